What follows belongs to an exercise in optimizing a design on an open flow for small area; a production flow would make more cautious choices. RTL that was checked went through simulation tests only; none was proved equivalent to the original. Order is by start time. A run may have started before the one above it ended, and the first run may already hold edits. Some runs may be left out. An edit can pass the tests and still lose a function that they never use. Only the layout flow was run in runs 1 to 5 and 8; the RTL was not checked for function there. In runs 6 to 10 the design's own scripts or RTL, not TritonCTS, make the clock network. No driver is modelled on the clock port, so clock power and skew are understated where the tree is cut down; a real chip needs a root buffer or a tree. Power and IR drop assume default switching activity.

## config.mk

```make
export PLATFORM = sky130hd
export DESIGN_NAME = master
export DESIGN_NICKNAME = master
export VERILOG_FILES = /design/flow/design.v
export SDC_FILE = /design/flow/constraint.sdc
export NUM_CORES = 4
export LEC_CHECK = 0
export CAP_MARGIN = 20
export CORE_MARGIN = 2
export CORE_UTILIZATION = 40
export SLEW_MARGIN = 20
```

## run.sh

```bash
#!/bin/bash
# synth_recipe.tcl (not shown) runs the flow's synth.tcl, then flattens the netlist and writes it again
# the make line also repeats each setting of config.mk as NAME=value (left out here)
make -C /OpenROAD-flow-scripts/flow DESIGN_CONFIG=/design/flow/config.mk WORK_HOME=/design/flow/orfs CLKGATE_MAP_FILE= SYNTH_SCRIPT=/design/flow/synth_recipe.tcl finish
```

## constraint.sdc

```tcl
create_clock -name core_clock -period 10.0 [get_ports {clk}]
set_input_delay 2.0000 -clock core_clock [delete_from_list [all_inputs] [get_ports {clk}]]
set_output_delay 2.0000 -clock core_clock [all_outputs]
set_load 0.01 [all_outputs]
```

## design.v

```verilog
module master(
    input clk,
    input ADJ,
    input SEL,
    input rst,
    input PAUSE,
    output [6:0] out,
    output [3:0] an
    );
    reg [10:0] sc;
    reg [2:0]  seg;
    reg        c1;
    wire seg2 = seg[1] & ~seg[2];
    wire seg5 = seg[2] & ~seg[1];
    wire term = sc[10] & sc[9] & sc[7] & sc[1];       
    wire c2   = seg[2];                               
    wire cb   = c1 ^ (seg[1] & seg[0]) ^ (seg5 & term);
    always @(posedge clk)
        if (rst) begin
            sc  <= 11'd0;
            seg <= 3'b000;
            c1  <= 1'b0;
        end else begin
            if (term) begin
                sc  <= {10'd0, seg2};
                seg <= {seg[1:0], ~seg[2]};
            end else
                sc  <= sc + 11'd1;
            if (term & seg5)
                c1 <= ~c1;
        end
    reg [4:0] fc;
    wire fire  = fc[4] & fc[2] & ~fc[0];
    wire first = fc[4] & fc[2] & fc[0];
    always @(posedge clk)
        if (rst)
            fc <= 5'd21;
        else if (fc[4] & fc[2])
            fc <= 5'd0;
        else
            fc <= fc + 5'd1;
    reg [3:0] ph;
    reg [2:0] sd;
    reg       paused;
    always @(posedge clk)
        if (rst) begin
            ph     <= 4'd0;
            sd     <= 3'd0;
            paused <= 1'b0;
        end else begin
            ph <= ph + 4'd1;
            if (ph == 4'd0 && !first)
                sd <= {PAUSE, sd[2:1]};
            if (ph == 4'd2 && !sd[0] && sd[1])
                paused <= ~paused;
        end
    reg clkOut;
    reg clkPrev;
    always @(posedge clk)
        clkOut <= ADJ ? c2 : c1;
    always @(posedge clk)
        clkPrev <= rst ? 1'b0 : clkOut;
    wire step = (clkOut ^ clkPrev) & ~paused;
    reg [3:0] secO, minO;
    reg [2:0] secT, minT;
    wire secO9 = secO[3] & secO[0];
    wire minO9 = minO[3] & minO[0];
    wire secT5 = secT[2] & secT[0];
    wire minT5 = minT[2] & minT[0];
    wire incS  = ~ADJ | ~SEL;
    wire incM  = ADJ ? SEL : (secO9 & secT5);
    always @(posedge clk)
        if (rst) begin
            secO <= 4'd0; secT <= 3'd0; minO <= 4'd0; minT <= 3'd0;
        end else if (step) begin
            if (incS) begin
                secO <= secO9 ? 4'd0 : secO + 4'd1;
                if (secO9)
                    secT <= secT5 ? 3'd0 : secT + 3'd1;
            end
            if (incM) begin
                minO <= minO9 ? 4'd0 : minO + 4'd1;
                if (minO9)
                    minT <= minT5 ? 3'd0 : minT + 3'd1;
            end
        end
    reg [1:0] d;
    reg       blank;
    reg [3:0] code;
    reg [3:0] nxt;
    always @(*)
        case (d)
            2'd3: nxt = secO;
            2'd0: nxt = {1'b0, secT};
            2'd1: nxt = minO;
            default: nxt = {1'b0, minT};
        endcase
    always @(posedge clk)
        if (rst) begin
            d     <= 2'd3;
            blank <= 1'b1;
            code  <= 4'hf;
        end else if (fire) begin
            d     <= d + 2'd1;
            blank <= ADJ & cb;
            code  <= nxt;
        end
    assign an[0] = blank | (d != 2'd0);
    assign an[1] = blank | (d != 2'd1);
    assign an[2] = blank | (d != 2'd2);
    assign an[3] = blank | (d != 2'd3);
    reg [6:0] seg7;
    always @(*)
        case (code)
            4'd0: seg7 = 7'b1000000;
            4'd1: seg7 = 7'b1111001;
            4'd2: seg7 = 7'b0100100;
            4'd3: seg7 = 7'b0110000;
            4'd4: seg7 = 7'b0011001;
            4'd5: seg7 = 7'b0010010;
            4'd6: seg7 = 7'b0000010;
            4'd7: seg7 = 7'b1111000;
            4'd8: seg7 = 7'b0000000;
            4'd9: seg7 = 7'b0011000;
            default: seg7 = 7'b1111111;
        endcase
    assign out = seg7;
endmodule
```

==> results.txt, run 1 <==
Avg WL per Cell=11.63 um; worst-path maximum fanout=5; ANT cells=0; via count=1912; Num CTS Buffers=9; Least-Margin Pin Slew=0.4819 ns; CP Class=flip-flop to primary output; IO buf count=15; number of routed nets with antenna violations=0; Syn Area/Cell=9.334 um2; Final Non-Filler Cells=385; Hold-fix buffers, CTS=0; clock buffer depth=2; delay-heaviest family, CP=buffers and inverters; Post CTS Setup Buffer Count=0; setup tns final=0 ns; synth warn=1; gr busiest metal=met2; Clock Skew=0.007122 ns; sequential cell area fraction in the yosys report=0.4365; setup violators final=0; post-cts sizing count=0; DRT Pass-1 Iters=4; RePlAce Congestion=0.8087; insertion delay to the later sink of the worst-skew pair=0.33 ns; Synth cell types=45; layout cell share with drive strength beyond 1=0.09740; CTS tree=yes; dpl hpwl=3094 um; post-route minimum period=3.659 ns; Global Route met1 Usage=0.1771; top post-synthesis cells by area=dfxtp_1 44%, ha_1 8.0%, nor2_1 5.5%; num rows=29; Worst Hold Path EP=ph[0]$_SDFF_PP0_; Critical Path Start Type=flip-flop; worst vdd ir=0.00008724 V; Final Power=515.2 uW; first-pass GRT wire length=7866 um; register bit total from synthesis=58; clock sink count=58; Max H-tree Level=3; largest net degree at the start of global routing=45; Hold Crit Start=ph[0]$_SDFF_PP0_; Buffers & Inverters on Critical Path=2; post-route design area=0.003074 mm2; crit path DAT=1.66 ns; Iter 0 DRT Violations=93; crit share post-route=0.3659; top cell type's share of synthesized area=0.4365; Filler cells=623; Mapped Cells=285; initial antenna violation count=0; Hold Path Class=flip-flop to flip-flop; clock-pin slew of the registers on the worst-case setup and hold paths=0.07 ns; vias in the first global route=1767; placed cell area=0.002870 mm2; cell area after synthesis=0.002660 mm2; met2 Usage GRT=0.2003; Setup crit end kind=primary output; Starting Density=0.4165; hold slack=0.4734 ns; Root Driver=clkbuf_8; Post-Syn Nets=307; outcome=finished clean; worst reg2reg path depth=10; core footprint=0.006386 mm2; area delta synth->final=15.57%; Peak Freq=0.2733 GHz; Power per Cell Area=167.6 mW/mm2; Worst path max stage delay=0.53 ns; Post-synth EDFFs=0; I/O pins=16; P_leak=0.001224 uW; M3 GR Usage=0.06064; reg-to-reg endpoint=out[3]$_DFF_P_; Post-Route WL=4477 um; slowest CP cell=clkdlybuf4s50_1; # DRC=0; fin nets=325; Slew headroom=0.6777; count leader, synth=dfxtp_1; Max-Cap Viols=0; Final Hold Viols=0; Via density=4.966; RSZ-0062 raised after global routing=false; R2R Path Start=d[0]$_SDFFE_PP1N_; gr ovfl total=0; CP Cell Sequence=inv_1 -> ha_1 -> nand2b_1 -> clkdlybuf4s50_1; Post-synth top flop=dfxtp_1; hold depth=1; dominant cell type by area after synthesis=dfxtp_1; Synth async-reset ratio=0; Data required, critical path=8.00 ns; GRT Util Overall=0.1359; chip width=85.55 um; Die ar.=0.007319 mm2; Cells after DPL=369; final max-slew violation count=0; synth cell count leaders=58 x dfxtp_1, 39 x nor2_1, 21 x nand2_1, 17 x a21oi_1, 17 x ha_1; reg2reg setup slack=7.80 ns; Die Ht=85.55 um
kinds of logic after synthesis:
group           share of synthesized area
compound gates                     0.1336
xor+xnor                          0.07243
fa+ha+maj                         0.07996
buf+inv                           0.03763
flops                              0.4365
mux                               0.04186
simple gates                       0.1980
worst register-to-register path, delay by kind of cell, from the launching register on:
family	cells	cell delay, ns
simple gates	2	0.31
buf+inv	2	0.24
flops	1	0.32
compound gates	3	0.51
mux	1	0.12
fa+ha+maj	2	0.56
flip-flops by register name (all words and copies together) (netlist names):
name     cells
sc          11
out          7
fc           5
code         4
minO         4
ph           4
secO         4
minT         3
sd           3
secT         3
seg          3
d            2
blank        1
c1           1
clkOut       1
clkPrev      1
paused       1
cell type report:
cell class | instances | area (um2) | share of cell area
multi-input combinational | 205 | 1399 | 0.4550
sequential | 58 | 1161 | 0.3777
timing repair buffer | 16 | 157.7 | 0.05128
clock buffer | 11 | 151.4 | 0.04925
tap | 77 | 96.34 | 0.03134
inverter | 13 | 56.30 | 0.01832
clock inverter | 5 | 52.55 | 0.01709
cells in the final DEF, fill, tap and decap left out, types with 2 or more instances in the layout:
master,count
a21oi_1,17
o31ai_1,3
nand3_1,15
nand4_1,2
a221oi_2,2
and4_1,2
xor2_1,12
xnor2_1,10
nand2_1,21
nand2b_1,10
a22oi_1,5
nor2_1,39
o21ai_0,4
nor2b_1,3
inv_1,10
a211oi_4,2
clkdlybuf4s50_1,15
a211oi_1,2
mux2i_1,10
clkinv_2,3
nor3_1,7
and3_1,5
dfxtp_1,58
ha_1,17
clkbuf_8,11
where the power goes:
group | total, uW | switching (uW) | leakage (uW) | internal (uW)
registers | 247 | 6.89 | 0.000472 | 241
logic | 50.0 | 27.2 | 0.000647 | 22.8
clock network | 218 | 90.5 | 0.000105 | 127
metal layers:
metal	vias up	routed length, um
li1	1011	-
met1	879	2339
met2	17	1930
met3	5	168
met4	0	39
met5	-	0
how the worst max path moves through the flow:
stage,from,to,depth (start not counted),slack (ns)
after global routing,d[0]$_SDFFE_PP1N_,an[0],4,6.24
after detailed placement,rst,out[3]$_DFF_P_,7,6.19
after global placement,rst,out[3]$_DFF_P_,7,6.21
final,d[1]$_SDFFE_PP1N_,an[1],4,6.34
after floorplan,rst,out[5]$_DFF_P_,4,6.83
after CTS,d[1]$_SDFFE_PP1N_,an[1],4,6.30
stage by stage:
stage / setup slack [ns] / utilization
after CTS: 6.304 / 0.4814
after floorplan: 6.829 / -
final: 6.341 / 0.4814
after detailed placement: 6.187 / 0.4495
after global placement: 6.208 / 0.4495
after global routing: 6.239 / 0.4814
==> run 2: changes to the inputs <==
--- a/design.v
+++ b/design.v
@@ -13,5 +13,6 @@
     wire seg2 = seg[1] & ~seg[2];
     wire seg5 = seg[2] & ~seg[1];
-    wire term = sc[10] & sc[9] & sc[7] & sc[1];       
+    wire term = ~sc[0] & ~sc[1] & sc[2] & ~sc[3] & sc[4] & ~sc[5] & ~sc[6]
+              & ~sc[7] & ~sc[8] & ~sc[10];
     wire c2   = seg[2];                               
     wire cb   = c1 ^ (seg[1] & seg[0]) ^ (seg5 & term);
@@ -26,33 +27,37 @@
                 seg <= {seg[1:0], ~seg[2]};
             end else
-                sc  <= sc + 11'd1;
+                sc  <= {sc[9:0], ~(sc[7] ^ sc[10])};
             if (term & seg5)
                 c1 <= ~c1;
         end
     reg [4:0] fc;
-    wire fire  = fc[4] & fc[2] & ~fc[0];
-    wire first = fc[4] & fc[2] & fc[0];
+    wire fire  = fc[0] & ~fc[2] & ~fc[3] & fc[4];
+    wire first = ~fc[0] & ~fc[1] & ~fc[2] & ~fc[3];
     always @(posedge clk)
         if (rst)
-            fc <= 5'd21;
-        else if (fc[4] & fc[2])
             fc <= 5'd0;
+        else if (fire)
+            fc <= 5'd1;
         else
-            fc <= fc + 5'd1;
+            fc <= {fc[3:0], ~(fc[1] ^ fc[4])};
     reg [3:0] ph;
-    reg [2:0] sd;
+    reg [2:1] sd;
+    reg       sd0;
     reg       paused;
     always @(posedge clk)
         if (rst) begin
             ph     <= 4'd0;
-            sd     <= 3'd0;
+            sd     <= 2'd0;
             paused <= 1'b0;
         end else begin
             ph <= ph + 4'd1;
             if (ph == 4'd0 && !first)
-                sd <= {PAUSE, sd[2:1]};
-            if (ph == 4'd2 && !sd[0] && sd[1])
+                sd <= {PAUSE, sd[2]};
+            if (ph == 4'd2 && !sd0 && sd[1])
                 paused <= ~paused;
         end
+    always @(posedge clk)
+        if (!rst && ph == 4'd0 && !first)
+            sd0 <= sd[1];
     reg clkOut;
     reg clkPrev;
@@ -110,19 +115,11 @@
     assign an[2] = blank | (d != 2'd2);
     assign an[3] = blank | (d != 2'd3);
-    reg [6:0] seg7;
-    always @(*)
-        case (code)
-            4'd0: seg7 = 7'b1000000;
-            4'd1: seg7 = 7'b1111001;
-            4'd2: seg7 = 7'b0100100;
-            4'd3: seg7 = 7'b0110000;
-            4'd4: seg7 = 7'b0011001;
-            4'd5: seg7 = 7'b0010010;
-            4'd6: seg7 = 7'b0000010;
-            4'd7: seg7 = 7'b1111000;
-            4'd8: seg7 = 7'b0000000;
-            4'd9: seg7 = 7'b0011000;
-            default: seg7 = 7'b1111111;
-        endcase
-    assign out = seg7;
+    wire [3:0] k = code;
+    assign out[0] = (~k[3] & ~k[2] & ~k[1] &  k[0]) | (k[2] & ~k[1] & ~k[0]) | (k[3] & k[2]);
+    assign out[1] = (k[2] & ~k[1] &  k[0]) | (k[2] & k[1] & ~k[0]) | (k[3] & k[2]);
+    assign out[2] = (~k[2] & k[1] & ~k[0]) | (k[3] & k[2]);
+    assign out[3] = (~k[2] & ~k[1] & k[0]) | (k[2] & ~k[1] & ~k[0]) | (k[2] & k[1] & k[0]) | (k[3] & k[2]);
+    assign out[4] = k[0] | (k[2] & ~k[1]);
+    assign out[5] = (~k[3] & ~k[2] & k[0]) | (~k[2] & k[1]) | (k[1] & k[0]) | (k[3] & k[2]);
+    assign out[6] = (~k[3] & ~k[2] & ~k[1]) | (k[2] & k[1] & k[0]) | (k[3] & k[2]);
 endmodule
--- a/config.mk
+++ b/config.mk
@@ -9,3 +9,6 @@
 export CORE_MARGIN = 2
 export CORE_UTILIZATION = 40
+export CTS_BUF_LIST = sky130_fd_sc_hd__clkbuf_4 sky130_fd_sc_hd__clkbuf_8
+export CTS_CLUSTER_DIAMETER = 500
+export CTS_CLUSTER_SIZE = 100
 export SLEW_MARGIN = 20
==> results.txt, run 2 <==
outcome=finished clean; insertion delay to the later sink of the worst-skew pair=0.31 ns; Least-Margin Pin Slew=0.9148 ns; Buffers & Inverters on Critical Path=1; Post-Syn Nets=272; P_leak=0.0009962 uW; hold depth=1; RePlAce Congestion=0.8562; Max-Cap Viols=0; Final Power=374.2 uW; via count=1752; post-route minimum period=3.728 ns; final core utilization=0.4772; Root Driver=clkbuf_8; Mapped Cells=255; Via density=5.138; Multi-input gate area=0.001260 mm2; Sequential Power Share=0.562; delay-heaviest family, CP=buffers and inverters; layout cell share with drive strength beyond 1=0.06691; Internal=290.8 uW; NetSw=83.39 uW; final max-slew violation count=0; R2R Path Start=ph[0]$_SDFF_PP0_; post-cts sizing count=0; I/O pins=16; Slew headroom=0.3901; CP Class=flip-flop to primary output; placed cell area=0.002560 mm2; Starting Density=0.4206; Worst Hold Path EP=sc[10]$_SDFF_PP0_; top post-synthesis cells by area=dfxtp_1 42%, ha_1 6.4%, nor2b_1 4.2%; core footprint=0.005608 mm2; RSZ-0062 raised after global routing=false; setup tns final=0 ns; slowest CP cell=clkdlybuf4s50_1; Post CTS Setup Buffer Count=0; number of routed nets with antenna violations=0; Clock Skew=0.006416 ns; register bit total from synthesis=51; Post-synth top flop=dfxtp_1; dpl hpwl=2956 um; ANT cells=0; Power per Cell Area=139.8 mW/mm2; GRT Util Overall=0.1399; clock sink count=51; Worst path max stage delay=0.55 ns; Hold Path Class=flip-flop to flip-flop; Avg WL per Cell=12.28 um; Die ar.=0.006526 mm2; Hold Crit Start=sc[9]$_SDFF_PP0_; Post-Route WL=4188 um; vias in the first global route=1529; Clk pwr share=0.392; Setup crit end kind=primary output; largest net degree at the start of global routing=54; most frequent cells in the layout=50 x dfxtp_1, 23 x nor2_1, 16 x nor2b_1, 16 x nand2_1, 15 x a21oi_1; IO buf count=15; Post-synth EDFFs=1; switch share=0.2229; Num CTS Buffers=5; CTS tree=yes; crit share post-route=0.3728; Hold-fix buffers, CTS=0; hold slack=0.4445 ns; Largest Register=sc; FF/Latch Area=0.001031 mm2; clock-pin slew of the registers on the worst-case setup and hold paths=0.10 ns; first-pass GRT wire length=7072 um; cell area after synthesis=0.002359 mm2; synth cell count leaders=50 x dfxtp_1, 23 x nor2_1, 16 x nand2_1, 16 x nor2b_1, 15 x a21oi_1; count leader, synth=dfxtp_1; Final Hold Viols=0; gr ovfl total=0; worst vdd ir=0.00009344 V; clock buffer depth=2; post-route design area=0.002676 mm2; crit path DAT=1.73 ns; Die Ht=80.79 um; CP Cell Sequence=nor2_1 -> nand2b_1 -> a21boi_0 -> clkdlybuf4s50_1; reg-to-reg endpoint=sd0$_DFFE_PP_; DRT Pass-1 Iters=4; worst-path maximum fanout=8; Syn Area/Cell=9.249 um2; Critical Path Start Type=flip-flop; chip width=80.79 um; Data required, critical path=8.00 ns; initial antenna violation count=0; sequential cell area fraction in the yosys report=0.4371; # DRC=0; Synth cell types=47; reg2reg setup slack=8.38 ns; commonest non-fill, non-tap cell in the layout=dfxtp_1; Synth async-reset ratio=0; Iter 0 DRT Violations=104; Max H-tree Level=2; Crit path depth=4; num rows=27; Filler cells=550; setup violators final=0; dominant cell type by area after synthesis=dfxtp_1; combinational power share=0.045; Peak Freq=0.2682 GHz; synth warn=1; Largest register FFs=11; area delta synth->final=13.47%; worst reg2reg path depth=4; fin nets=285; top cell type's share of synthesized area=0.4244
==> run 2: how the worst max path moves through the flow <==
stage | start | endpoint
after floorplan | code[0]$_SDFFE_PP1P_ | out[1]
after global placement | ADJ | minT[2]$_SDFFE_PP0P_
after detailed placement | ADJ | minT[2]$_SDFFE_PP0P_
after CTS | code[0]$_SDFFE_PP1P_ | out[1]
after global routing | code[0]$_SDFFE_PP1P_ | out[1]
final | code[0]$_SDFFE_PP1P_ | out[1]
==> run 2: cell families (layout without fill, tap and decap cells) <==
kind of cell,Yosys count,in the layout,synth area share
buffers and inverters,18,32,0.02865
AOI/OAI and AO/OA,51,51,0.1496
adders and majority gates,12,12,0.06366
muxes,7,7,0.03024
xor gates and xnor gates,11,11,0.04404
DFF,51,51,0.4371
and+or+nand+nor,105,105,0.2467
==> run 2: worst reg2reg max path, stage by stage (launching register included) <==
cell and delay [ns]:
dfxtp_1 0.34, inv_1 0.08, ha_1 0.14, nor4b_1 0.54, nor2b_1 0.23
==> run 2: area by class of cell <==
type                            count  area share
Inverter                            9     0.01262
Multi-Input combinational cell    186      0.4708
Sequential cell                    51      0.3852
Tap cell                           72     0.03366
Timing Repair Buffer               15     0.05423
Clock inverter                      3     0.01777
Clock buffer                        5     0.02571
==> run 2: metrics by stage <==
step	worst slack [ns]	std cells
floorplan	6.986	255
global placement	6.418	333
detailed placement	6.356	333
CTS	6.249	341
global route	6.139	341
finish	6.272	341
==> run 2: per-layer routing <==
metal / GRT usage / routed length [um]
met5: 0 / 0
met3: 0.03444 / 165
met1: 0.1992 / 2180
met2: 0.2058 / 1778
met4: 0.05085 / 64
==> run 2: power by group through the flow <==
stage                     logic, uW  clock network, uW  registers [uW]
after floorplan                12.4                  0             214
after global placement         16.9                  0             215
after detailed placement       17.2                  0             215
after CTS                      17.3                151             211
after global routing           19.2                161             211
final                          16.9                147             210
==> run 3: changes to the inputs <==
--- a/config.mk
+++ b/config.mk
@@ -9,6 +9,3 @@
 export CORE_MARGIN = 2
 export CORE_UTILIZATION = 40
-export CTS_BUF_LIST = sky130_fd_sc_hd__clkbuf_4 sky130_fd_sc_hd__clkbuf_8
-export CTS_CLUSTER_DIAMETER = 500
-export CTS_CLUSTER_SIZE = 100
 export SLEW_MARGIN = 20
==> results.txt, run 3 <==
clock sink count=51; crit path DAT=1.73 ns; most frequent cells in the layout=50 x dfxtp_1, 23 x nor2_1, 16 x nor2b_1, 16 x nand2_1, 15 x a21oi_1; Multi-input gate area=0.001260 mm2; top post-synthesis cells by area=dfxtp_1 42%, ha_1 6.4%, nor2b_1 4.2%; NetSw=83.82 uW; count leader, synth=dfxtp_1; RePlAce Congestion=0.8562; num rows=27; Slew headroom=0.3898; hold depth=1; Least-Margin Pin Slew=0.9153 ns; setup violators final=0; Largest Register=sc; Max-Cap Viols=0; Final Hold Viols=0; ANT cells=0; Post-synth EDFFs=1; worst-path maximum fanout=8; fin nets=285; RSZ-0062 raised after global routing=false; Die Ht=80.79 um; # DRC=0; via count=1754; Iter 0 DRT Violations=104; Post-Syn Nets=272; Post CTS Setup Buffer Count=0; Clock Skew=0.005441 ns; Data required, critical path=8.00 ns; first-pass GRT wire length=7072 um; area delta synth->final=13.26%; dpl hpwl=2956 um; Post-Route WL=4187 um; clock buffer depth=2; Clk pwr share=0.377; vias in the first global route=1529; Peak Freq=0.2682 GHz; worst reg2reg path depth=4; synth warn=1; DRT Pass-1 Iters=4; Starting Density=0.4206; Via density=5.144; I/O pins=16; Internal=280.8 uW; crit share post-route=0.3729; Hold-fix buffers, CTS=0; Filler cells=551; synth cell count leaders=50 x dfxtp_1, 23 x nor2_1, 16 x nand2_1, 16 x nor2b_1, 15 x a21oi_1; Root Driver=clkbuf_8; post-cts sizing count=0; insertion delay to the later sink of the worst-skew pair=0.31 ns; final max-slew violation count=0; Avg WL per Cell=12.28 um; Die ar.=0.006526 mm2; worst vdd ir=0.00008367 V; Max H-tree Level=2; register bit total from synthesis=51; clock-pin slew of the registers on the worst-case setup and hold paths=0.10 ns; largest net degree at the start of global routing=54; gr ovfl total=0; Synth async-reset ratio=0; switch share=0.2299; Post-synth top flop=dfxtp_1; Largest register FFs=11; CTS tree=yes; post-route minimum period=3.729 ns; Critical Path Start Type=flip-flop; FF/Latch Area=0.001031 mm2; CP Class=flip-flop to primary output; IO buf count=15; chip width=80.79 um; Synth cell types=47; P_leak=0.0009944 uW; initial antenna violation count=0; top cell type's share of synthesized area=0.4244; layout cell share with drive strength beyond 1=0.06691; Sequential Power Share=0.577; hold slack=0.4446 ns; cell area after synthesis=0.002359 mm2; GRT Util Overall=0.1399; dominant cell type by area after synthesis=dfxtp_1; Setup crit end kind=primary output; setup tns final=0 ns; Power per Cell Area=136.5 mW/mm2; Hold Path Class=flip-flop to flip-flop; Num CTS Buffers=5; number of routed nets with antenna violations=0; sequential cell area fraction in the yosys report=0.4371; core footprint=0.005608 mm2; Final Power=364.6 uW; outcome=finished clean; commonest non-fill, non-tap cell in the layout=dfxtp_1; Mapped Cells=255; combinational power share=0.046; Syn Area/Cell=9.249 um2
==> run 3: cell types whose count changed in the layout (fill, tap and decap cells not counted) <==
cell       previous run  this run
bufinv_16             1         0
clkbuf_16             0         1
==> run 3: layout make-up <==
cell class	count	share of cell area
Sequential cell	51	0.3859
Clock buffer	6	0.03513
Timing Repair Buffer	15	0.05433
Inverter	9	0.01265
Tap cell	72	0.03372
Clock inverter	2	0.006557
Multi-Input combinational cell	186	0.4717
==> run 3: worst max-delay path, stage by stage (launching register included) <==
cell,delay [ns]
dfxtp_1,0.46
nor2_1,0.10
nand2b_1,0.15
a21boi_0,0.16
clkdlybuf4s50_1,0.55
==> run 3: per-layer routing <==
layer	wire length (um)	up-vias	GRT usage	part of all wire
li1	-	918	-	-
met1	2194	806	0.1992	0.52
met2	1768	25	0.2058	0.42
met3	159	5	0.03444	0.038
met4	64	0	0.05085	0.015
met5	0	-	0	0
==> run 3: stage by stage <==
stage | area, um2 | setup WS, ns | instances | utilization
global placement | 2560 | 6.418 | 333 | 0.4565
finish | 2671 | 6.271 | 341 | 0.4764
CTS | 2671 | 6.249 | 341 | 0.4764
global route | 2671 | 6.139 | 341 | 0.4764
floorplan | 2359 | 6.986 | 255 | -
detailed placement | 2560 | 6.356 | 333 | 0.4565
==> run 3: kinds of logic after synthesis <==
kind of cell	Yosys count	share of synthesized area
mux	7	0.03024
compound gates	51	0.1496
xor+xnor	11	0.04404
flops	51	0.4371
fa+ha+maj	12	0.06366
buf+inv	18	0.02865
simple gates	105	0.2467
==> run 3: final timing paths <==
path	from	end	slack (ns)
worst max register to register	ph[0]$_SDFF_PP0_	sd0$_DFFE_PP_	8.38
worst min-delay path	sc[9]$_SDFF_PP0_	sc[10]$_SDFF_PP0_	0.44
worst min register to register	sc[9]$_SDFF_PP0_	sc[10]$_SDFF_PP0_	0.44
worst max-delay path	code[0]$_SDFFE_PP1P_	out[1]	6.27
==> run 3: power by group through the flow <==
stage	Combinational, uW	Clock (uW)	Sequential [uW]
after floorplan	12.4	0	214
after global placement	16.9	0	215
after detailed placement	17.2	0	215
after CTS	17.3	142	211
after global routing	19.2	151	211
final	16.9	137	210
==> run 4: changes to the inputs <==
==> flow/run.sh (new file) <==
#!/bin/bash
# Standard ORFS flow (standard.sh) with a lighter clock tree and small port buffers.
set -euo pipefail
CTS="-sink_clustering_enable -repair_clock_nets -dont_use_dummy_load -sink_clustering_size 100 -sink_clustering_max_diameter 1000 -root_buf sky130_fd_sc_hd__clkbuf_8 -buf_list sky130_fd_sc_hd__clkbuf_8"
bash standard.sh synth > synth.log 2>&1
bash standard.sh "CTS_ARGS=$CTS" "BUFFER_PORTS_ARGS=-buffer_cell sky130_fd_sc_hd__buf_1" finish > layout.log 2>&1
==> standard.sh (new file) <==
#!/bin/bash
# synth_recipe.tcl (not shown) runs the flow's synth.tcl, then flattens the netlist and writes it again
# the make line also repeats each setting of config.mk as NAME=value (left out here)
make -C /OpenROAD-flow-scripts/flow DESIGN_CONFIG=/design/flow/config.mk WORK_HOME=/design/flow/orfs CLKGATE_MAP_FILE= SYNTH_SCRIPT=/design/flow/synth_recipe.tcl "${@:-finish}"
removed: run.sh
==> results.txt, run 4 <==
outcome=finished clean; DRT Pass-1 Iters=4; Hold Crit Start=sc[9]$_SDFF_PP0_; Clk pwr share=0.318; Starting Density=0.4206; Setup crit end kind=primary output; Iter 0 DRT Violations=108; Synth async-reset ratio=0; Post-Syn Nets=272; Hold-fix buffers, CTS=0; Post-synth top flop=dfxtp_1; largest family of logic cells by synthesized area=simple AND/OR/NAND/NOR gates; Synth Area in Compound Gates=0.1496; # DRC=0; Highest Signal Layer=met4; setup tns final=0 ns; I/O pins=16; met3 WL=168 um; post-cts sizing count=0; crit path DAT=1.30 ns; Largest register FFs=11; Power per Cell Area=130.6 mW/mm2; Root Driver=clkbuf_8; mux cell area share after synthesis=0.03024; post-route minimum period=3.301 ns; RSZ-0062 raised after global routing=false; Hold Path Class=flip-flop to flip-flop; area delta synth->final=7.745%; Critical Path Start Type=flip-flop; Max-Cap Viols=0; Die Ht=80.79 um; clock buffer depth=2; gr ovfl total=0; Die ar.=0.006526 mm2; fin nets=285; Data required, critical path=8.00 ns; Metal-1 WL=2305 um; synth warn=1; Syn Area/Cell=9.249 um2; met2 routed wirelength=1635 um; insertion delay to the later sink of the worst-skew pair=0.30 ns; top post-synthesis cells by area=dfxtp_1 42%, ha_1 6.4%, nor2b_1 4.2%; top cell type's share of synthesized area=0.4244; most frequent cells in the layout=50 x dfxtp_1, 23 x nor2_1, 16 x nor2b_1, 16 x nand2_1, 15 x a21oi_1; R2R Path Start=secO[0]$_SDFFE_PP0P_; combinational power share=0.047; setup violators final=0; Max H-tree Level=2; via count=1725; sequential cell area fraction in the yosys report=0.4371; synthesized-area fraction occupied by adder cells=0.06366; cell area after synthesis=0.002359 mm2; GRT Util Overall=0.1416; Avg WL per Cell=12.33 um; core footprint=0.005608 mm2; num rows=27; Final Hold Viols=0; Mapped Cells=255; commonest non-fill, non-tap cell in the layout=dfxtp_1; vias in the first global route=1538; RePlAce Congestion=0.7973; largest net degree at the start of global routing=54; Post CTS Setup Buffer Count=0; Via density=5.104; Synth cell types=47; initial antenna violation count=0; Sequential Power Share=0.634; crit share post-route=0.3301; P_leak=0.0009297 uW; number of routed nets with antenna violations=0; Largest Register=sc; dpl hpwl=2942 um; Peak Freq=0.3030 GHz; synth cell count leaders=50 x dfxtp_1, 23 x nor2_1, 16 x nand2_1, 16 x nor2b_1, 15 x a21oi_1; CP Launch Point=code[0]$_SDFFE_PP1P_; first-pass GRT wire length=7148 um; clock-pin slew of the registers on the worst-case setup and hold paths=0.10 ns; Num CTS Buffers=5; Post-Route WL=4169 um; Slew headroom=0.3205; CTS tree=yes; Internal=258.9 uW; ANT cells=0; CP Class=flip-flop to primary output; Post-Synth Simple-Gate Area=0.2467; final max-slew violation count=0; NetSw=72.88 uW; register bit total from synthesis=51; worst-path maximum fanout=8; layout cell share with drive strength beyond 1=0.05639; count leader, synth=dfxtp_1; worst vdd ir=0.00006244 V; IO buf count=15; Clock Skew=0.02516 ns; chip width=80.79 um; final core utilization=0.4531; Post-synth EDFFs=1; clock sink count=51; post-synthesis xor/xnor area fraction=0.04403; Least-Margin Pin Slew=1.019 ns; switch share=0.2196; dominant cell type by area after synthesis=dfxtp_1
-- run 4: cell types whose count changed in the layout (fill, tap and decap cells not counted) --
cell | previous run | this run
clkbuf_2 | 0 | 1
inv_6 | 1 | 0
clkinv_4 | 1 | 0
clkbuf_16 | 1 | 0
clkdlybuf4s50_1 | 14 | 0
buf_1 | 0 | 14
buf_2 | 1 | 0
-- run 4: per-stage QoR --
stage	setup WS (ns)	cells	cell area [um2]	total power, uW	hold slack, ns
floorplan	6.986	255	2359	226.8	0.4057
global placement	6.692	333	2472	231.0	0.4105
detailed placement	6.655	333	2472	231.1	0.4258
CTS	6.688	338	2541	336.8	0.4561
global route	6.588	338	2541	346.9	0.4846
finish	6.699	338	2541	331.8	0.4530
-- run 4: power by group through the flow --
stage	Combinational [uW]	Sequential [uW]	Clock [uW]
floorplan	12.4	214	0
global placement	15.7	215	0
detailed placement	15.8	215	0
CTS	15.9	211	110
global route	18.3	211	118
finish	15.6	211	106
-- run 4: cell families (layout without fill, tap and decap cells) --
group	Yosys count	count (layout)
adders and majority gates	12	12
DFF	51	51
muxes	7	7
and+or+nand+nor	105	105
buffers and inverters	18	29
AOI/OAI and AO/OA	51	51
xor gates and xnor gates	11	11
-- run 4: path summary, 6_finish.rpt --
kind	end	slack, ns	cells after the start
min reg2reg	sc[10]$_SDFF_PP0_	0.45	1
max	out[1]	6.70	4
min	sc[10]$_SDFF_PP0_	0.45	1
max reg2reg	minT[2]$_SDFFE_PP0P_	8.36	4
-- run 4: metal layers --
metal,vias to the layer above,track usage
met4,0,0.05085
met1,783,0.2098
met2,23,0.1967
li1,913,-
met5,-,0
met3,6,0.03778
-- run 4: cell type report --
class,count,area [um2]
inverters,9,33.78
multi-input cells,186,1260
clock buffers,5,68.82
well taps,72,90.09
flip-flops and latches,51,1031
fillers,568,3067
repair buffers,15,57.56
-- run 4: critical path: stages (launching register included) --
cell and delay [ns]:
dfxtp_1 0.45, nor2_1 0.10, nand2b_1 0.14, a21boi_0 0.16, buf_1 0.17
==> run 5: changes to the inputs <==
==> flow/run.sh (replaced) <==
#!/bin/bash
# ORFS flow (standard.sh) with an area-oriented ABC mapping script, adders left
# to ABC, a lighter clock tree and small port buffers. Each step logs to its own file.
set -euo pipefail
rm -rf myscripts
cp -r "$FLOW_HOME/scripts" myscripts
cp flow/abc.script myscripts/abc_speed.script
bash standard.sh "SCRIPTS_DIR=$PWD/myscripts" "ADDER_MAP_FILE=" synth > synth.log 2>&1
CTS="-sink_clustering_enable -repair_clock_nets -dont_use_dummy_load -sink_clustering_size 100 -sink_clustering_max_diameter 1000 -root_buf sky130_fd_sc_hd__clkbuf_8 -buf_list sky130_fd_sc_hd__clkbuf_8"
bash standard.sh "CTS_ARGS=$CTS" "BUFFER_PORTS_ARGS=-buffer_cell sky130_fd_sc_hd__buf_1" finish > layout.log 2>&1
==> flow/abc.script (new file) <==
strash; &get -n; &fraig -x; &put; scorr; dc2; strash; &get -n; &dch -f; &nf -R 1000; &put
==> results.txt, run 5 <==
Hold Crit Start=sc[5]$_SDFF_PP0_; RSZ-0062 raised after global routing=false; Largest Register=sc; cell area after synthesis=0.001958 mm2; outcome=finished clean; Post CTS Setup Buffer Count=0; Clock Skew=0.004862 ns; Power per Cell Area=150.3 mW/mm2; DRT Pass-1 Iters=4; post-route minimum period=3.421 ns; Num CTS Buffers=5; sequential cell area fraction in the yosys report=0.5265; dpl hpwl=2397 um; Least-Margin Pin Slew=0.6606 ns; gr ovfl total=0; Post-synth top flop=dfxtp_1; crit share post-route=0.3421; Largest register FFs=11; num rows=25; setup tns final=0 ns; Slew headroom=0.5534; setup violators final=0; Hold-fix buffers, CTS=0; top cell type's share of synthesized area=0.5112; Setup crit end kind=primary output; clock-pin slew of the registers on the worst-case setup and hold paths=0.08 ns; Worst Hold Path EP=sc[6]$_SDFF_PP0_; largest net degree at the start of global routing=36; insertion delay to the later sink of the worst-skew pair=0.29 ns; core footprint=0.004723 mm2; GRT Util Overall=0.1390; Synth async-reset ratio=0; reg2reg setup slack=8.02 ns; via count=1499; first-pass GRT wire length=5927 um; Multi-input gate area=923.4 um2; Synth cell types=31; Data required, critical path=8.00 ns; top post-synthesis cells by area=dfxtp_1 51%, nor2_1 7.3%, a21oi_1 5.1%; R2R Path Start=sc[6]$_SDFF_PP0_; Final Hold Viols=0; worst-path maximum fanout=11; final core utilization=0.4604; initial antenna violation count=0; Starting Density=0.4146; worst reg2reg path depth=8; Hold Path Class=flip-flop to flip-flop; Peak Freq=0.2923 GHz; worst vdd ir=0.00008121 V; commonest non-fill, non-tap cell in the layout=dfxtp_1; most frequent cells in the layout=50 x dfxtp_1, 38 x nor2_1, 20 x a21oi_1; Iter 0 DRT Violations=49; vias in the first global route=1319; FF/Latch Area=0.001031 mm2; Max-Cap Viols=0; Via density=4.867; hold depth=1; register bit total from synthesis=51; Post-Route WL=3414 um; IO buf count=15; CP Class=flip-flop to primary output; Syn Area/Cell=8.901 um2; # DRC=0; crit path DAT=1.42 ns; RePlAce Congestion=0.7471; Filler cells=492; Critical Path Start Type=flip-flop; Root Driver=clkbuf_8; Cells after DPL=303; Post-synth EDFFs=1; synth warn=1; Final Non-Filler Cells=308; fin nets=248; ANT cells=0; Mapped Cells=220; reg-to-reg endpoint=blank$_SDFFE_PP1P_; Max H-tree Level=2; final max-slew violation count=0; Die ar.=0.005471 mm2; synth cell count leaders=50 x dfxtp_1, 38 x nor2_1, 20 x a21oi_1, 15 x nand2_1, 15 x nor2b_1; I/O pins=16; Post-Syn Nets=225; post-cts sizing count=0; clock sink count=51; area delta synth->final=11.05%; clock buffer depth=2; layout cell share with drive strength beyond 1=0.02490; number of routed nets with antenna violations=0; P_leak=0.0007747 uW; dominant cell type by area after synthesis=dfxtp_1; Die Ht=73.97 um; hold slack=0.4595 ns; chip width=73.97 um; CTS tree=yes; count leader, synth=dfxtp_1; Avg WL per Cell=11.08 um
==> run 5: changes by cell type in the layout (fill, tap and decap cells not counted), moves of 4 or more <==
| cell | delta |
|---|---|
| ha_1 | -12 |
| o31ai_1 | -5 |
| nand2b_1 | -4 |
| nor2_1 | +15 |
| a21oi_1 | +5 |
| xnor2_1 | -5 |
| and3_1 | +7 |
| and2_1 | -7 |
| nor3_1 | +5 |
| and2_0 | +10 |
| o21ai_0 | -6 |
| inv_1 | -9 |
==> run 5: kinds of logic after synthesis <==
family,synth area share
muxes,0.02109
and+or+nand+nor,0.3022
AOI/OAI and AO/OA,0.1303
xor gates and xnor gates,0.01789
DFF,0.5265
buffers and inverters,0.001915
==> run 5: cell type report <==
cell class / instances / area share
clock buffer: 5 / 0.03165
inverter: 1 / 0.001726
tap: 67 / 0.03855
sequential: 51 / 0.4741
multi-input combinational: 168 / 0.4246
timing repair buffer: 16 / 0.02934
==> run 5: per-stage QoR <==
step	power (uW)	area, um2	setup WS (ns)
3_3_place_gp	227.4	2106	6.633
3_5_place_dp	227.4	2106	6.593
4_1_cts	331.6	2175	6.558
6_report	326.8	2175	6.579
5_1_grt	341.3	2175	6.413
2_1_floorplan	222.1	1958	6.938
==> run 5: critical path: stages (launching register included) <==
cell      delay (ns)
dfxtp_1         0.49
nor2b_1         0.41
nand2b_1        0.09
buf_1           0.13
==> run 5: how the worst max path moves through the flow <==
stage | from | endpoint | slack [ns] | cells after the start
floorplan | ADJ | minT[2]$_SDFFE_PP0P_ | 6.94 | 7
global placement | ADJ | minT[1]$_SDFFE_PP0P_ | 6.63 | 9
detailed placement | ADJ | minT[1]$_SDFFE_PP0P_ | 6.59 | 9
CTS | d[0]$_SDFFE_PP1P_ | an[1] | 6.56 | 3
global route | code[2]$_SDFFE_PP1P_ | out[1] | 6.41 | 5
finish | d[0]$_SDFFE_PP1P_ | an[1] | 6.58 | 3
==> run 5: per-layer routing <==
layer | global-route usage | vias up | wire length [um]
li1 | - | 811 | -
met2 | 0.2163 | 19 | 1418
met4 | 0.06061 | 0 | 63
met3 | 0.03659 | 6 | 112
met1 | 0.1824 | 663 | 1819
met5 | 0 | - | 0
==> run 5: power by group <==
group / switching, uW / total [uW] / internal, uW
Combinational: 7.12 / 12.4 / 5.29
Sequential: 2.90 / 210 / 207
Clock: 59.1 / 104 / 45.2
Total: 69.1 / 327 / 258
==> run 6: changes to the inputs <==
--- a/design.v
+++ b/design.v
@@ -51,5 +51,5 @@
             paused <= 1'b0;
         end else begin
-            ph <= ph + 4'd1;
+            ph <= {ph[2:0], ph[3] ^ ph[2] ^ (ph[2:0] == 3'd0)};    
             if (ph == 4'd0 && !first)
                 sd <= {PAUSE, sd[2]};
==> flow/run.sh (replaced) <==
#!/bin/bash
# ORFS flow (standard.sh) with:
#  - an area-oriented ABC mapping script, adders left to ABC (synthesis otherwise standard)
#  - small port buffers
#  - the clock tree replaced after CTS by three balanced clock buffers fed from the
#    clock port, each driving a third of the registers (flow/clocktree.tcl)
# Each step writes its full output to a log file of its own.
set -euo pipefail
rm -rf myscripts
cp -r "$FLOW_HOME/scripts" myscripts
cp flow/abc.script myscripts/abc_speed.script
bash standard.sh "SCRIPTS_DIR=$PWD/myscripts" "ADDER_MAP_FILE=" synth > synth.log 2>&1
export ONEBUF_CELL=sky130_fd_sc_hd__clkbuf_8
export ONEBUF_N=3
CTS="-sink_clustering_enable -repair_clock_nets -dont_use_dummy_load"
bash standard.sh "CTS_ARGS=$CTS" "POST_CTS_TCL=$PWD/flow/clocktree.tcl" \
  "BUFFER_PORTS_ARGS=-buffer_cell sky130_fd_sc_hd__buf_1" finish > layout.log 2>&1
==> flow/clocktree.tcl (new file) <==
# Replace the clock tree built by CTS with ONEBUF_N clock buffers, each driving
# one cluster of registers (split by position), all fed from the clock port.
set block [ord::get_db_block]
set buf_master [[ord::get_db] findMaster $::env(ONEBUF_CELL)]
set nbuf $::env(ONEBUF_N)
set clk_net [$block findNet clk]
foreach inst [$block getInsts] {
  set n [$inst getName]
  if {[string match clkbuf_* $n] || [string match clkload* $n]} { odb::dbInst_destroy $inst }
}
set sinks {}
foreach inst [$block getInsts] {
  if {![[$inst getMaster] isSequential]} continue
  foreach it [$inst getITerms] {
    if {[[$it getMTerm] getName] == "CLK"} {
      set bb [$inst getBBox]
      lappend sinks [list $it [$bb xMin] [$bb yMin]]
    }
  }
}
foreach net [$block getNets] {
  if {[string match clknet_* [$net getName]]} { odb::dbNet_destroy $net }
}
$clk_net setSigType CLOCK
# split by the wider dimension into nbuf groups of equal size
set xs [lmap s $sinks {lindex $s 1}]; set ys [lmap s $sinks {lindex $s 2}]
set dx [expr {[tcl::mathfunc::max {*}$xs] - [tcl::mathfunc::min {*}$xs]}]
set dy [expr {[tcl::mathfunc::max {*}$ys] - [tcl::mathfunc::min {*}$ys]}]
set key [expr {$dx >= $dy ? 1 : 2}]
set sinks [lsort -integer -index $key $sinks]
set n [llength $sinks]
for {set g 0} {$g < $nbuf} {incr g} {
  set lo [expr {$g * $n / $nbuf}]; set hi [expr {($g + 1) * $n / $nbuf - 1}]
  set bnet [odb::dbNet_create $block clknet_${g}_clk]
  $bnet setSigType CLOCK
  set sx 0; set sy 0; set c 0
  foreach s [lrange $sinks $lo $hi] {
    set it [lindex $s 0]
    $it disconnect
    $it connect $bnet
    set sx [expr {$sx + [lindex $s 1]}]; set sy [expr {$sy + [lindex $s 2]}]; incr c
  }
  set b [odb::dbInst_create $block $buf_master clkbuf_${g}_clk]
  [$b findITerm A] connect $clk_net
  [$b findITerm X] connect $bnet
  $b setLocation [expr {$sx / $c}] [expr {$sy / $c}]
  $b setPlacementStatus PLACED
  puts "clock buffer clkbuf_${g}_clk ([$buf_master getName]) drives $c registers"
}
detailed_placement
estimate_parasitics -placement
==> results.txt, run 6 <==
outcome=finished clean; cell area after synthesis=0.001922 mm2; final core utilization=0.4464; R2R Path Start=sc[5]$_SDFF_PP0_; worst reg2reg path depth=8; combinational power share=0.048; synth cell count leaders=50 x dfxtp_1, 38 x nor2_1, 18 x nor2b_1, 15 x a21oi_1, 12 x nand2_1; post-route design area=0.002095 mm2; Max-Cap Viols=0; final setup margin=6.638 ns; Synth async-reset ratio=0; Final Hold Viols=0; Filler cells=469; Largest register FFs=11; worst-path maximum fanout=5; crit path DAT=1.36 ns; FF/Latch Area=0.001031 mm2; final max-slew violation count=0; I/O pins=16; commonest non-fill, non-tap cell in the layout=dfxtp_1; largest net degree at the start of global routing=35; Setup crit end kind=primary output; setup violators final=0; synth warn=1; Critical Path Start Type=flip-flop; # DRC=0; P_leak=0.0007572 uW; post-route minimum period=3.362 ns; CP Class=flip-flop to primary output; Final Power=301.7 uW; Mapped Cells=213; reg-to-reg endpoint=blank$_SDFFE_PP1P_; crit share post-route=0.3362; Post-synth EDFFs=1; vias in the first global route=1327; Clk pwr share=0.255; dpl hpwl=2423 um; CP Launch Point=code[1]$_SDFFE_PP1P_; via count=1435; insertion delay to the later sink of the worst-skew pair=0.16 ns; top cell type's share of synthesized area=0.5208; NetSw=60.02 uW; worst vdd ir=0.0001151 V; gr ovfl total=0; DRT Pass-1 Iters=4; worst slack at placement=6.562 ns; chip width=73.32 um; Via density=5.017; reg2reg setup slack=7.99 ns; first-pass GRT wire length=5540 um; Hold Path Class=flip-flop to flip-flop; count leader, synth=dfxtp_1; clock-pin slew of the registers on the worst-case setup and hold paths=0.10 ns; Data required, critical path=8.00 ns; placed cell area=0.002053 mm2; Post-Route WL=3281 um; Peak Freq=0.2974 GHz; Starting Density=0.4096; Sequential Power Share=0.697; RePlAce Congestion=0.7342; top post-synthesis cells by area=dfxtp_1 52%, nor2_1 7.4%, nor2b_1 5.9%; Post-synth top flop=dfxtp_1; GRT Util Overall=0.1292; initial antenna violation count=0; Internal=241.7 uW; dominant cell type by area after synthesis=dfxtp_1; most frequent cells in the layout=50 x dfxtp_1, 38 x nor2_1, 18 x nor2b_1, 15 x a21oi_1, 15 x buf_1; setup tns final=0 ns; Power per Cell Area=144.0 mW/mm2; area delta synth->final=8.984%; Iter 0 DRT Violations=56; register bit total from synthesis=51; Syn Area/Cell=9.023 um2; Post-Syn Nets=218; IO buf count=15; Die Ht=73.32 um; fin nets=239; Largest Register=sc; ANT cells=0; Slew headroom=0.6448; Synth cell types=32; Multi-input gate area=875.8 um2; RSZ-0062 raised after global routing=false; switch share=0.1990; sequential cell area fraction in the yosys report=0.5365; clock sink count=51; core footprint=0.004692 mm2; Hold Crit Start=sc[9]$_SDFF_PP0_; crit path to=out[0]; Least-Margin Pin Slew=0.5287 ns; number of routed nets with antenna violations=0; Avg WL per Cell=11.47 um; num rows=25; Die ar.=0.005375 mm2; Clock Skew=0.008027 ns; layout cell share with drive strength beyond 1=0.01724
-- run 6: cells by family (layout without fill, tap and decap cells) --
| kind of cell | Yosys count | in the layout | synth area share |
|---|---|---|---|
| multiplexers | 3 | 3 | 0.01628 |
| XOR/XNOR | 5 | 5 | 0.02279 |
| buffers and inverters | 4 | 23 | 0.007810 |
| AND/OR/NAND/NOR | 108 | 108 | 0.2832 |
| flip-flops | 51 | 51 | 0.5365 |
| AO/OA/AOI/OAI | 42 | 42 | 0.1335 |
-- run 6: cell type report --
| class | instances | area share |
|---|---|---|
| buffer | 3 | 0.01971 |
| inverter | 4 | 0.007168 |
| multi-input combinational | 158 | 0.4182 |
| sequential | 51 | 0.4922 |
| tap | 54 | 0.03226 |
| timing repair buffer | 16 | 0.03047 |
-- run 6: power groups by stage --
stage	Clock, uW	Sequential, uW	Combinational [uW]
finish	76.8	210	14.6
global route	85.0	211	16.6
detailed placement	0	215	14.7
global placement	0	215	14.4
floorplan	0	214	9.73
-- run 6: through the flow --
step | hold slack [ns] | instances
finish | 0.4472 | 286
global placement | 0.4324 | 283
global route | 0.4769 | 286
detailed placement | 0.4379 | 283
floorplan | 0.4072 | 213
-- run 6: how the worst min path moves through the flow --
stage / end / slack [ns] / cells past startpoint
floorplan: sc[10]$_SDFF_PP0_ / 0.41 / 1
global placement: sc[10]$_SDFF_PP0_ / 0.43 / 1
detailed placement: fc[1]$_SDFF_PP0_ / 0.44 / 2
global route: fc[1]$_SDFF_PP0_ / 0.48 / 2
finish: sc[10]$_SDFF_PP0_ / 0.45 / 1
-- run 6: worst max-delay path, stage by stage (launching register included) --
cell	delay [ns]
dfxtp_1	0.35
or3_1	0.39
and2_0	0.16
o21ai_0	0.14
buf_1	0.16
-- run 6: routing by layer --
| metal | vias up | GRT usage | routed length [um] |
|---|---|---|---|
| met4 | 0 | 0.03030 | 27 |
| met5 | - | 0 | 0 |
| met1 | 636 | 0.1707 | 1692 |
| li1 | 775 | - | - |
| met2 | 21 | 0.2132 | 1423 |
| met3 | 3 | 0.03292 | 138 |
==> run 7: changes to the inputs <==
--- a/flow/run.sh
+++ b/flow/run.sh
@@ -14,4 +14,4 @@
 export ONEBUF_N=3
 CTS="-sink_clustering_enable -repair_clock_nets -dont_use_dummy_load"
-bash standard.sh "CTS_ARGS=$CTS" "POST_CTS_TCL=$PWD/flow/clocktree.tcl" \
+bash standard.sh "CORE_UTILIZATION=65" "CTS_ARGS=$CTS" "POST_CTS_TCL=$PWD/flow/clocktree.tcl" \
   "BUFFER_PORTS_ARGS=-buffer_cell sky130_fd_sc_hd__buf_1" finish > layout.log 2>&1
==> flow/abc.script (replaced) <==
strash; &get -n; &fraig -x; &put; scorr; dc2; strash; &get -n; &deepsyn -T 10; &dch -f; &nf -R 1000; &put
==> results.txt, run 7 <==
R2R Path Start=clkOut$_DFF_P_; Slew headroom=0.6323; final max-slew violation count=0; commonest non-fill, non-tap cell in the layout=dfxtp_1; num rows=19; worst reg2reg path depth=12; top post-synthesis cells by area=dfxtp_1 53%, nor2_1 5.1%, nor2b_1 4.6%; Largest register FFs=11; Sequential Power Share=0.701; layout cell share with drive strength beyond 1=0.01802; clock-pin slew of the registers on the worst-case setup and hold paths=0.10 ns; Final Hold Viols=0; Hold Crit Start=sc[9]$_SDFF_PP0_; switch share=0.1999; cell area after synthesis=0.001902 mm2; synth cell count leaders=50 x dfxtp_1, 26 x nor2_1, 14 x a21oi_1, 14 x nor2b_1, 13 x nand2_1; initial antenna violation count=0; area delta synth->final=7.566%; setup violators final=0; clock sink count=51; register bit total from synthesis=51; combinational power share=0.043; crit path DAT=4.09 ns; final setup margin=5.984 ns; Post-Syn Nets=208; Critical Path Start Type=primary input; Setup crit end kind=flip-flop; Mapped Cells=203; sequential cell area fraction in the yosys report=0.5421; Peak Freq=0.2490 GHz; ANT cells=0; count leader, synth=dfxtp_1; Clk pwr share=0.257; crit share post-route=0.4016; post-route minimum period=4.016 ns; GRT Util Overall=0.2292; worst vdd ir=0.0001310 V; Syn Area/Cell=9.369 um2; Filler cells=208; DRT Pass-1 Iters=4; Synth cell types=32; Starting Density=0.6897; insertion delay to the later sink of the worst-skew pair=0.16 ns; I/O pins=16; most frequent cells in the layout=50 x dfxtp_1, 26 x nor2_1, 15 x buf_1, 14 x a21oi_1, 14 x nor2b_1; Die ar.=0.003374 mm2; Power per Cell Area=146.8 mW/mm2; # DRC=0; Largest Register=sc; NetSw=60.01 uW; Via density=5.881; Max-Cap Viols=0; reg-to-reg endpoint=minT[1]$_SDFFE_PP0P_; Least-Margin Pin Slew=0.5465 ns; Iter 0 DRT Violations=94; outcome=finished clean; CP Class=primary input to flip-flop; number of routed nets with antenna violations=0; Clock Skew=0.005759 ns; dominant cell type by area after synthesis=dfxtp_1; Post-synth top flop=dfxtp_1; synth warn=1; Post-synth EDFFs=1; worst-path maximum fanout=7; vias in the first global route=1421; Worst Hold Path EP=sc[10]$_SDFF_PP0_; chip width=58.09 um; via count=1488; fin nets=229; setup tns final=0 ns; RSZ-0062 raised after global routing=false; gr ovfl total=0; Hold Path Class=flip-flop to flip-flop; hold depth=1; dpl hpwl=2601 um; Post-Route WL=3515 um; Internal=240.3 uW; Data required, critical path=10.08 ns; first-pass GRT wire length=6078 um; top cell type's share of synthesized area=0.5263; IO buf count=15; Synth async-reset ratio=0; RePlAce Congestion=0.7552; largest net degree at the start of global routing=32; core footprint=0.002758 mm2; reg2reg setup slack=7.39 ns; Avg WL per Cell=13.89 um; worst slack at placement=5.839 ns; Die Ht=58.09 um; P_leak=0.0007538 uW
-- run 7: cell types whose count changed after synthesis, sizes merged, moves of 2 or more --
cell    change
nor2b       -4
nor2       -12
a211oi      +2
a21boi      +2
xor2        -2
a22o        +4
nor3        +4
mux2i       -2
o211ai      -2
-- run 7: how the worst max path moves through the flow --
stage	start	endpoint	slack [ns]	cells past startpoint
3_3_place_gp	ADJ	minT[2]$_SDFFE_PP0P_	5.99	11
5_1_grt	ADJ	minT[2]$_SDFFE_PP0P_	5.72	11
3_5_place_dp	ADJ	minT[1]$_SDFFE_PP0P_	5.84	11
6_report	ADJ	minT[1]$_SDFFE_PP0P_	5.98	11
2_1_floorplan	SEL	minT[2]$_SDFFE_PP0P_	6.25	10
-- run 7: logic make-up after synthesis --
group,after synthesis,synth area share
and+or+nand+nor,95,0.2546
DFF,51,0.5421
AOI/OAI and AO/OA,48,0.1671
xor gates and xnor gates,4,0.01842
buffers and inverters,3,0.005921
muxes,2,0.01184
-- run 7: per-layer routing --
metal | vias to the layer above | part of all wire | track usage | wire length, um
met5 | - | 0 | 0 | 0
met4 | 0 | 0.011 | 0.05980 | 37
met3 | 4 | 0.038 | 0.02455 | 132
met2 | 34 | 0.47 | 0.3961 | 1669
met1 | 691 | 0.48 | 0.3070 | 1676
li1 | 759 | - | - | -
-- run 7: power by group through the flow --
stage	sequential, uW	combinational, uW	clock [uW]
after floorplan	214	8.02	0
after global placement	215	12.1	0
after detailed placement	215	12.8	0
after global routing	211	14.5	85.9
final	210	12.8	77.1
-- run 7: critical path: stages --
cell      delay (ns)
buf_1           0.14
a21oi_1         0.24
and3_1          0.31
nand2_1         0.10
nor3b_1         0.18
a21oi_1         0.06
nor2_1          0.12
and2_0          0.33
and3_1          0.30
xnor2_1         0.09
a211oi_1        0.21
-- run 7: stage by stage --
step	instances	power, uW	util	cell area (um2)	hold slack, ns
2_1_floorplan	203	222.3	-	1902	0.4072
3_3_place_gp	250	226.9	0.7269	2004	0.4215
3_5_place_dp	250	227.8	0.7269	2004	0.4264
5_1_grt	253	311.4	0.7418	2046	0.4753
6_report	253	300.3	0.7418	2046	0.4369
-- run 7: layout make-up --
cell class              count  area, um2  share of cell area
repair buffers             16      63.81             0.03119
inverters                   3      11.26            0.005505
multi-input cells         149      859.6              0.4202
flip-flops and latches     51       1031              0.5040
plain buffers               3      41.29             0.02018
well taps                  31      38.79             0.01896
==> run 8: changes to the inputs <==
--- a/design.v
+++ b/design.v
@@ -96,16 +96,16 @@
     always @(*)
         case (d)
-            2'd3: nxt = secO;
-            2'd0: nxt = {1'b0, secT};
-            2'd1: nxt = minO;
+            2'b10: nxt = secO;             
+            2'b00: nxt = {1'b0, secT};
+            2'b01: nxt = minO;
             default: nxt = {1'b0, minT};
         endcase
     always @(posedge clk)
         if (rst) begin
-            d     <= 2'd3;
+            d     <= 2'b10;
             blank <= 1'b1;
             code  <= 4'hf;
         end else if (fire) begin
-            d     <= d + 2'd1;
+            d     <= {d[0], ~d[1]};
             blank <= ADJ & cb;
             code  <= nxt;
@@ -113,6 +113,6 @@
     assign an[0] = blank | (d != 2'd0);
     assign an[1] = blank | (d != 2'd1);
-    assign an[2] = blank | (d != 2'd2);
-    assign an[3] = blank | (d != 2'd3);
+    assign an[2] = blank | (d != 2'b11);
+    assign an[3] = blank | (d != 2'b10);
     wire [3:0] k = code;
     assign out[0] = (~k[3] & ~k[2] & ~k[1] &  k[0]) | (k[2] & ~k[1] & ~k[0]) | (k[3] & k[2]);
--- a/flow/run.sh
+++ b/flow/run.sh
@@ -3,5 +3,5 @@
 #  - an area-oriented ABC mapping script, adders left to ABC (synthesis otherwise standard)
 #  - small port buffers
-#  - the clock tree replaced after CTS by three balanced clock buffers fed from the
+#  - the clock tree replaced after CTS by three balanced clock buffers (buf_6) fed from the
 #    clock port, each driving a third of the registers (flow/clocktree.tcl)
 # Each step writes its full output to a log file of its own.
@@ -11,5 +11,5 @@
 cp flow/abc.script myscripts/abc_speed.script
 bash standard.sh "SCRIPTS_DIR=$PWD/myscripts" "ADDER_MAP_FILE=" synth > synth.log 2>&1
-export ONEBUF_CELL=sky130_fd_sc_hd__clkbuf_8
+export ONEBUF_CELL=sky130_fd_sc_hd__buf_6
 export ONEBUF_N=3
 CTS="-sink_clustering_enable -repair_clock_nets -dont_use_dummy_load"
==> results.txt, run 8 <==
outcome=finished clean; Post-synth top flop=dfxtp_1; number of routed nets with antenna violations=0; Iter 0 DRT Violations=61; delay-heaviest family, CP=simple AND/OR/NAND/NOR gates; chip width=58.43 um; Slew headroom=0.6193; most frequent cells in the layout=50 x dfxtp_1, 22 x nor2_1, 21 x nand2_1, 15 x buf_1; Post-Route WL=3615 um; worst vdd ir=0.0001297 V; final setup margin=5.598 ns; Starting Density=0.6923; Synth cell types=32; Post-Syn Nets=206; sequential cell area fraction in the yosys report=0.5354; synthesized-area fraction occupied by adder cells=0; top cell type's share of synthesized area=0.5198; RePlAce Congestion=0.8230; slowest CP cell=and2_0; Die Ht=58.43 um; Cells after DPL=248; worst-path maximum fanout=7; Hold Path Class=flip-flop to flip-flop; gr ovfl total=0; clock-pin slew of the registers on the worst-case setup and hold paths=0.11 ns; placed cell area=0.002028 mm2; synth warn=1; first-pass GRT wire length=6285 um; Filler cells=212; vias in the first global route=1392; Post-synth EDFFs=1; DRT Pass-1 Iters=4; post-route minimum period=4.402 ns; P_leak=0.0007475 uW; Largest Register=sc; Synth Area in Compound Gates=0.1280; count leader, synth=dfxtp_1; Via density=5.972; Least-Margin Pin Slew=0.5658 ns; worst slack at placement=5.462 ns; setup violators final=0; via count=1499; Final Hold Viols=0; setup tns final=0 ns; Post-Synth Simple-Gate Area=0.2716; hold slack=0.4561 ns; Avg WL per Cell=14.40 um; dominant cell type by area after synthesis=dfxtp_1; Power per Cell Area=144.1 mW/mm2; crit share post-route=0.4402; Die ar.=0.003414 mm2; initial antenna violation count=0; register bit total from synthesis=51; post-route design area=0.002062 mm2; post-synthesis xor/xnor area fraction=0.01819; Mapped Cells=201; Peak Freq=0.2272 GHz; final max-slew violation count=0; Critical Path Start Type=primary input; Syn Area/Cell=9.580 um2; CP Cell Sequence=buf_1 -> a211oi_1 -> and3_1 -> and2_0 -> nand2_1 -> nor2_1 -> a21oi_1 -> nor3_1 -> and2_0 -> and3_1 -> xnor2_1 -> a211oi_1; Worst path max stage delay=0.38 ns; ANT cells=0; core footprint=0.002781 mm2; crit path DAT=4.45 ns; Final Non-Filler Cells=251; largest family of logic cells by synthesized area=simple AND/OR/NAND/NOR gates; synth cell count leaders=50 x dfxtp_1, 22 x nor2_1, 21 x nand2_1, 14 x and2_0, 14 x nor3_1; clock sink count=51; num rows=19; top post-synthesis cells by area=dfxtp_1 52%, and2_0 4.5%, nor2_1 4.3%; dpl hpwl=2687 um; cell area after synthesis=0.001926 mm2; largest net degree at the start of global routing=28; insertion delay to the later sink of the worst-skew pair=0.14 ns; Multi-input gate area=883.3 um2; Largest register FFs=11; area delta synth->final=7.083%; I/O pins=16; fin nets=227; mux cell area share after synthesis=0.04094; commonest non-fill, non-tap cell in the layout=dfxtp_1; IO buf count=15; FF/Latch Area=0.001031 mm2; Buffers & Inverters on Critical Path=1; layout cell share with drive strength beyond 1=0.03182; # DRC=0; GRT Util Overall=0.2353; Max-Cap Viols=0; Setup crit end kind=flip-flop; CP Class=primary input to flip-flop; RSZ-0062 raised after global routing=false; Clock Skew=0.008122 ns; Synth async-reset ratio=0; Data required, critical path=10.05 ns
==> run 8: cell count changes after synthesis, sizes merged, moves of 3 or more <==
cell   previous run  this run
a21oi            14        10
a22oi             7         0
and2             10        14
mux4              0         3
nand2            13        21
nor2             26        22
nor2b            14         9
o22a              0         4
==> run 8: layout make-up <==
cell class	count	share of cell area
Sequential cell	51	0.5000
Multi-Input combinational cell	147	0.4284
Timing Repair Buffer	16	0.03095
Tap cell	31	0.01881
Buffer	3	0.01638
Inverter	3	0.005461
==> run 8: per-stage QoR <==
stage	total power, uW	util
global placement	227.4	0.7292
floorplan	223.0	-
finish	297.0	0.7413
global route	307.9	0.7413
detailed placement	228.6	0.7292
==> run 8: cell families after synthesis <==
kind of cell	count (synthesis)
simple gates	102
flops	51
compound gates	37
xor+xnor	4
mux	4
buf+inv	3
==> run 8: per-layer routing <==
metal	vias up	global-route usage	wire, um
met3	4	0.02198	172
met4	0	0.06977	39
met2	41	0.3740	1623
li1	755	-	-
met5	-	0	0
met1	699	0.3429	1780
==> run 8: worst reg2reg max path, cell delays in order, from the launching register on <==
cell and delay (ns):
dfxtp_1 0.34, xnor2_1 0.14, a211oi_1 0.33, and3_1 0.28, and2_0 0.28, nand2_1 0.08, nor2_1 0.08, a21oi_1 0.04
nor3_1 0.20, and2_0 0.38, and3_1 0.32, xnor2_1 0.10, a211oi_1 0.22
==> run 8: final timing paths <==
| kind | from | endpoint | slack, ns | cells after the start |
|---|---|---|---|---|
| max reg2reg | clkOut$_DFF_P_ | minT[1]$_SDFFE_PP0P_ | 7.12 | 12 |
| min reg2reg | sc[9]$_SDFF_PP0_ | sc[10]$_SDFF_PP0_ | 0.46 | 1 |
| min | sc[9]$_SDFF_PP0_ | sc[10]$_SDFF_PP0_ | 0.46 | 1 |
| max | ADJ | minT[1]$_SDFFE_PP0P_ | 5.60 | 12 |
==> run 8: power breakdown <==
group / total (uW) / internal (uW) / switching (uW)
logic: 13.1 / 5.05 / 8.05
registers: 211 / 208 / 3.27
clock network: 73.1 / 24.3 / 48.8
total: 297 / 237 / 60.1
==> run 9: changes to the inputs <==
--- a/design.v
+++ b/design.v
@@ -96,16 +96,16 @@
     always @(*)
         case (d)
-            2'b10: nxt = secO;             
-            2'b00: nxt = {1'b0, secT};
-            2'b01: nxt = minO;
+            2'd3: nxt = secO;
+            2'd0: nxt = {1'b0, secT};
+            2'd1: nxt = minO;
             default: nxt = {1'b0, minT};
         endcase
     always @(posedge clk)
         if (rst) begin
-            d     <= 2'b10;
+            d     <= 2'd3;
             blank <= 1'b1;
             code  <= 4'hf;
         end else if (fire) begin
-            d     <= {d[0], ~d[1]};
+            d     <= d + 2'd1;
             blank <= ADJ & cb;
             code  <= nxt;
@@ -113,6 +113,6 @@
     assign an[0] = blank | (d != 2'd0);
     assign an[1] = blank | (d != 2'd1);
-    assign an[2] = blank | (d != 2'b11);
-    assign an[3] = blank | (d != 2'b10);
+    assign an[2] = blank | (d != 2'd2);
+    assign an[3] = blank | (d != 2'd3);
     wire [3:0] k = code;
     assign out[0] = (~k[3] & ~k[2] & ~k[1] &  k[0]) | (k[2] & ~k[1] & ~k[0]) | (k[3] & k[2]);
--- a/flow/run.sh
+++ b/flow/run.sh
@@ -14,4 +14,4 @@
 export ONEBUF_N=3
 CTS="-sink_clustering_enable -repair_clock_nets -dont_use_dummy_load"
-bash standard.sh "CORE_UTILIZATION=65" "CTS_ARGS=$CTS" "POST_CTS_TCL=$PWD/flow/clocktree.tcl" \
+bash standard.sh "CTS_ARGS=$CTS" "POST_CTS_TCL=$PWD/flow/clocktree.tcl" \
   "BUFFER_PORTS_ARGS=-buffer_cell sky130_fd_sc_hd__buf_1" finish > layout.log 2>&1
==> results.txt, run 9 <==
top post-synthesis cells by area=dfxtp_1 53%, nor2_1 5.1%, nor2b_1 4.6%; RSZ-0062 raised after global routing=false; Final Hold Viols=0; via count=1433; vias in the first global route=1268; CP Cell Sequence=buf_1 -> a21oi_1 -> and3_1 -> nand2_1 -> nor3b_1 -> a21oi_1 -> nor2_1 -> and2_0 -> and3_1 -> xnor2_1 -> a211oi_1; Avg WL per Cell=12.13 um; chip width=72.96 um; clock-pin slew of the registers on the worst-case setup and hold paths=0.11 ns; fin nets=229; Critical Path Start Type=primary input; Worst Hold Path EP=sc[10]$_SDFF_PP0_; delay-heaviest family, CP=simple AND/OR/NAND/NOR gates; sequential cell area fraction in the yosys report=0.5421; slowest CP cell=and2_0; R2R Path Start=clkOut$_DFF_P_; gr ovfl total=0; number of routed nets with antenna violations=0; worst vdd ir=0.00005608 V; dpl hpwl=2408 um; Least-Margin Pin Slew=0.5036 ns; Clock Skew=0.002145 ns; Max-Cap Viols=0; Buffers & Inverters on Critical Path=1; Synth Area in Compound Gates=0.1671; hold depth=1; cell area after synthesis=0.001902 mm2; # DRC=0; largest family of logic cells by synthesized area=simple AND/OR/NAND/NOR gates; Die ar.=0.005322 mm2; gr busiest metal=met1; Global Route met1 Usage=0.2215; Syn Area/Cell=9.369 um2; I/O pins=16; P_leak=0.0007504 uW; largest net degree at the start of global routing=32; Data required, critical path=10.06 ns; reg2reg setup slack=7.41 ns; count leader, synth=dfxtp_1; insertion delay to the later sink of the worst-skew pair=0.13 ns; Hold Crit Start=sc[9]$_SDFF_PP0_; Post-Syn Nets=208; Largest Register=sc; Iter 0 DRT Violations=84; setup violators final=0; setup tns final=0 ns; final max-slew violation count=0; CP Class=primary input to flip-flop; M3 GR Usage=0.01796; RePlAce Congestion=0.7821; Post-Synth Simple-Gate Area=0.2546; post-synthesis xor/xnor area fraction=0.01842; worst reg2reg path depth=12; synth cell count leaders=50 x dfxtp_1, 26 x nor2_1, 14 x a21oi_1, 14 x nor2b_1, 13 x nand2_1; outcome=finished clean; Die Ht=72.96 um; Synth cell types=32; GRT Util Overall=0.1394; Slew headroom=0.6612; layout cell share with drive strength beyond 1=0.01802; Starting Density=0.4081; Synth async-reset ratio=0; num rows=25; reg-to-reg endpoint=minT[1]$_SDFFE_PP0P_; Multi-input gate area=859.6 um2; Setup crit end kind=flip-flop; register bit total from synthesis=51; Mapped Cells=203; ANT cells=0; dominant cell type by area after synthesis=dfxtp_1; crit path DAT=4.09 ns; top cell type's share of synthesized area=0.5263; DRT Pass-1 Iters=5; initial antenna violation count=0; worst-path maximum fanout=7; post-route minimum period=4.030 ns; synthesized-area fraction occupied by adder cells=0; first-pass GRT wire length=5851 um; synth warn=1; clock sink count=51; core footprint=0.004661 mm2; most frequent cells in the layout=50 x dfxtp_1, 26 x nor2_1, 15 x buf_1, 14 x a21oi_1, 14 x nor2b_1; Post-synth EDFFs=1; Via density=5.192; met2 Usage GRT=0.1939; FF/Latch Area=0.001031 mm2; Worst path max stage delay=0.34 ns; hold slack=0.4429 ns; crit share post-route=0.4030; Power per Cell Area=143.3 mW/mm2; Largest register FFs=11; mux cell area share after synthesis=0.01184; area delta synth->final=8.684%; commonest non-fill, non-tap cell in the layout=dfxtp_1; Post-synth top flop=dfxtp_1; Post-Route WL=3347 um; Peak Freq=0.2481 GHz; IO buf count=15; Filler cells=480; Hold Path Class=flip-flop to flip-flop
[run 9: cell count changes in the layout (fill, tap and decap cells not counted), moves of 3 or more]
| cell | before | now |
|---|---|---|
| a22oi_1 | 0 | 7 |
| nor2b_1 | 9 | 14 |
| o22a_1 | 4 | 0 |
| nand2_1 | 21 | 13 |
| mux4_2 | 3 | 0 |
| and2_0 | 14 | 10 |
| a21oi_1 | 10 | 14 |
| nor2_1 | 22 | 26 |
[run 9: worst max-delay path by stage]
stage                     startpoint  depth (start not counted)                    to  slack, ns
after floorplan                  SEL                         10  minT[2]$_SDFFE_PP0P_       6.25
after global placement           ADJ                         11  minT[2]$_SDFFE_PP0P_       5.96
after global routing             ADJ                         11  minT[1]$_SDFFE_PP0P_       5.65
after detailed placement         ADJ                         11  minT[1]$_SDFFE_PP0P_       5.82
final                            ADJ                         11  minT[1]$_SDFFE_PP0P_       5.97
[run 9: logic make-up (layout without fill, tap and decap cells)]
logic type | Yosys count | in the layout
simple gates | 95 | 95
flops | 51 | 51
compound gates | 48 | 48
xor+xnor | 4 | 4
buf+inv | 3 | 22
mux | 2 | 2
[run 9: layout make-up]
class | count | share of cell area
Sequential cell | 51 | 0.4988
Tap cell | 54 | 0.03269
Multi-Input combinational cell | 149 | 0.4159
Timing Repair Buffer | 16 | 0.03087
Inverter | 3 | 0.005448
Buffer | 3 | 0.01634
[run 9: through the flow]
step	std cells	setup slack [ns]	cell area (um2)	power, uW	util
2_1_floorplan	203	6.250	1902	222.3	-
3_3_place_gp	273	5.958	2033	227.6	0.4362
3_5_place_dp	273	5.819	2033	227.7	0.4362
5_1_grt	276	5.650	2067	310.5	0.4435
6_report	276	5.970	2067	296.3	0.4435
[run 9: layer usage]
metal	share of wire	up-vias
met2	0.38	27
met4	0.014	0
met5	0	-
li1	-	762
met3	0.035	4
met1	0.57	640
[run 9: power breakdown]
part	total (uW)	internal (uW)	switching, uW	leakage (uW)
sequential	210	208	2.72	0.000415
combinational	12.5	4.79	7.70	0.000317
clock	73.5	24.3	49.2	0.0000182
==> run 10: changes to the inputs <==
==> flow/abc.script (replaced) <==
strash; &get -n; &fraig -x; &put; scorr; dc2; strash; &get -n; &deepsyn -T 10; &dch; &nf -R 1000; &put
==> results.txt, run 10 <==
outcome=finished clean; cell area after synthesis=0.001897 mm2; synth cell count leaders=50 x dfxtp_1, 24 x nor2_1, 16 x a21oi_1, 15 x nor2b_1, 14 x nand2_1; RePlAce Congestion=0.7819; largest family of logic cells by synthesized area=simple AND/OR/NAND/NOR gates; fin nets=230; Post-Route WL=3343 um; Synth Area in Compound Gates=0.1847; Slew headroom=0.6600; Multi-input gate area=850.8 um2; Die ar.=0.005309 mm2; Post-synth top flop=dfxtp_1; initial antenna violation count=0; CP dominant cell by count=a21oi_1; Least-Margin Pin Slew=0.5036 ns; chip width=72.86 um; worst vdd ir=0.00007110 V; Worst path max stage delay=0.33 ns; DRT Pass-1 Iters=4; dpl hpwl=2418 um; I/O pins=16; Iter 0 DRT Violations=67; P_leak=0.0007396 uW; Filler cells=479; Largest Register=sc; crit share post-route=0.3925; count leader, synth=dfxtp_1; slowest CP cell=and2_0; num rows=25; setup violators final=0; Power per Cell Area=143.6 mW/mm2; largest net degree at the start of global routing=31; worst-path maximum fanout=7; Post-synth EDFFs=1; crit path DAT=3.99 ns; top post-synthesis cells by area=dfxtp_1 53%, nor2b_1 4.9%, nor2_1 4.7%; placed cell area=0.002028 mm2; CP Class=primary input to flip-flop; Setup crit end kind=flip-flop; NetSw=59.28 uW; Max-Cap Viols=0; IO buf count=15; Hold Path Class=flip-flop to flip-flop; Data required, critical path=10.06 ns; post-route design area=0.002062 mm2; mux cell area share after synthesis=0.01187; Syn Area/Cell=9.298 um2; Peak Freq=0.2548 GHz; Post-Syn Nets=209; number of routed nets with antenna violations=0; Post-Synth Simple-Gate Area=0.2427; Mapped Cells=204; vias in the first global route=1326; switch share=0.2002; sequential cell area fraction in the yosys report=0.5435; FF/Latch Area=0.001031 mm2; Sequential Power Share=0.710; layout cell share with drive strength beyond 1=0.01794; top cell type's share of synthesized area=0.5277; Avg WL per Cell=12.07 um; Via density=5.177; Starting Density=0.4070; first-pass GRT wire length=5713 um; Synth async-reset ratio=0; CP Cell Sequence=buf_1 -> a21oi_1 -> and3_1 -> nand2_1 -> nor3b_1 -> a21oi_1 -> nor2_1 -> and2_0 -> and3_1 -> a21oi_1 -> a211oi_1; Clk pwr share=0.247; gr ovfl total=0; core footprint=0.004661 mm2; Final Hold Viols=0; clock sink count=51; insertion delay to the later sink of the worst-skew pair=0.13 ns; commonest non-fill, non-tap cell in the layout=dfxtp_1; ANT cells=0; Clock Skew=0.004218 ns; area delta synth->final=8.707%; Internal=236.8 uW; post-route minimum period=3.925 ns; via count=1434; synthesized-area fraction occupied by adder cells=0; most frequent cells in the layout=50 x dfxtp_1, 24 x nor2_1, 16 x a21oi_1, 15 x nor2b_1, 15 x buf_1; Die Ht=72.86 um; setup tns final=0 ns; Largest register FFs=11; Critical Path Start Type=primary input; Synth cell types=29; RSZ-0062 raised after global routing=false; combinational power share=0.043; post-synthesis xor/xnor area fraction=0.009235; dominant cell type by area after synthesis=dfxtp_1; clock-pin slew of the registers on the worst-case setup and hold paths=0.11 ns; final max-slew violation count=0; GRT Util Overall=0.1356; synth warn=1; register bit total from synthesis=51; # DRC=0
==> run 10: critical path, delay by kind of cell <==
family | cells | cell delay [ns]
simple gates | 6 | 1.31
buf+inv | 1 | 0.13
compound gates | 4 | 0.55
==> run 10: logic make-up after synthesis <==
group                  Yosys count
XOR/XNOR                         2
AND/OR/NAND/NOR                 90
multiplexers                     2
buffers and inverters            4
AO/OA/AOI/OAI                   55
flip-flops                      51
==> run 10: metal layers <==
metal | share of wire | vias to the layer above | wire, um | track usage
met5 | 0 | - | 0 | 0
met4 | 0.014 | 0 | 48 | 0.04938
met3 | 0.033 | 3 | 109 | 0.01657
met2 | 0.39 | 23 | 1294 | 0.2010
met1 | 0.57 | 639 | 1890 | 0.2023
li1 | - | 769 | - | -
==> run 10: final timing paths <==
path                                       start  slack, ns  cells past startpoint                   end
worst min-delay path            sc[2]$_SDFF_PP0_       0.46                      1      sc[3]$_SDFF_PP0_
worst max register to register    clkOut$_DFF_P_       7.49                     12  minT[2]$_SDFFE_PP0P_
worst max-delay path                         ADJ       6.07                     11  minT[2]$_SDFFE_PP0P_
worst min register to register  sc[2]$_SDFF_PP0_       0.46                      1      sc[3]$_SDFF_PP0_
==> run 10: layout make-up <==
type,instances,share of cell area
buffer,3,0.01638
inverter,4,0.007282
multi-input combinational,149,0.4126
sequential,51,0.5000
tap,54,0.03277
timing repair buffer,16,0.03095
==> run 10: per-stage QoR <==
stage | hold WS [ns] | utilization | setup slack (ns) | instances | power (uW)
detailed placement | 0.4180 | 0.4352 | 5.930 | 274 | 227.8
global placement | 0.4303 | 0.4352 | 6.018 | 274 | 227.7
finish | 0.4595 | 0.4424 | 6.075 | 277 | 296.1
floorplan | 0.4072 | - | 6.301 | 204 | 222.5
global route | 0.4795 | 0.4424 | 5.849 | 277 | 309.0
==> run 10: power by group through the flow <==
stage	registers, uW	logic, uW	clock network, uW
after global placement	215	12.7	0
after global routing	211	14.7	83.2
after floorplan	214	8.22	0
after detailed placement	215	12.8	0
final	210	12.7	73.0

[separate check: timing with driven ports]
How much do the figures lean on ideal ports? The routed layouts below were timed once more, with nothing changed but the port constraints.
Step 1 (the two cells are an assumption about what drives the block):
set clk [get_ports {clk}]
set_driving_cell -lib_cell sky130_fd_sc_hd__clkbuf_16 $clk
set_driving_cell -lib_cell sky130_fd_sc_hd__buf_2 [delete_from_list [all_inputs] $clk]
Step 2, shift: input delay + t, output delay - t, t = (earliest + latest rising clock arrival at the registers) / 2. This alone moves slack from input paths to output paths.
Three values: no drivers, after step 1, after step 2; two values: the first two.
run | t (ns) | setup slack, ns | hold slack, ns
run 1 | 0.352 | 6.341 / 6.316 / 6.209 | 0.473 / 0.473 / 0.473
run 2 | 0.331 | 6.272 / 6.243 / 6.341 | 0.445 / 0.445 / 0.445
run 3 | 0.332 | 6.271 / 6.242 / 6.345 | 0.445 / 0.445 / 0.445
run 4 | 0.321 | 6.699 / 6.671 / 6.656 | 0.453 / 0.453 / 0.453
run 5 | 0.315 | 6.579 / 6.553 / 6.585 | 0.460 / 0.460 / 0.460
run 6 | 0.195 | 6.638 / 6.597 / 6.553 | 0.447 / 0.447 / 0.447
run 7 | 0.194 | 5.984 / 6.000 / 5.806 | 0.437 / 0.437 / 0.437
run 8 | 0.174 | 5.598 / 5.621 / 5.447 | 0.456 / 0.456 / 0.456
run 9 | 0.177 | 5.970 / 5.994 / 5.817 | 0.443 / 0.443 / 0.443
run 10 | 0.179 | 6.075 / 6.098 / 5.918 | 0.459 / 0.459 / 0.459
After both steps setup and hold are still met in every run listed. The setup slack of run 7, which loses most, moves by +0.016 ns with the drivers and by -0.178 ns with both steps.
